From an optimization exercise on the open Yosys and OpenROAD flow, aimed at small area, a short achievable clock period and few clock cycles per item; shortcuts taken in it are not production practice. The RTL was checked by simulation tests, not by an equivalence proof against the original design. The runs stand in the order in which they began. Some may have run side by side, so a run need not build on the results above it, and the first need not be the original design. Not every run is shown, and edits may drop behaviour that the tests do not exercise. Power is estimated from default activity; no workload was simulated.

<file path="flow/config.mk">
export PLATFORM = sky130hd
export DESIGN_NAME = controller
export DESIGN_NICKNAME = controller
export VERILOG_FILES = /design/flow/design.v
export SDC_FILE = /design/flow/constraint.sdc
export NUM_CORES = 4
export LEC_CHECK = 0
export CAP_MARGIN = 20
export CORE_MARGIN = 2
export CORE_UTILIZATION = 40
export SLEW_MARGIN = 20
</file>
<file path="flow/constraint.sdc">
create_clock -name core_clock -period 10.0 [get_ports {clk}]
set_input_delay 2.0000 -clock core_clock [delete_from_list [all_inputs] [get_ports {clk}]]
set_output_delay 2.0000 -clock core_clock [all_outputs]
set_load 0.01 [all_outputs]
</file>
<file path="flow/design.v">
module MAC_Element #(
    parameter DW = 16
)
(
    input clk,
    input rst,   
    input start,
    input signed [DW-1:0] x_i,
    input signed [DW-1:0] w_i,
    input signed [2*DW-1:0] acc_in,
    output reg signed [2*DW-1:0] acc_out,
    output reg done
);
    wire signed [2*DW-1:0] product;
    assign product = x_i * w_i;
    always @(posedge clk) begin
        if (rst) begin
            acc_out <= 0;
            done <= 0;
        end
        else if (start) begin
            acc_out <= acc_in + product;
            done <= 1;
        end
        else begin
            done <= 0;
        end
    end
endmodule
module ROW_Element #(
    parameter DW = 16
)(
    input clk,
    input rst,
    input start,
    input signed [DW-1:0] x0,
    input signed [DW-1:0] x1,
    input signed [DW-1:0] x2,
    input signed [DW-1:0] w0,
    input signed [DW-1:0] w1,
    input signed [DW-1:0] w2,
    input signed [2*DW-1:0] acc_in,
    output signed [2*DW-1:0] acc0_out,
    output signed [2*DW-1:0] acc1_out,
    output signed [2*DW-1:0] acc2_out,
    output done
);
    wire done0, done1, done2;
    MAC_Element #(.DW(DW)) mac0 (
        .clk(clk),
        .rst(rst),
        .start(start),
        .x_i(x0),
        .w_i(w0),
        .acc_in(acc_in),
        .acc_out(acc0_out),
        .done(done0)
    );
    MAC_Element #(.DW(DW)) mac1 (
        .clk(clk),
        .rst(rst),
        .start(start),
        .x_i(x1),
        .w_i(w1),
        .acc_in(acc_in),
        .acc_out(acc1_out),
        .done(done1)
    );
    MAC_Element #(.DW(DW)) mac2 (
        .clk(clk),
        .rst(rst),
        .start(start),
        .x_i(x2),
        .w_i(w2),
        .acc_in(acc_in),
        .acc_out(acc2_out),
        .done(done2)
    );
    assign done = done0 & done1 & done2;
endmodule
module controller #(
    parameter DW = 16
)(
    input clk,
    input rst,
    input start,
    input signed [DW-1:0] x0,
    input signed [DW-1:0] x1,
    input signed [DW-1:0] x2,
    input signed [DW-1:0] w00, input signed [DW-1:0] w01, input signed [DW-1:0] w02,
    input signed [DW-1:0] w10, input signed [DW-1:0] w11, input signed [DW-1:0] w12,
    input signed [DW-1:0] w20, input signed [DW-1:0] w21, input signed [DW-1:0] w22,
    input signed [2*DW-1:0] b0,
    input signed [2*DW-1:0] b1,
    input signed [2*DW-1:0] b2,
    output signed [2*DW-1:0] y0,
    output signed [2*DW-1:0] y1,
    output signed [2*DW-1:0] y2,
    output done
);
    wire signed [2*DW-1:0] r0_0, r0_1, r0_2;
    wire signed [2*DW-1:0] r1_0, r1_1, r1_2;
    wire signed [2*DW-1:0] r2_0, r2_1, r2_2;
    wire done0, done1, done2;
    reg signed [2*DW-1:0] b0_r, b1_r, b2_r;
    always @(posedge clk) begin
        if (start && !rst) begin
            b0_r <= b0;
            b1_r <= b1;
            b2_r <= b2;
        end
    end
    ROW_Element #(.DW(DW)) row0 (
        .clk(clk),
        .rst(rst),
        .start(start),
        .x0(x0), .x1(x1), .x2(x2),
        .w0(w00), .w1(w01), .w2(w02),
        .acc_in(0),
        .acc0_out(r0_0), .acc1_out(r0_1), .acc2_out(r0_2),
        .done(done0)
    );
    ROW_Element #(.DW(DW)) row1 (
        .clk(clk),
        .rst(rst),
        .start(start),
        .x0(x0), .x1(x1), .x2(x2),
        .w0(w10), .w1(w11), .w2(w12),
        .acc_in(0),
        .acc0_out(r1_0), .acc1_out(r1_1), .acc2_out(r1_2),
        .done(done1)
    );
    ROW_Element #(.DW(DW)) row2 (
        .clk(clk),
        .rst(rst),
        .start(start),
        .x0(x0), .x1(x1), .x2(x2),
        .w0(w20), .w1(w21), .w2(w22),
        .acc_in(0),
        .acc0_out(r2_0), .acc1_out(r2_1), .acc2_out(r2_2),
        .done(done2)
    );
    wire signed [2*DW-1:0] dot0 = r0_0 + r0_1 + r0_2 + b0_r;
    wire signed [2*DW-1:0] dot1 = r1_0 + r1_1 + r1_2 + b1_r;
    wire signed [2*DW-1:0] dot2 = r2_0 + r2_1 + r2_2 + b2_r;
    assign y0 = (dot0 > 0) ? dot0 : 0;
    assign y1 = (dot1 > 0) ? dot1 : 0;
    assign y2 = (dot2 > 0) ? dot2 : 0;
    assign done = done0 & done1 & done2;
endmodule
</file>
<file path="flow/run.sh">
#!/bin/bash
# synth_recipe.tcl (not shown) runs the flow's synth.tcl, then flattens the netlist and writes it again
# the make line also repeats each setting of config.mk as NAME=value (left out here)
make -C /OpenROAD-flow-scripts/flow DESIGN_CONFIG=/design/flow/config.mk WORK_HOME=/design/flow/orfs CLKGATE_MAP_FILE= SYNTH_SCRIPT=/design/flow/synth_recipe.tcl finish
</file>
==> results of run 1 <==
[cell usage after synthesis, types with 10 or more instances]
library cell               count
sky130_fd_sc_hd__xnor2_1     286
sky130_fd_sc_hd__a31oi_1      33
sky130_fd_sc_hd__dfxtp_1     289
sky130_fd_sc_hd__a21oi_1     286
sky130_fd_sc_hd__and2_1     1116
sky130_fd_sc_hd__mux2i_1     128
sky130_fd_sc_hd__nand2_1    1255
sky130_fd_sc_hd__o22ai_1      10
sky130_fd_sc_hd__and3_1       27
sky130_fd_sc_hd__o31ai_1      19
sky130_fd_sc_hd__o211ai_1     15
sky130_fd_sc_hd__or3_1        18
sky130_fd_sc_hd__o21bai_1     55
sky130_fd_sc_hd__nor3_1       52
sky130_fd_sc_hd__a211oi_1     64
sky130_fd_sc_hd__inv_1      2665
sky130_fd_sc_hd__o21a_1       49
sky130_fd_sc_hd__edfxtp_1     96
sky130_fd_sc_hd__ha_1        831
sky130_fd_sc_hd__a21o_1      145
sky130_fd_sc_hd__o21ai_0     201
sky130_fd_sc_hd__a211o_1      12
sky130_fd_sc_hd__nor2b_1      39
sky130_fd_sc_hd__fa_1       2544
sky130_fd_sc_hd__buf_1        19
sky130_fd_sc_hd__nand4_1      28
sky130_fd_sc_hd__clkbuf_1    449
sky130_fd_sc_hd__nand2b_1     81
sky130_fd_sc_hd__nand3_1      77
sky130_fd_sc_hd__nor2_1      517
sky130_fd_sc_hd__xor2_1      108
[registers in the layout, summed over array words and instances (netlist names)]
register	count
b0_r	32
b1_r	32
b2_r	32
row0.mac0.acc_out	32
row0.mac1.acc_out	32
row0.mac2.acc_out	32
row1.mac0.acc_out	32
row1.mac1.acc_out	32
row1.mac2.acc_out	32
row2.mac0.acc_out	32
row2.mac1.acc_out	32
row2.mac2.acc_out	32
row1.mac0.done	1
[metal layers]
layer	vias up	GRT usage [%]	wire length, microns
met4	14	9.77	15600
li1	35258	-	-
met3	391	2.51	14800
met1	40432	32.0	137000
met5	-	0	89
met2	1838	38.1	147000
[layout by cell type, fill, tap and decap left out, types with 48 or more instances in the layout]
master,Yosys,routed
sky130_fd_sc_hd__nor2_1,517,516
sky130_fd_sc_hd__nand2_1,1255,1254
sky130_fd_sc_hd__edfxtp_1,96,96
sky130_fd_sc_hd__dfxtp_1,289,289
sky130_fd_sc_hd__a21oi_1,286,286
sky130_fd_sc_hd__clkdlybuf4s50_1,0,334
sky130_fd_sc_hd__o21a_1,49,49
sky130_fd_sc_hd__o21bai_1,55,55
sky130_fd_sc_hd__buf_4,4,171
sky130_fd_sc_hd__xor2_1,108,107
sky130_fd_sc_hd__mux2i_1,128,128
sky130_fd_sc_hd__xnor2_1,286,285
sky130_fd_sc_hd__nand3_1,77,77
sky130_fd_sc_hd__a211oi_1,64,64
sky130_fd_sc_hd__o21ai_0,201,201
sky130_fd_sc_hd__nor3_1,52,52
sky130_fd_sc_hd__clkbuf_16,0,50
sky130_fd_sc_hd__buf_2,8,48
sky130_fd_sc_hd__a21o_1,145,145
sky130_fd_sc_hd__fa_1,2544,2544
sky130_fd_sc_hd__inv_1,2665,2664
sky130_fd_sc_hd__ha_1,831,831
sky130_fd_sc_hd__and2_1,1116,1116
sky130_fd_sc_hd__nand2b_1,81,81
[kinds of logic (layout without fill, tap and decap cells)]
logic type	Yosys count	count (layout)
AO/OA/AOI/OAI	1024	1024
XOR/XNOR	394	394
other	1	27
multiplexers	128	128
buffers and inverters	3148	3327
adder cells (fa/ha/maj)	3375	3375
flip-flops	385	385
AND/OR/NAND/NOR	3258	3258
[worst min-delay path by stage]
stage | endpoint | cells after the start
2_1_floorplan | row2.mac2.acc_out[31] | 2
3_3_place_gp | row2.mac0.acc_out[0] | 2
3_5_place_dp | row2.mac0.acc_out[0] | 2
4_1_cts | row2.mac0.acc_out[0] | 2
5_1_grt | row2.mac0.acc_out[0] | 2
6_report | row2.mac0.acc_out[0] | 2
[tightest hold or removal path, delay by kind of cell, from the launching register on]
kind,cells,cell delay [ps]
DFF,1,320
and+or+nand+nor,1,60
AOI/OAI and AO/OA,1,50
[layout make-up]
type                       count  area, sq um  area share [%]
sequential                   385         8670            7.30
inverter                    2667        10000            8.44
timing repair buffer         566         5120            4.31
tap                         3570         4470            3.76
clock inverter                31          422           0.355
clock buffer                  63         1350            1.14
antenna                       24         60.1          0.0506
multi-input combinational   8182        88600            74.6
[stage by stage]
stage | setup slack, ps | area (sq um) | utilization (%) | cells
5_1_grt | 727 | 119000 | 43.8 | 15484
3_3_place_gp | 841 | 117000 | 43.1 | 15370
4_1_cts | 1030 | 119000 | 43.8 | 15464
3_5_place_dp | 831 | 117000 | 43.1 | 15370
6_report | 893 | 119000 | 43.8 | 15488
2_1_floorplan | 1810 | 109000 | - | 11715
==> summary.txt, run 1 <==
Synthesis
The area share of fa/ha/maj cells after synthesis is 56.2%. After Yosys synthesis, and, or, nand and nor cells account for 14.5% of the synthesized area. The number of distinct standard cells referenced by the synthesized netlist is 91.

The share of async-settable or async-resettable flops after synthesis is 0%. The synthesized design spends more area on one cell type than any other, namely sky130_fd_sc_hd__fa_1. In the synthesized netlist, mux cells make up 1.17% of the area. The average instance area after synthesis is 9.31 sq um.

The synthesized design devotes to its leading area cell type 46.7% of total area. Summing the areas of all compound-gate instances in the mapped netlist gives 6.10% of the synthesized area. The number of warnings reported in the yosys synthesis log is 2. The cell area after synthesis is 109000 sq um. Ranked by total cell area, the synthesized netlist is headed by sky130_fd_sc_hd__fa_1 (47%), sky130_fd_sc_hd__ha_1 (9.5%), sky130_fd_sc_hd__inv_1 (9.2%), sky130_fd_sc_hd__and2_1 (6.4%), sky130_fd_sc_hd__dfxtp_1 (5.3%).

The synthesized design contains 96 enable-type register cells. The main combinational cell family by area after synthesis is adder cells. The fraction of the yosys area taken by sequential cells is 7.95%. Among all flip-flop cells after synthesis, the most frequent one is sky130_fd_sc_hd__dfxtp_1. The post-synthesis sequential element count is 385. The parity-gate share of the synthesized area counting xor and xnor cells is 3.16%.

Synthesis produced a netlist whose cell count is 11713.

Clock tree
Post-CTS timing repair inserted 0 buffers for setup. The number of gates resized after cts is 0. The clock reaches the later pin of the worst-skew pair after 690 ps. In this run the deepest clock path goes through 3 buffers.

The CTS tree is done. The register clock-pin slew on the reported worst setup and hold paths is 60 ps. The H-tree was split into 2 levels. Buffers inserted to repair hold after CTS numbered 0.

The TritonCTS sink count is 385. The clock tree root driver cell is sky130_fd_sc_hd__clkbuf_16. In this run, CTS created clock tree buffers numbering 50.

Critical path
The largest stage delay on the critical path is 680 ps. The start of the worst register-to-register path is row1.mac0.acc_out[24]. Data on the critical path is required at its endpoint by 8000 ps. The endpoint identified for the worst register-to-register timing path is row1.mac0.acc_out[24]. The signal on the critical path passes through fa_1, fa_1, ha_1, o21ai_1, a211oi_2, a31oi_1, o311a_1, o21a_1, o21ai_2, a41oi_2, o21ai_0, a311oi_4, buf_4, nor3_1, clkdlybuf4s50_1. The cell with the largest stage delay on the worst path is sky130_fd_sc_hd__a211oi_2. The critical path starts at row2.mac1.acc_out[5]. The type of the worst setup path is register to output port. The endpoint kind of the worst setup timing path is an output port. The cell class contributing the biggest share of worst-path delay is compound AO/OA/AOI/OAI gates. The register-to-register setup slack is 8820 ps. Following the worst setup path forward leads to its endpoint at y2[5]. The cell that appears most often on the critical path is sky130_fd_sc_hd__fa_1. The cell depth of the worst flop-to-flop path is 2. The nature of the critical path startpoint is a register. The data arrival at the endpoint of the critical path is 7110 ps. The number of buffers and inverters on the critical path is 2.

In this run the worst path has a maximum fanout of 29. The critical path depth in cells is 15.

GRT
The global-route wire length before repair is 499 mm. The largest net degree at the start of global routing is 81. The number of antenna violations at the first check in global routing is 33. After global routing the overflow that remains totals 0. Global routing consumed, over all layers together, 23.5% of the routing resources. The number of global-route vias before repair was 84002.

Timing
The worst hold slack after final layout is 479 ps. The worst clock skew is 0 ps. The pin slew with the least headroom to its limit is 1060 ps. For the final routed database, the setup TNS stands at 0 ps. The number of hold violations in the final report is 0. The post-route clock period utilization is 91.1%. The clock period could shrink to 9110 ps. For this run, the top clock speed supported by timing is 0.110 GHz. The number of pins exceeding their max-slew limit in the final report is 0. Setup repair after global routing left no endpoint under its margin.

The headroom to the max-slew limit is 28.9%. Setup violations remaining at the end of the flow were counted as 0.

Floorplanning
The initial cell density of the core is 40.3%. For this design the top-level I/O count stands at 388. The floorplan step set the die width to 526 microns. The region available for standard cell placement spans 271000 sq um. The full die area is 277000 sq um. After floorplanning, the core was divided into 191 placement rows. The die outline height is 526 microns.

Detailed routing
The first-pass iteration count of the detailed router is 8. The count of unresolved DRC violations after routing is 0. The count of vias placed by the detailed router is 77933. The via-per-instance ratio is 5.03. Summed over all layers, the routed wires come to 315 mm. The starting DRC count in detailed routing is 4218. The detailed-route wire length per cell is 20.3 microns. Once detail routing completed, the nets flagged for antenna violations numbered 0.

Min path
The critical hold path startpoint is row2.mac0.acc_out[0]. The min-delay analysis places its worst path in the category register to register.

Status
The run finished with no timing, DRC or antenna violations.

Finish
Fill cells in the final layout number 26640. The number of nets at the end of the flow is 15518. Relative to the synthesized area, the layout overhead comes to 8.84%. The fraction of final layout cells with drive strength greater than 1 is 2.97%.

Placement
Routability-driven placement finished with a final weighted congestion of 0.919. The half-perimeter wire length after placement is 262 mm. The count of port buffers added during placement is 384.

Job
The max-capacitance violation count is 0.
Testbench counts, summed over its fixed seeds: cycles 2,056, items 2,048.
Power of run 1 is not shown: default switching activity piles up to over one toggle a cycle in this logic, so the estimate is an artifact.
## Run 2: large edit since run 1, in outline
flow/design.v: 150 -> 5188 lines; modules unchanged: 0
  MAC_Element: edited, 29 -> 24 lines
  FA: new, 4 lines
  HA: new, 4 lines
  controller: edited, 70 -> 5156 lines, shown in part
  removed: ROW_Element
==> module MAC_Element as of run 2 <==
module MAC_Element #(
    parameter DW = 16
)(
    input clk,
    input rst,
    input start,
    input signed [DW-1:0] x_i,
    input signed [DW-1:0] w_i,
    input signed [2*DW-1:0] acc_in,
    output reg signed [2*DW-1:0] acc_out,
    output reg done
);
    always @(posedge clk) begin
        if (rst) begin
            acc_out <= 0;
            done <= 0;
        end else if (start) begin
            acc_out <= acc_in + x_i * w_i;
            done <= 1;
        end else begin
            done <= 0;
        end
    end
endmodule
==> module FA as of run 2 <==
module FA (input a, input b, input c, output s, output co);
  assign s = a ^ b ^ c;
  assign co = (a & b) | (a & c) | (b & c);
endmodule
==> module HA as of run 2 <==
module HA (input a, input b, output s, output co);
  assign s = a ^ b;
  assign co = a & b;
endmodule
==> module controller, changes in run 2, first 61 of 5187 lines <==
@@ -20,51 +20,5137 @@
 );
-    wire signed [2*DW-1:0] r0_0, r0_1, r0_2;
-    wire signed [2*DW-1:0] r1_0, r1_1, r1_2;
-    wire signed [2*DW-1:0] r2_0, r2_1, r2_2;
-    wire done0, done1, done2;
-    reg signed [2*DW-1:0] b0_r, b1_r, b2_r;
-    always @(posedge clk) begin
-        if (start && !rst) begin
-            b0_r <= b0;
-            b1_r <= b1;
-            b2_r <= b2;
-        end
-    end
-    ROW_Element #(.DW(DW)) row0 (
-        .clk(clk),
-        .rst(rst),
-        .start(start),
-        .x0(x0), .x1(x1), .x2(x2),
-        .w0(w00), .w1(w01), .w2(w02),
-        .acc_in(0),
-        .acc0_out(r0_0), .acc1_out(r0_1), .acc2_out(r0_2),
-        .done(done0)
-    );
-    ROW_Element #(.DW(DW)) row1 (
-        .clk(clk),
-        .rst(rst),
-        .start(start),
-        .x0(x0), .x1(x1), .x2(x2),
-        .w0(w10), .w1(w11), .w2(w12),
-        .acc_in(0),
-        .acc0_out(r1_0), .acc1_out(r1_1), .acc2_out(r1_2),
-        .done(done1)
-    );
-    ROW_Element #(.DW(DW)) row2 (
-        .clk(clk),
-        .rst(rst),
-        .start(start),
-        .x0(x0), .x1(x1), .x2(x2),
-        .w0(w20), .w1(w21), .w2(w22),
-        .acc_in(0),
-        .acc0_out(r2_0), .acc1_out(r2_1), .acc2_out(r2_2),
-        .done(done2)
-    );
-    wire signed [2*DW-1:0] dot0 = r0_0 + r0_1 + r0_2 + b0_r;
-    wire signed [2*DW-1:0] dot1 = r1_0 + r1_1 + r1_2 + b1_r;
-    wire signed [2*DW-1:0] dot2 = r2_0 + r2_1 + r2_2 + b2_r;
-    assign y0 = (dot0 > 0) ? dot0 : 0;
-    assign y1 = (dot1 > 0) ? dot1 : 0;
-    assign y2 = (dot2 > 0) ? dot2 : 0;
-    assign done = done0 & done1 & done2;
+  reg [2:0] vld;
+  always @(posedge clk) begin
+    if (rst) vld <= 3'd0;
+    else vld <= {vld[1:0], start};
+  end
+  assign done = vld[2];
+  reg r1;
+  reg r2;
+  reg r3;
+  reg r4;
--- a/flow/config.mk
+++ b/flow/config.mk
@@ -7,5 +7,8 @@
 export LEC_CHECK = 0
+export ABC_AREA = 1
 export CAP_MARGIN = 20
 export CORE_MARGIN = 2
-export CORE_UTILIZATION = 40
+export CORE_UTILIZATION = 55
 export SLEW_MARGIN = 20
+export SYNTH_HIERARCHICAL = 1
+export SYNTH_MINIMUM_KEEP_SIZE = 0
==> run 2 against run 1 <==
Global-route usage up 20 points. Largest cell class unchanged. Sequential share of layout area up 13 points. Die area down 54%. Worst setup slack better by 3300 ps. Highest routed layer unchanged. Worst hold slack worse by 150 ps. Area after synthesis down 37%. Critical endpoint is now r2819. Critical path depth down 5. First-iteration DRC count up 74%.
==> summary.txt, run 2 <==
Status
Outcome: no timing/DRC/antenna violations (unchanged).

Timing
The worst clock skew is 36.7 ps (was 0 ps). The number of pins exceeding their max-slew limit in the final report is 0 (unchanged). The headroom to the max-slew limit is 19.0% (was 28.9%). The total negative slack came to 0 ps (unchanged). The post-route worst setup slack is 4190 ps (was 893 ps). The number of hold violations in the final report is 0 (unchanged). The time the final worst path needs with I/O delays and setup is 5810 ps (was 9110 ps). The post-route clock period utilization is 58.1% (was 91.1%). The maximum operating frequency is 0.172 GHz (was 0.110 GHz). The pin slew with the least headroom to its limit came to 1210 ps (was 1060 ps). The final number of setup-violating endpoints is 0 (unchanged).

Unrepaired setup endpoints after global routing: no (unchanged).

Min path
The critical hold path startpoint is r226 (was row2.mac0.acc_out[0]). The capture endpoint of the worst hold path is r2760 (was row2.mac0.acc_out[0]). The path type of the worst min-delay path is register to register (unchanged). The count of cells along the worst hold path is 0 (was 2).

Clock tree
The H-tree level count is 3 (was 2). The register clock-pin slew on the reported worst setup and hold paths is 70 ps (was 60 ps). The count of buffers added by post-CTS timing repair for setup is 0 (unchanged).

The TritonCTS sink count is 760 (was 385). The CTS tree is done (unchanged). The clock tree root driver cell is sky130_fd_sc_hd__clkbuf_16 (unchanged).

The latest clock arrival within the worst-skew pair is 740 ps (was 690 ps). The cts-stage hold buffer count came to 0 (unchanged). The total CTS buffers was 89 (was 50). The number of gates resized after cts was 0 (unchanged). The maximum root-to-sink buffer count is 3 (unchanged).

Job
The max-capacitance violation count came to 0 (unchanged).

Detailed routing
The number of antenna-violating nets in the routed design was 0 (unchanged). The detailed-route wire length per cell came to 31.9 microns (was 20.3 microns). The first-pass iteration count of the detailed router came to 7 (was 8). The via-per-instance ratio is 6.46 (was 5.03). The starting DRC count in detailed routing is 7349 (was 4218). The count of vias placed by the detailed router is 56213 (was 77933). The count of unresolved DRC violations after routing came to 0 (unchanged). The total wirelength of the detailed-routed design came to 277 mm (was 315 mm).

Synthesis
The number of warnings reported in the yosys synthesis log came to 7 (was 2). Most area-consuming cells after synthesis: sky130_fd_sc_hd__fa_1 (35%), sky130_fd_sc_hd__dfxtp_1 (22%), sky130_fd_sc_hd__xor2_1 (15%), sky130_fd_sc_hd__o22ai_1 (9.7%), sky130_fd_sc_hd__nand2_1 (4.4%) (was sky130_fd_sc_hd__fa_1 (47%), sky130_fd_sc_hd__ha_1 (9.5%), sky130_fd_sc_hd__inv_1 (9.2%), sky130_fd_sc_hd__and2_1 (6.4%), sky130_fd_sc_hd__dfxtp_1 (5.3%)). The parity-gate share of the synthesized area counting xor and xnor cells was 15.2% (was 3.16%).

The complex-gate fraction of the synthesized area is 11.3% (was 6.10%). The main combinational cell family by area after synthesis is adder cells (unchanged). The fraction of the mapped netlist area in simple logic gates is 7.55% (was 14.5%).

The share of async-settable or async-resettable flops after synthesis is 0% (unchanged). The number of distinct standard cells referenced by the synthesized netlist came to 33 (was 91). The cell area after synthesis is 69000 sq um (was 109000 sq um). The most used flip-flop cell after synthesis was sky130_fd_sc_hd__dfxtp_1 (unchanged). The cell with the most instances after synthesis is sky130_fd_sc_hd__fa_1 (was sky130_fd_sc_hd__inv_1).

Cell types with the highest counts after synthesis: sky130_fd_sc_hd__fa_1 (1197), sky130_fd_sc_hd__xor2_1 (1149), sky130_fd_sc_hd__o22ai_1 (1071) (was sky130_fd_sc_hd__inv_1 (2665), sky130_fd_sc_hd__fa_1 (2544), sky130_fd_sc_hd__nand2_1 (1255)). The number of flops mapped to enable cells by yosys is 0 (was 96). The area share of fa/ha/maj cells after synthesis was 37.4% (was 56.2%). The average instance area after synthesis is 9.97 sq um (was 9.31 sq um). The share of the synthesized area in the top cell type is 34.7% (was 46.7%). The multiplexer area fraction after synthesis is 0% (was 1.17%).

The count of mapped cells out of synthesis is 6922 (was 11713). The fraction of the yosys area taken by sequential cells is 22.1% (was 7.95%). The cell taking the most area after synthesis is sky130_fd_sc_hd__fa_1 (unchanged). The post-synthesis sequential element count is 760 (was 385).

GRT
The overflow left after global routing is 0 (unchanged). The largest net degree at the start of global routing is 56 (was 81). The number of antenna violations at the first check in global routing is 11 (was 33). The number of global-route vias before repair is 58377 (was 84002). The global-route wire length before repair is 397 mm (was 499 mm). The overall routing resource usage is 43.4% (was 23.5%).

Floorplanning
The initial cell density of the core is 55.6% (was 40.3%). The number of rows in the core area came to 129 (was 191). The die outline height is 358 microns (was 526 microns). The width of the die is 358 microns (was 526 microns). The count of boundary I/O pins was 388 (unchanged). The area of the placeable core is 124000 sq um (was 271000 sq um). The full die area came to 128000 sq um (was 277000 sq um).

Critical path
The endpoint kind of the worst setup timing path is a register (was output port). The largest fanout on the critical path was 55 (was 29). The largest stage delay on the critical path is 1100 ps (was 680 ps). CP Cell Sequence: inv_1, o21ai_4, buf_4, o22ai_1, xor2_1, fa_1, fa_1, fa_1, fa_1, fa_1 (was fa_1, fa_1, ha_1, o21ai_1, a211oi_2, a31oi_1, o311a_1, o21a_1, o21ai_2, a41oi_2, o21ai_0, a311oi_4, buf_4, nor3_1, clkdlybuf4s50_1). The data arrival at the endpoint of the critical path was 6410 ps (was 7110 ps).

The start of the worst register-to-register path is r24 (was row1.mac0.acc_out[24]). The most prevalent standard cell on the critical path is sky130_fd_sc_hd__fa_1 (unchanged). The register-to-register setup slack was 4190 ps (was 8820 ps). The data required time at the worst endpoint is 10610 ps (was 8000 ps). The type of the worst setup path is register to register (was register to output port). The cell depth of the worst flop-to-flop path was 10 (was 2).

The nature of the critical path startpoint is a register (unchanged). The start point of the critical path is r24 (was row2.mac1.acc_out[5]). The cell with the largest stage delay on the worst path was sky130_fd_sc_hd__dfxtp_4 (was sky130_fd_sc_hd__a211oi_2). The reg-to-reg critical path endpoint is r2819 (was row1.mac0.acc_out[24]).

Finish
In the final layout, the registers with the most flip-flops are yr0: 31 flops, yr1: 31 flops, yr2: 31 flops. The most common cell after layout, fill and taps aside is sky130_fd_sc_hd__fa_1 (was sky130_fd_sc_hd__inv_1). The area growth from synthesis to layout is 11.3% (was 8.84%). The fraction of final layout cells with drive strength greater than 1 is 4.85% (was 2.97%).

Highest-count cells in the layout ignoring fill and taps: sky130_fd_sc_hd__fa_1 (1197), sky130_fd_sc_hd__xor2_1 (1149), sky130_fd_sc_hd__o22ai_1 (1071) (was sky130_fd_sc_hd__inv_1 (2664), sky130_fd_sc_hd__fa_1 (2544), sky130_fd_sc_hd__nand2_1 (1254)). The number of nets at the end of the flow is 8632 (was 15518).

Placement
The half-perimeter wire length after placement is 204 mm (was 262 mm). The routability congestion estimate from global placement is 1.00 (was 0.919). The post-placement setup slack was 4390 ps (was 831 ps). The count of port buffers added during placement is 384 (unchanged).
## run 2: cell count changes after synthesis, sizes merged, moves of 681 or more
cell and delta:
and2 -1107, ha -681, fa -1347, xor2 +1041, o22ai +1061, inv -2132
## run 2: worst max-delay path by stage
stage                  to  slack, ps  cells past startpoint
floorplan           r2836       5930                     13
global placement    r2824       4480                     10
detailed placement  r2819       4390                     10
CTS                 r2819       4380                     10
global route        r2686       4150                     11
finish              r2819       4190                     10
## run 2: per-stage QoR
stage | hold slack [ps] | instance area (sq um) | utilization [%] | instances
after floorplan | 310 | 69000 | - | 6924
after global placement | 311 | 73600 | 59.3 | 8540
after detailed placement | 313 | 73600 | 59.3 | 8540
after CTS | 325 | 76800 | 61.8 | 8704
after global routing | 328 | 76800 | 61.9 | 8704
final | 325 | 76800 | 61.9 | 8707
## run 2: layout make-up
| class | instances | area (sq um) |
|---|---|---|
| inverter | 540 | 2030 |
| tap | 1637 | 2050 |
| sequential | 760 | 15300 |
| fill | 10495 | 47300 |
| clock inverter | 53 | 707 |
| clock buffer | 111 | 2460 |
| antenna | 3 | 7.51 |
| multi-input combinational | 5103 | 49500 |
| timing repair buffer | 500 | 4710 |
## run 2: kinds of logic after synthesis
group	Yosys count
compound gates	1251
xor+xnor	1194
fa+ha+maj	1347
buf+inv	1061
flops	760
other cells	1
simple gates	1308
## run 2: worst max-delay path, delay by kind of cell (launching register included)
kind | cells | cell delay [ps]
flops | 1 | 1100
xor+xnor | 1 | 210
compound gates | 2 | 950
buf+inv | 2 | 780
fa+ha+maj | 5 | 2540
## run 2: Yosys stat by module (local to each module, per instance)
module	times used	flops+latches	cell area, sq um
FA	1194	0	20.0
controller	1	760	44400
HA	54	0	12.5
## run 2: layer usage
metal / share of wire (%) / track usage (%)
met2: 42 / 62.8
met4: 9.2 / 32.2
met3: 14 / 17.4
met5: 0.076 / 0.333
met1: 35 / 52.0
Testbench counts for the RTL of run 2, summed over its fixed seeds: cycles 2,072, items 2,048.
Power of run 2 is left out for the same reason.
==> run 3: too many edits to list; what changed since run 2 <==
flow/design.v: 5188 -> 5536 lines; modules unchanged: 3
  controller: edited, 5156 -> 5504 lines, shown in part
==> module controller, changes in run 3, first 128 of 2407 lines <==
@@ -314,2 +314,179 @@
   reg r288;
+  reg r2452;
+  reg r2453;
+  reg r2454;
+  reg r2455;
+  reg r2456;
+  reg r2457;
+  reg r2458;
+  reg r2459;
+  reg r2460;
+  reg r2461;
+  reg r2462;
+  reg r2463;
+  reg r2464;
+  reg r2465;
+  reg r2466;
+  reg r2467;
+  reg r2468;
+  reg r2469;
+  reg r2470;
+  reg r2471;
+  reg r2472;
+  reg r2473;
+  reg r2474;
+  reg r2475;
+  reg r2476;
+  reg r2477;
+  reg r2478;
+  reg r2479;
+  reg r2480;
+  reg r2481;
+  reg r2482;
+  reg r2483;
+  reg r2484;
+  reg r2485;
+  reg r2486;
+  reg r2487;
+  reg r2488;
+  reg r2489;
+  reg r2490;
+  reg r2491;
+  reg r2492;
+  reg r2493;
+  reg r2494;
+  reg r2495;
+  reg r2496;
+  reg r2497;
+  reg r2498;
+  reg r2499;
+  reg r2500;
+  reg r2501;
+  reg r2502;
+  reg r2503;
+  reg r2504;
+  reg r2505;
+  reg r2506;
+  reg r2507;
+  reg r2508;
+  reg r2509;
+  reg r2510;
+  reg r2511;
+  reg r2512;
+  reg r2513;
+  reg r2514;
+  reg r2515;
+  reg r2516;
+  reg r2517;
+  reg r2518;
+  reg r2519;
+  reg r2520;
+  reg r2521;
+  reg r2522;
+  reg r2523;
+  reg r2524;
+  reg r2525;
+  reg r2526;
+  reg r2527;
+  reg r2528;
+  reg r2529;
+  reg r2530;
+  reg r2531;
+  reg r2532;
+  reg r2533;
+  reg r2534;
+  reg r2535;
+  reg r2536;
+  reg r2537;
+  reg r2538;
+  reg r2539;
+  reg r2540;
+  reg r2541;
+  reg r2542;
+  reg r2543;
+  reg r2544;
+  reg r2545;
+  reg r2546;
+  reg r2547;
+  reg r2548;
+  reg r2549;
+  reg r2550;
+  reg r2551;
+  reg r2552;
+  reg r2553;
+  reg r2554;
+  reg r2555;
+  reg r2556;
+  reg r2557;
+  reg r2558;
+  reg r2559;
+  reg r2560;
+  reg r2561;
+  reg r2562;
+  reg r2563;
+  reg r2564;
+  reg r2565;
+  reg r2566;
+  reg r2567;
+  reg r2568;
+  reg r2569;
+  reg r2570;
+  reg r2571;
+  reg r2572;
+  reg r2573;
+  reg r2574;
+  reg r2575;
+  reg r2576;
+  reg r2577;
==> run 3 against run 2 <==
Critical path depth rose by 2. Highest routed layer unchanged. Via count fell by 0.26%. Critical path type unchanged. Global-route usage fell by 1.6 points. Critical endpoint is now r2732.
==> summary.txt, run 3 <==
Status
Outcome: no timing/DRC/antenna violations (unchanged).

Detailed routing
The detailed-route wire length per cell came to 31.2 microns (was 31.9 microns). The via-per-instance ratio came to 6.23 (was 6.46). The first-pass iteration count of the detailed router is 8 (was 7).

The number of antenna-violating nets in the routed design is 0 (unchanged). The count of unresolved DRC violations after routing was 0 (unchanged). The total wirelength of the detailed-routed design is 281 mm (was 277 mm).

The starting DRC count in detailed routing came to 7149 (was 7349). The count of vias placed by the detailed router is 56069 (was 56213).

Floorplanning
The full die area was 135000 sq um (was 128000 sq um). The count of boundary I/O pins is 388 (unchanged). The initial cell density of the core is 55.2% (was 55.6%). The die outline height is 367 microns (was 358 microns). The number of rows in the core area is 133 (was 129). The area of the placeable core was 131000 sq um (was 124000 sq um). The width of the die is 367 microns (was 358 microns).

Timing
The headroom to the max-slew limit is 20.6% (was 19.0%). The total negative slack was 0 ps (unchanged). The post-route worst setup slack came to 4350 ps (was 4190 ps).

The pin slew with the least headroom to its limit is 1190 ps (was 1210 ps). The number of hold violations in the final report is 0 (unchanged). The final number of setup-violating endpoints came to 0 (unchanged). The maximum operating frequency is 0.177 GHz (was 0.172 GHz). Unrepaired setup endpoints after global routing: no (unchanged).

The post-route clock period utilization came to 56.5% (was 58.1%). The worst clock skew is 51.1 ps (was 36.7 ps). The time the final worst path needs with I/O delays and setup is 5650 ps (was 5810 ps). The number of pins exceeding their max-slew limit in the final report is 0 (unchanged).

Finish
The most common cell after layout, fill and taps aside is sky130_fd_sc_hd__fa_1 (unchanged). The number of antenna repair diodes is 0 (was 3). The number of nets at the end of the flow is 8791 (was 8632). The fraction of final layout cells with drive strength greater than 1 is 5.07% (was 4.85%).

Highest-count cells in the layout ignoring fill and taps: sky130_fd_sc_hd__fa_1 (1197), sky130_fd_sc_hd__xor2_1 (1149), sky130_fd_sc_hd__o22ai_1 (1071) (unchanged). Largest registers in the final layout: yr0: 31 flops, yr1: 31 flops, yr2: 31 flops (unchanged). The area growth from synthesis to layout came to 11.5% (was 11.3%).

GRT
The number of antenna violations at the first check in global routing came to 8 (was 11). The number of global-route vias before repair is 57451 (was 58377). The largest net degree at the start of global routing is 49 (was 56).

The overflow left after global routing is 0 (unchanged). The overall routing resource usage was 41.8% (was 43.4%). The routing usage on met3 was 18.3% (was 17.4%). The global-route wire length before repair came to 406 mm (was 397 mm). The global routing's busiest layer is met2 (unchanged). The met1 global-route usage is 53.4% (was 52.0%). The global routing met2 resource utilization is 59.9% (was 62.8%).

Critical path
The data arrival at the endpoint of the critical path is 6280 ps (was 6410 ps). CP Cell Sequence: buf_4, nor2_1, inv_1, nand2_2, buf_4, o22ai_1, xor2_1, ha_1, inv_1, fa_1, fa_1, fa_1 (was inv_1, o21ai_4, buf_4, o22ai_1, xor2_1, fa_1, fa_1, fa_1, fa_1, fa_1). The type of the worst setup path is register to register (unchanged). The largest fanout on the critical path is 34 (was 55). The data required time at the worst endpoint was 10630 ps (was 10610 ps). The nature of the critical path startpoint is a register (unchanged). The largest stage delay on the critical path is 750 ps (was 1100 ps). The most prevalent standard cell on the critical path was sky130_fd_sc_hd__fa_1 (unchanged). The endpoint kind of the worst setup timing path is a register (unchanged). The cell with the largest stage delay on the worst path is sky130_fd_sc_hd__dfxtp_2 (was sky130_fd_sc_hd__dfxtp_4).

Synthesis
The number of flops mapped to enable cells by yosys is 0 (unchanged). The fraction of the yosys area taken by sequential cells came to 25.7% (was 22.1%). The number of distinct standard cells referenced by the synthesized netlist is 33 (unchanged). The cell with the most instances after synthesis is sky130_fd_sc_hd__fa_1 (unchanged). The cell area after synthesis is 72400 sq um (was 69000 sq um). The share of async-settable or async-resettable flops after synthesis is 0% (unchanged). The cell taking the most area after synthesis is sky130_fd_sc_hd__fa_1 (unchanged). The count of mapped cells out of synthesis was 7092 (was 6922). Most area-consuming cells after synthesis: sky130_fd_sc_hd__fa_1 (33%), sky130_fd_sc_hd__dfxtp_1 (26%), sky130_fd_sc_hd__xor2_1 (14%), sky130_fd_sc_hd__o22ai_1 (9.3%), sky130_fd_sc_hd__nand2_1 (4.2%) (was sky130_fd_sc_hd__fa_1 (35%), sky130_fd_sc_hd__dfxtp_1 (22%), sky130_fd_sc_hd__xor2_1 (15%), sky130_fd_sc_hd__o22ai_1 (9.7%), sky130_fd_sc_hd__nand2_1 (4.4%)). The most used flip-flop cell after synthesis is sky130_fd_sc_hd__dfxtp_1 (unchanged). The share of the synthesized area in the top cell type was 33.1% (was 34.7%). Cell types with the highest counts after synthesis: sky130_fd_sc_hd__fa_1 (1197), sky130_fd_sc_hd__xor2_1 (1149), sky130_fd_sc_hd__o22ai_1 (1071) (unchanged). The number of warnings reported in the yosys synthesis log is 7 (unchanged). The average instance area after synthesis was 10.2 sq um (was 9.97 sq um). The post-synthesis sequential element count was 930 (was 760).

Clock tree
The count of buffers added by post-CTS timing repair for setup was 0 (unchanged). The H-tree level count is 3 (unchanged). The total CTS buffers is 102 (was 89). The number of gates resized after cts is 0 (unchanged). The clock tree root driver cell is sky130_fd_sc_hd__clkbuf_16 (unchanged). The cts-stage hold buffer count is 0 (unchanged). The CTS tree is done (unchanged).

The maximum root-to-sink buffer count was 3 (unchanged). The latest clock arrival within the worst-skew pair is 780 ps (was 740 ps). The TritonCTS sink count came to 930 (was 760). The register clock-pin slew on the reported worst setup and hold paths came to 60 ps (was 70 ps).

Min path
The path type of the worst min-delay path is register to register (unchanged).

Placement
The routability congestion estimate from global placement is 1.00 (about the same). The half-perimeter wire length after placement is 210 mm (was 204 mm). The post-placement setup slack is 4770 ps (was 4390 ps). The count of port buffers added during placement is 384 (unchanged).

Job
The max-capacitance violation count is 0 (unchanged).
## run 3: cell types whose count changed after synthesis
cell	previous run	this run
sky130_fd_sc_hd__buf_1	5	10
sky130_fd_sc_hd__clkbuf_1	254	249
sky130_fd_sc_hd__dfxtp_1	760	930
sky130_fd_sc_hd__buf_2	212	218
sky130_fd_sc_hd__buf_4	41	35
## run 3: modules after synthesis, one instance, submodules excluded
| module | cell area, sq um | flops+latches | cells |
|---|---|---|---|
| FA | 20.0 | 0 | 1 |
| controller | 47800 | 930 | 5844 |
| HA | 12.5 | 0 | 1 |
## run 3: per-layer routing
metal  vias to the layer above  part of all wire [%]
met2                      4136                    41
met4                         8                   6.5
li1                      23246                     -
met3                       907                    15
met1                     27772                    37
met5                         -                 0.016
## run 3: area by class of cell
| type | count | area (sq um) |
|---|---|---|
| sequential | 930 | 18700 |
| clock buffer | 137 | 2960 |
| timing repair buffer | 476 | 4530 |
| clock inverter | 55 | 693 |
| multi-input combinational | 5103 | 49600 |
| inverter | 540 | 2030 |
| fill | 11091 | 50400 |
| tap | 1755 | 2200 |
## run 3: stage by stage
stage / hold slack [ps] / util, % / std cells / cell area, sq um
after global placement: 311 / 58.8 / 8804 / 77000
after global routing: 331 / 61.5 / 8996 / 80700
after floorplan: 310 / - / 7094 / 72400
after detailed placement: 312 / 58.8 / 8804 / 77000
after CTS: 326 / 61.5 / 8996 / 80700
final: 326 / 61.5 / 8996 / 80700
## run 3: worst paths after layout
check                              to  cells after the start  slack (ps)  start
worst max-delay path            r2732                     12        4350     r2
worst min-delay path            r3003                      0         330   r288
worst max register to register  r2732                     12        4350     r2
worst min register to register  r3003                      0         330   r288
## run 3: kinds of logic after synthesis
family | share of synthesized area [%]
AND/OR/NAND/NOR | 7.19
other | 0.00518
flip-flops | 25.7
AO/OA/AOI/OAI | 10.8
adder cells (fa/ha/maj) | 35.7
buffers and inverters | 6.15
XOR/XNOR | 14.4
## run 3: worst max-delay path, delay by kind of cell, from the launching register on
family	cells	cell delay, ps
AND/OR/NAND/NOR	2	430
flip-flops	1	750
buffers and inverters	4	1200
AO/OA/AOI/OAI	1	510
adder cells (fa/ha/maj)	4	1860
XOR/XNOR	1	740
Testbench counts for the RTL of run 3, summed over its fixed seeds: cycles 2,072, items 2,048.
Power of run 3 is left out for the same reason.
## Run 4: large edit since run 3, in outline
flow/design.v: 5536 -> 5122 lines; modules unchanged: 3
  controller: edited, 5504 -> 5090 lines, shown in part
==> module controller as of run 4, first 118 of 5090 lines <==
module controller #(
    parameter DW = 16
)(
    input clk,
    input rst,
    input start,
    input signed [DW-1:0] x0,
    input signed [DW-1:0] x1,
    input signed [DW-1:0] x2,
    input signed [DW-1:0] w00, input signed [DW-1:0] w01, input signed [DW-1:0] w02,
    input signed [DW-1:0] w10, input signed [DW-1:0] w11, input signed [DW-1:0] w12,
    input signed [DW-1:0] w20, input signed [DW-1:0] w21, input signed [DW-1:0] w22,
    input signed [2*DW-1:0] b0,
    input signed [2*DW-1:0] b1,
    input signed [2*DW-1:0] b2,
    output signed [2*DW-1:0] y0,
    output signed [2*DW-1:0] y1,
    output signed [2*DW-1:0] y2,
    output done
);
  reg [2:0] vld;
  always @(posedge clk) begin
    if (rst) vld <= 3'd0;
    else vld <= {vld[1:0], start};
  end
  assign done = vld[2];
  reg r1;
  reg r2;
  reg r3;
  reg r4;
  reg r5;
  reg r6;
  reg r7;
  reg r8;
  reg r9;
  reg r10;
  reg r11;
  reg r12;
  reg r13;
  reg r14;
  reg r15;
  reg r16;
  reg r17;
  reg r18;
  reg r19;
  reg r20;
  reg r21;
  reg r22;
  reg r23;
  reg r24;
  reg r25;
  reg r26;
  reg r27;
  reg r28;
  reg r29;
  reg r30;
  reg r31;
  reg r32;
  reg r33;
  reg r34;
  reg r35;
  reg r36;
  reg r37;
  reg r38;
  reg r39;
  reg r40;
  reg r41;
  reg r42;
  reg r43;
  reg r44;
  reg r45;
  reg r46;
  reg r47;
  reg r48;
  reg r49;
  reg r50;
  reg r51;
  reg r52;
  reg r53;
  reg r54;
  reg r55;
  reg r56;
  reg r57;
  reg r58;
  reg r59;
  reg r60;
  reg r61;
  reg r62;
  reg r63;
  reg r64;
  reg r65;
  reg r66;
  reg r67;
  reg r68;
  reg r69;
  reg r70;
  reg r71;
  reg r72;
  reg r73;
  reg r74;
  reg r75;
  reg r76;
  reg r77;
  reg r78;
  reg r79;
  reg r80;
  reg r81;
  reg r82;
  reg r83;
  reg r84;
  reg r85;
  reg r86;
  reg r87;
  reg r88;
  reg r89;
  reg r90;
  reg r91;
  reg r92;
removed: flow/run.sh
==> flow/flow/run.sh (new file) <==
#!/bin/bash
# Standard layout (standard.sh, unchanged synthesis and steps), with the
# timing repair asked to leave a larger setup margin than the 10 ns clock needs,
# so that the resizer works on the paths that set the achieved period.
set -euo pipefail
M=$(cat flow/margin.txt)
bash standard.sh SETUP_SLACK_MARGIN=$M finish > flow_make.log 2>&1
==> flow/flow/margin.txt (new file) <==
6.5
==> flow/standard.sh (new file) <==
#!/bin/bash
# synth_recipe.tcl (not shown) runs the flow's synth.tcl, then flattens the netlist and writes it again
# the make line also repeats each setting of config.mk as NAME=value (left out here)
make -C /OpenROAD-flow-scripts/flow DESIGN_CONFIG=/design/flow/config.mk WORK_HOME=/design/flow/orfs CLKGATE_MAP_FILE= SYNTH_SCRIPT=/design/flow/synth_recipe.tcl "${@:-finish}"
==> run 4 against run 3 <==
The flow now stops in global routing. Area after synthesis decreased by 6.0%. Synthesized cell count decreased by 2.3%.
==> summary.txt, run 4 <==
Placement
The half-perimeter wire length after placement is 209 mm (was 210 mm). The routability congestion estimate from global placement is 1.04 (was 1.00). The number of placed cells counting well taps was 8478 (was 8804). The count of port buffers added during placement was 384 (unchanged).

Clock tree
The maximum root-to-sink buffer count is 3 (unchanged). The H-tree level count is 3 (unchanged). The clock tree root driver cell is sky130_fd_sc_hd__clkbuf_16 (unchanged).

The cts-stage hold buffer count is 0 (unchanged). The total CTS buffers is 83 (was 102). The TritonCTS sink count is 735 (was 930).

Synthesis
The most used flip-flop cell after synthesis is sky130_fd_sc_hd__dfxtp_1 (unchanged). The number of flops mapped to enable cells by yosys is 0 (unchanged). The cell area after synthesis was 68100 sq um (was 72400 sq um).

The fraction of the yosys area taken by sequential cells is 21.6% (was 25.7%). The number of distinct standard cells referenced by the synthesized netlist is 32 (was 33). Most area-consuming cells after synthesis: sky130_fd_sc_hd__fa_1 (35%), sky130_fd_sc_hd__dfxtp_1 (22%), sky130_fd_sc_hd__xor2_1 (13%), sky130_fd_sc_hd__o22ai_1 (8.7%), sky130_fd_sc_hd__nand2_1 (4.2%) (was sky130_fd_sc_hd__fa_1 (33%), sky130_fd_sc_hd__dfxtp_1 (26%), sky130_fd_sc_hd__xor2_1 (14%), sky130_fd_sc_hd__o22ai_1 (9.3%), sky130_fd_sc_hd__nand2_1 (4.2%)). The cell taking the most area after synthesis is sky130_fd_sc_hd__fa_1 (unchanged). Cell types with the highest counts after synthesis: sky130_fd_sc_hd__fa_1 (1206), sky130_fd_sc_hd__xor2_1 (1017), sky130_fd_sc_hd__o22ai_1 (945) (was sky130_fd_sc_hd__fa_1 (1197), sky130_fd_sc_hd__xor2_1 (1149), sky130_fd_sc_hd__o22ai_1 (1071)).

The number of warnings reported in the yosys synthesis log is 7 (unchanged). The share of async-settable or async-resettable flops after synthesis came to 0% (unchanged). The average instance area after synthesis was 9.83 sq um (was 10.2 sq um). The share of the synthesized area in the top cell type was 35.5% (was 33.1%). The post-synthesis sequential element count is 735 (was 930). The count of mapped cells out of synthesis came to 6928 (was 7092). The cell with the most instances after synthesis is sky130_fd_sc_hd__fa_1 (unchanged).

Floorplanning
The count of boundary I/O pins came to 388 (unchanged). The number of rows in the core area is 129 (was 133). The initial cell density of the core is 55.2% (about the same).

The die outline height is 356 microns (was 367 microns). The width of the die is 356 microns (was 367 microns).

GRT
The largest net degree at the start of global routing is 56.

Status
The last stage reached is global routing. The tool reported: "[ERROR GRT-0232] Routing congestion too high. Check the congestion heatmap in the GUI". Outcome: did not finish (was no timing/DRC/antenna violations).
-- run 4: cell count changes after synthesis, moves of 79 or more --
cell                      previous run  this run
sky130_fd_sc_hd__a21oi_1            59       174
sky130_fd_sc_hd__buf_1              10        96
sky130_fd_sc_hd__dfxtp_1           930       735
sky130_fd_sc_hd__inv_1             533       444
sky130_fd_sc_hd__nor2_1            352       431
sky130_fd_sc_hd__o21ai_0            18       147
sky130_fd_sc_hd__o22ai_1          1071       945
sky130_fd_sc_hd__xor2_1           1149      1017
-- run 4: how the worst min path moves through the flow --
stage | endpoint | from | depth (start not counted)
after detailed placement | yr1[2] | r2724 | 2
after floorplan | vld[1] | vld[0] | 2
after global placement | vld[1] | vld[0] | 2
after CTS | yr1[2] | r2724 | 2
-- run 4: logic make-up after synthesis --
kind of cell               share of synthesized area, %
buffers and inverters                              6.21
other                                           0.00551
xor gates and xnor gates                           13.7
and+or+nand+nor                                    8.35
AOI/OAI and AO/OA                                  12.3
adders and majority gates                          37.8
DFF                                                21.6
-- run 4: modules after synthesis (local to each module, per instance) --
module,cell area [sq um],cells inside,copies in the design,flops+latches
HA,12.5,1,39,0
controller,43500,5686,1,735
FA,20.0,1,1203,0
-- run 4: per-stage QoR --
stage               utilization [%]  instance area, sq um  setup WS (ps)
floorplan                         -                 68100           6500
detailed placement             58.7                 72400           4730
CTS                            67.7                 83500           6300
global placement               58.7                 72400           4740
-- run 4: timing repair --
| item | 4_1_cts |
|---|---|
| gates resized for setup | 1014 |
| cloned | 92 |
| setup buffers | 251 |
| pin swaps | 287 |
| endpoints found under the hold margin | 0 |
| endpoints found under the setup margin | 536 |
Testbench counts for the RTL of run 4, summed over its fixed seeds: cycles 2,072, items 2,048.
## Run 5: large edit since run 4, in outline
flow/design.v: 5122 -> 4948 lines; modules unchanged: 3
  controller: edited, 5090 -> 4916 lines, shown in part
==> module controller as of run 5, first 118 of 4916 lines <==
module controller #(
    parameter DW = 16
)(
    input clk,
    input rst,
    input start,
    input signed [DW-1:0] x0,
    input signed [DW-1:0] x1,
    input signed [DW-1:0] x2,
    input signed [DW-1:0] w00, input signed [DW-1:0] w01, input signed [DW-1:0] w02,
    input signed [DW-1:0] w10, input signed [DW-1:0] w11, input signed [DW-1:0] w12,
    input signed [DW-1:0] w20, input signed [DW-1:0] w21, input signed [DW-1:0] w22,
    input signed [2*DW-1:0] b0,
    input signed [2*DW-1:0] b1,
    input signed [2*DW-1:0] b2,
    output signed [2*DW-1:0] y0,
    output signed [2*DW-1:0] y1,
    output signed [2*DW-1:0] y2,
    output done
);
  reg [2:0] vld;
  always @(posedge clk) begin
    if (rst) vld <= 3'd0;
    else vld <= {vld[1:0], start};
  end
  assign done = vld[2];
  reg r1;
  reg r2;
  reg r3;
  reg r4;
  reg r5;
  reg r6;
  reg r7;
  reg r8;
  reg r9;
  reg r10;
  reg r11;
  reg r12;
  reg r13;
  reg r14;
  reg r15;
  reg r16;
  reg r17;
  reg r18;
  reg r19;
  reg r20;
  reg r21;
  reg r22;
  reg r23;
  reg r24;
  reg r25;
  reg r26;
  reg r27;
  reg r28;
  reg r29;
  reg r30;
  reg r31;
  reg r32;
  reg r33;
  reg r34;
  reg r35;
  reg r36;
  reg r37;
  reg r38;
  reg r39;
  reg r40;
  reg r41;
  reg r42;
  reg r43;
  reg r44;
  reg r45;
  reg r46;
  reg r47;
  reg r48;
  reg r49;
  reg r50;
  reg r51;
  reg r52;
  reg r53;
  reg r54;
  reg r55;
  reg r56;
  reg r57;
  reg r58;
  reg r59;
  reg r60;
  reg r61;
  reg r62;
  reg r63;
  reg r64;
  reg r65;
  reg r66;
  reg r67;
  reg r68;
  reg r69;
  reg r70;
  reg r71;
  reg r72;
  reg r73;
  reg r74;
  reg r75;
  reg r76;
  reg r77;
  reg r78;
  reg r79;
  reg r80;
  reg r81;
  reg r82;
  reg r83;
  reg r84;
  reg r85;
  reg r86;
  reg r87;
  reg r88;
  reg r89;
  reg r90;
  reg r91;
  reg r92;
==> flow/flow/margin.txt (replaced) <==
6
==> run 5 against run 4 <==
The flow again stops in global routing. Area after synthesis decreased by 3.1%. Synthesized cell count decreased by 6.3%.
==> summary.txt, run 5 <==
Floorplanning
The width of the die was 350 microns (was 356 microns). The count of boundary I/O pins is 388 (unchanged). The number of rows in the core area came to 127 (was 129).

The initial cell density of the core is 55.2% (about the same). The die outline height is 350 microns (was 356 microns).

Status
Outcome: did not finish (unchanged). Error that ended the run: [ERROR GRT-0232] Routing congestion too high. Check the congestion heatmap in the GUI (unchanged). The last stage reached is global routing (unchanged).

Clock tree
The cts-stage hold buffer count is 0 (unchanged). The clock tree root driver cell was sky130_fd_sc_hd__clkbuf_16 (unchanged). The total CTS buffers was 76 (was 83). The maximum root-to-sink buffer count is 3 (unchanged). The H-tree level count came to 3 (unchanged).

The TritonCTS sink count came to 648 (was 735).

Placement
The routability congestion estimate from global placement is 1.03 (was 1.04). The half-perimeter wire length after placement is 200 mm (was 209 mm). The number of placed cells counting well taps is 8036 (was 8478). The cell area reported after detailed placement is 70200 sq um (was 72400 sq um). The count of port buffers added during placement came to 384 (unchanged).

Synthesis
The most used flip-flop cell after synthesis is sky130_fd_sc_hd__dfxtp_1 (unchanged). The cell area after synthesis is 65900 sq um (was 68100 sq um). Cell types with the highest counts after synthesis: sky130_fd_sc_hd__fa_1 (1209), sky130_fd_sc_hd__xor2_1 (1149), sky130_fd_sc_hd__o22ai_1 (1071) (was sky130_fd_sc_hd__fa_1 (1206), sky130_fd_sc_hd__xor2_1 (1017), sky130_fd_sc_hd__o22ai_1 (945)). The count of mapped cells out of synthesis is 6490 (was 6928). The fraction of the yosys area taken by sequential cells was 19.7% (was 21.6%). The number of distinct standard cells referenced by the synthesized netlist is 37 (was 32).

The cell with the most instances after synthesis is sky130_fd_sc_hd__fa_1 (unchanged). The number of warnings reported in the yosys synthesis log is 7 (unchanged). The share of async-settable or async-resettable flops after synthesis is 0% (unchanged). The cell taking the most area after synthesis is sky130_fd_sc_hd__fa_1 (unchanged). The post-synthesis sequential element count is 648 (was 735). Most area-consuming cells after synthesis: sky130_fd_sc_hd__fa_1 (37%), sky130_fd_sc_hd__dfxtp_1 (20%), sky130_fd_sc_hd__xor2_1 (15%), sky130_fd_sc_hd__o22ai_1 (10%), sky130_fd_sc_hd__nand2_1 (3.3%) (was sky130_fd_sc_hd__fa_1 (35%), sky130_fd_sc_hd__dfxtp_1 (22%), sky130_fd_sc_hd__xor2_1 (13%), sky130_fd_sc_hd__o22ai_1 (8.7%), sky130_fd_sc_hd__nand2_1 (4.2%)). The number of flops mapped to enable cells by yosys is 0 (unchanged).

The share of the synthesized area in the top cell type is 36.7% (was 35.5%). The average instance area after synthesis is 10.2 sq um (was 9.83 sq um).

GRT
The largest net degree at the start of global routing is 49.
==> run 5: cell types whose count changed after synthesis, sizes merged, moves of 25 or more <==
cell   previous run  this run
a21oi           183        49
buf             336       311
dfxtp           735       648
inv             465       433
nand2           780       604
nor2            489       349
o21ai           168        44
o22ai           945      1071
xor2           1017      1149
==> run 5: timing repair <==
item	4_1_cts
pin swaps	220
setup endpoints to repair	256
buffers inserted	241
gates cloned	75
resized for setup	641
==> run 5: Yosys stat by module (local to each module, per instance) <==
module,cells,cell area (sq um),copies in the design,flops+latches
controller,5248,41400,1,648
HA,1,12.5,36,0
FA,1,20.0,1206,0
==> run 5: cell families after synthesis <==
group | after synthesis | share of synthesized area [%]
adder cells (fa/ha/maj) | 1329 | 39.0
AO/OA/AOI/OAI | 1261 | 12.1
flip-flops | 648 | 19.7
XOR/XNOR | 1197 | 15.9
other | 1 | 0.00569
buffers and inverters | 961 | 6.28
AND/OR/NAND/NOR | 1093 | 7.11
==> run 5: worst max-delay path by stage <==
stage | startpoint | endpoint | slack, ps
4_1_cts | r44 | r2760 | 5930
3_5_place_dp | r30 | r2742 | 4220
3_3_place_gp | r30 | r2760 | 4230
2_1_floorplan | r10 | r2914 | 6010
==> run 5: metrics by stage <==
step	setup WS [ps]	utilization (%)
after detailed placement	4220	58.8
after CTS	5930	66.8
after floorplan	6010	-
after global placement	4230	58.7
Testbench counts for the RTL of run 5, summed over its fixed seeds: cycles 2,072, items 2,048.
## Run 6: large edit since run 5, in outline
flow/design.v: 4948 -> 5986 lines; modules unchanged: 3
  controller: edited, 4916 -> 5954 lines, shown in part
==> module controller, changes in run 6, first 126 of 8863 lines <==
@@ -20,8 +20,8 @@
 );
-  reg [2:0] vld;
+  reg [3:0] vld;
   always @(posedge clk) begin
-    if (rst) vld <= 3'd0;
-    else vld <= {vld[1:0], start};
+    if (rst) vld <= 4'd0;
+    else vld <= {vld[2:0], start};
   end
-  assign done = vld[2];
+  assign done = vld[3];
   reg r1;
@@ -266,4 +266,2 @@
   reg r240;
-  reg r241;
-  reg r242;
   reg r243;
@@ -272,9 +270,4 @@
   reg r246;
-  reg r247;
   reg r248;
-  reg r249;
   reg r250;
-  reg r251;
-  reg r252;
-  reg r253;
   reg r254;
@@ -283,9 +276,4 @@
   reg r257;
-  reg r258;
   reg r259;
-  reg r260;
   reg r261;
-  reg r262;
-  reg r263;
-  reg r264;
   reg r265;
@@ -294,9 +282,4 @@
   reg r268;
-  reg r269;
   reg r270;
-  reg r271;
   reg r272;
-  reg r273;
-  reg r274;
-  reg r275;
   reg r276;
@@ -305,11 +288,166 @@
   reg r279;
-  reg r280;
   reg r281;
-  reg r282;
   reg r283;
-  reg r284;
-  reg r285;
-  reg r286;
   reg r287;
   reg r288;
+  reg r289;
+  reg r290;
+  reg r292;
+  reg r294;
+  reg r298;
+  reg r299;
+  reg r300;
+  reg r301;
+  reg r303;
+  reg r305;
+  reg r309;
+  reg r310;
+  reg r311;
+  reg r312;
+  reg r314;
+  reg r316;
+  reg r320;
+  reg r321;
+  reg r322;
+  reg r323;
+  reg r325;
+  reg r327;
+  reg r331;
+  reg r332;
+  reg r333;
+  reg r334;
+  reg r336;
+  reg r338;
+  reg r342;
+  reg r343;
+  reg r344;
+  reg r345;
+  reg r347;
+  reg r349;
+  reg r353;
+  reg r354;
+  reg r355;
+  reg r356;
+  reg r358;
+  reg r360;
+  reg r364;
+  reg r365;
+  reg r366;
+  reg r367;
+  reg r369;
+  reg r371;
+  reg r375;
+  reg r376;
+  reg r377;
+  reg r378;
+  reg r380;
+  reg r382;
+  reg r386;
+  reg r387;
+  reg r388;
+  reg r389;
+  reg r391;
+  reg r393;
+  reg r397;
+  reg r398;
+  reg r399;
+  reg r400;
+  reg r402;
+  reg r404;
+  reg r408;
+  reg r409;
+  reg r410;
==> flow/flow/margin.txt (replaced) <==
6.9
==> run 6 against run 5 <==
Now clean on timing, DRC and antenna. Area after synthesis up 15%. Synthesized cell count up 8.8%.
==> summary.txt, run 6 <==
Floorplanning
The die covers 140000 sq um. The die outline height was 375 microns (was 350 microns). The number of rows in the core area is 135 (was 127). The count of boundary I/O pins is 388 (unchanged). The width of the die is 375 microns (was 350 microns). The initial cell density of the core was 55.6% (was 55.2%). The area of the placeable core is 136000 sq um.

Placement
The count of port buffers added during placement is 384 (unchanged). The half-perimeter wire length after placement is 213 mm (was 200 mm). The routability congestion estimate from global placement is 1.01 (was 1.03). The post-placement setup slack is 5800 ps (was 4220 ps).

Synthesis
The cell taking the most area after synthesis is sky130_fd_sc_hd__fa_1 (unchanged). The number of flops mapped to enable cells by yosys is 0 (unchanged). The cell area after synthesis is 75500 sq um (was 65900 sq um). The number of distinct standard cells referenced by the synthesized netlist is 31 (was 37).

The cell with the most instances after synthesis is sky130_fd_sc_hd__xor2_1 (was sky130_fd_sc_hd__fa_1). The share of async-settable or async-resettable flops after synthesis was 0% (unchanged). Most area-consuming cells after synthesis: sky130_fd_sc_hd__fa_1 (32%), sky130_fd_sc_hd__dfxtp_1 (30%), sky130_fd_sc_hd__xor2_1 (14%), sky130_fd_sc_hd__o22ai_1 (8.9%), sky130_fd_sc_hd__nand2_1 (2.9%) (was sky130_fd_sc_hd__fa_1 (37%), sky130_fd_sc_hd__dfxtp_1 (20%), sky130_fd_sc_hd__xor2_1 (15%), sky130_fd_sc_hd__o22ai_1 (10%), sky130_fd_sc_hd__nand2_1 (3.3%)). Cell types with the highest counts after synthesis: sky130_fd_sc_hd__xor2_1 (1217), sky130_fd_sc_hd__fa_1 (1215), sky130_fd_sc_hd__dfxtp_1 (1132) (was sky130_fd_sc_hd__fa_1 (1209), sky130_fd_sc_hd__xor2_1 (1149), sky130_fd_sc_hd__o22ai_1 (1071)).

The fraction of the yosys area taken by sequential cells is 30.0% (was 19.7%). The number of warnings reported in the yosys synthesis log was 7 (unchanged). The average instance area after synthesis was 10.7 sq um (was 10.2 sq um). The most used flip-flop cell after synthesis is sky130_fd_sc_hd__dfxtp_1 (unchanged). The count of mapped cells out of synthesis is 7058 (was 6490). The share of the synthesized area in the top cell type is 32.2% (was 36.7%). The post-synthesis sequential element count is 1132 (was 648).

Timing
The number of hold violations in the final report is 0. The post-route worst setup slack is 6790 ps. The number of pins exceeding their max-slew limit in the final report is 0. Setup violations remaining at the end of the flow were counted as 0. For the pin with the worst max-slew slack, the measured transition is 1110 ps. Setup repair after global routing could not meet its margin everywhere.

The maximum operating frequency is 0.311 GHz. The post-route clock period utilization is 32.1%. In the final timing run, aggregate negative setup slack is 0 ps.

After layout, the minimum clock period comes to 3210 ps. The worst hold slack after final layout is 324 ps. Clock skew on the completed layout was measured at 37.3 ps. The headroom to the max-slew limit is 26.0%.

Finish
Fill cells in the final layout number 10987. The fraction of final layout cells with drive strength greater than 1 is 10.2%. The final layout contains 8865 nets. The area growth from synthesis to layout is 14.6%. The library cells used most frequently in the layout, excluding fill and tap cells, are sky130_fd_sc_hd__fa_1 (1215), sky130_fd_sc_hd__xor2_1 (1194), sky130_fd_sc_hd__o22ai_1 (1078). The largest registers in the layout are yr0: 31 flops, yr1: 31 flops, yr2: 31 flops. The most common cell after layout, fill and taps aside is sky130_fd_sc_hd__fa_1.

Clock tree
The cts-stage hold buffer count is 0 (unchanged). The total CTS buffers is 130 (was 76). The H-tree level count is 4 (was 3). Clock latency on the worst-skew pair, taken at its later pin, is 800 ps. The CTS tree is done.

After clock tree synthesis, the clock-pin slew on the worst setup and hold paths is 60 ps. The clock tree root driver cell is sky130_fd_sc_hd__clkbuf_16 (unchanged). The TritonCTS sink count is 1132 (was 648). The maximum root-to-sink buffer count is 3 (unchanged).

Min path
The count of cells along the worst hold path is 0. For hold timing, the worst endpoint is r3537. The path type of the worst min-delay path is register to register. In this run the most critical hold path is launched from r2965.

Detailed routing
Dividing the detail-routed via count by the number of cells gives 6.36. The number of antenna-violating nets in the routed design is 0. The count of unresolved DRC violations after routing is 0. The detailed-route wire length per cell is 32.9 microns. The detailed router finished its first iteration with 8658 violations.

The first-pass iteration count of the detailed router is 7. Detailed routing inserted a total of 58172 vias. The total wirelength of the detailed-routed design is 301 mm.

GRT
Entering global routing, the biggest net connects 35 pins. The overflow left after global routing is 0. The overall routing resource usage is 42.5%.

The number of global-route vias before repair is 58966. The first global-routing pass estimated 424 mm of wire. The number of antenna violations at the first check in global routing came to 20.

Critical path
The reg-to-reg critical path endpoint is r2841. Measured in cells, the most critical reg-to-reg path has a length of 6. The worst setup path is captured at an output port. Across all register-to-register paths, the minimum setup slack is 6830 ps.

For this design, the slowest cell found on the critical path is sky130_fd_sc_hd__dfxtp_1. Of all nets on the critical path, the largest fanout is 1. The nature of the critical path startpoint is a register. At the worst endpoint, the required time is 8000 ps. The signal on the critical path passes through buf_2. The worst register-to-register path begins at r378. The data arrival at the endpoint of the critical path is 1210 ps. The largest single stage delay on the critical path is 320 ps. The worst setup path is of the register to output port kind. The cell class contributing the biggest share of worst-path delay is flip-flops.

The number of buffers and inverters on the critical path is 1.

Pwr
The power density over cell area is 377 nW/um^2. The leakage power figure is 36.5 nW. Overall power consumption after layout is estimated at 32.6 mW.

The worst vdd rail ir drop is 0.604 mV.

Status
Outcome: no timing/DRC/antenna violations (was did not finish).

Job
The max-capacitance violation count is 0.
[run 6: report_power, final]
group	internal (mW)	switching [mW]	total [mW]
logic	7.76	12.0	19.8
registers	6.69	1.05	7.74
clock network	3.04	2.06	5.10
[run 6: per-stage QoR]
stage	cell area (sq um)	std cells	util, %
final	86500	9143	63.7
after global routing	86500	9134	63.6
after CTS	84800	9056	62.4
after detailed placement	80200	8802	59.0
after global placement	80200	8802	59.0
after floorplan	75600	7060	-
[run 6: routing by layer]
layer / vias up / track usage [%] / wire length (microns) / share of wire [%]
li1: 23281 / - / - / -
met1: 28533 / 53.9 / 109000 / 36
met2: 5005 / 59.3 / 122000 / 41
met3: 1333 / 18.8 / 45600 / 15
met4: 20 / 26.6 / 23600 / 7.9
met5: - / 0.309 / 172 / 0.057
[run 6: layout make-up]
| type | instances | area, sq um | area share (%) |
|---|---|---|---|
| Antenna cell | 10 | 25.0 | 0.0289 |
| Clock buffer | 168 | 3680 | 4.25 |
| Clock inverter | 65 | 898 | 1.04 |
| Inverter | 606 | 2530 | 2.92 |
| Multi-Input combinational cell | 4810 | 48700 | 56.3 |
| Sequential cell | 1132 | 22800 | 26.4 |
| Tap cell | 1781 | 2230 | 2.57 |
| Timing Repair Buffer | 571 | 5670 | 6.55 |
[run 6: timing repair]
| item | CTS | global route |
|---|---|---|
| resized for setup | 489 | 158 |
| endpoints found under the setup margin | 401 | 272 |
| pin swaps | 0 | 1 |
| buffers inserted | 21 | 77 |
[run 6: worst max path at each step]
stage | startpoint | to | cells past startpoint
6_report | yr2[0] | y2[0] | 1
3_5_place_dp | r349 | r2874 | 6
2_1_floorplan | r272 | r2859 | 7
5_1_grt | yr1[22] | y1[22] | 1
3_3_place_gp | r349 | r2874 | 6
4_1_cts | yr2[17] | y2[17] | 1
[run 6: cell families after synthesis]
| logic type | share of synthesized area [%] |
|---|---|
| fa+ha+maj | 34.0 |
| xor+xnor | 14.7 |
| compound gates | 10.1 |
| flops | 30.0 |
| buf+inv | 5.86 |
| simple gates | 5.38 |
| other cells | 0.00496 |
[run 6: modules after synthesis (local to each module, per instance)]
module / times used / cells / flip-flops and latches / area [sq um]
FA: 1212 / 1 / 0 / 20.0
HA: 30 / 1 / 0 / 12.5
controller: 1 / 5816 / 1132 / 50900
Testbench counts for the RTL of run 6, summed over its fixed seeds: cycles 2,080, items 2,048.
==> run 7, diff against run 6 <==
==> flow/flow/run.sh (replaced) <==
#!/bin/bash
# Standard layout (standard.sh: unchanged synthesis and steps), with
#  - the timing repair asked to leave a larger setup margin than the 10 ns clock
#    needs, so that the resizer works on the paths that set the achieved period;
#  - the port buffers made with the smallest buffer cell (every port still gets one).
set -euo pipefail
M=$(cat flow/margin.txt)
bash standard.sh SETUP_SLACK_MARGIN=$M "BUFFER_PORTS_ARGS=-buffer_cell sky130_fd_sc_hd__buf_1" finish > flow_make.log 2>&1
==> run 7 against run 6 <==
Clock power decreased by 6.7%. First-iteration DRC count fell by 10%. Combinational power barely moved. Largest power group unchanged. Still clean on timing, DRC and antenna. Critical endpoint is now y2[8]. Count of clock-buffer cells in the layout shrank 11. Global-route usage is 0.30 points lower. Total power down 1.3%. Die area unchanged. Maximum frequency fell by 0.39%.
==> summary.txt, run 7 <==
Timing
The headroom to the max-slew limit is 31.1% (was 26.0%). The final number of setup-violating endpoints was 0 (unchanged). The total negative slack was 0 ps (unchanged). The time the final worst path needs with I/O delays and setup is 3230 ps (was 3210 ps). The pin slew with the least headroom to its limit is 1030 ps (was 1110 ps). The number of hold violations in the final report is 0 (unchanged).

The maximum operating frequency came to 0.310 GHz (was 0.311 GHz). Unrepaired setup endpoints after global routing: yes (unchanged). The post-route clock period utilization is 32.3% (was 32.1%).

The number of pins exceeding their max-slew limit in the final report is 0 (unchanged). The worst clock skew is 69.4 ps (was 37.3 ps).

Detailed routing
The number of antenna-violating nets in the routed design came to 0 (unchanged). The detailed-route wire length per cell came to 32.6 microns (was 32.9 microns). The starting DRC count in detailed routing came to 7772 (was 8658). The via-per-instance ratio came to 6.31 (was 6.36). The count of vias placed by the detailed router was 57820 (was 58172). The first-pass iteration count of the detailed router came to 8 (was 7).

The total wirelength of the detailed-routed design is 298 mm (was 301 mm). The count of unresolved DRC violations after routing is 0 (unchanged).

Clock tree
The register clock-pin slew on the reported worst setup and hold paths is 60 ps (about the same). The latest clock arrival within the worst-skew pair is 810 ps (was 800 ps). The cts-stage hold buffer count came to 0 (unchanged).

The CTS tree is done (unchanged). The TritonCTS sink count is 1132 (unchanged). The clock tree root driver cell was sky130_fd_sc_hd__clkbuf_16 (unchanged).

The maximum root-to-sink buffer count is 3 (unchanged). The H-tree level count is 3 (was 4). The total CTS buffers is 119 (was 130).

Finish
The most common cell after layout, fill and taps aside is sky130_fd_sc_hd__fa_1 (unchanged). The number of nets at the end of the flow was 8878 (was 8865). The area growth from synthesis to layout is 12.2% (was 14.6%). Highest-count cells in the layout ignoring fill and taps: sky130_fd_sc_hd__fa_1 (1212), sky130_fd_sc_hd__xor2_1 (1199), sky130_fd_sc_hd__o22ai_1 (1079) (was sky130_fd_sc_hd__fa_1 (1215), sky130_fd_sc_hd__xor2_1 (1194), sky130_fd_sc_hd__o22ai_1 (1078)). The fraction of final layout cells with drive strength greater than 1 came to 10.4% (was 10.2%). The final core area utilization is 62.3% (was 63.7%). The area of all placed cells without fillers is 84700 sq um (was 86500 sq um). Largest registers in the final layout: yr0: 31 flops, yr1: 31 flops, yr2: 31 flops (unchanged).

Synthesis
The number of distinct standard cells referenced by the synthesized netlist is 31 (unchanged). The cell taking the most area after synthesis is sky130_fd_sc_hd__fa_1 (unchanged). The number of warnings reported in the yosys synthesis log is 7 (unchanged). The number of flops mapped to enable cells by yosys is 0 (unchanged).

The count of mapped cells out of synthesis is 7058 (unchanged). The average instance area after synthesis was 10.7 sq um (unchanged). The share of the synthesized area in the top cell type is 32.2% (unchanged). The share of async-settable or async-resettable flops after synthesis is 0% (unchanged). The cell with the most instances after synthesis is sky130_fd_sc_hd__xor2_1 (unchanged). Most area-consuming cells after synthesis: sky130_fd_sc_hd__fa_1 (32%), sky130_fd_sc_hd__dfxtp_1 (30%), sky130_fd_sc_hd__xor2_1 (14%), sky130_fd_sc_hd__o22ai_1 (8.9%), sky130_fd_sc_hd__nand2_1 (2.9%) (unchanged). Cell types with the highest counts after synthesis: sky130_fd_sc_hd__xor2_1 (1217), sky130_fd_sc_hd__fa_1 (1215), sky130_fd_sc_hd__dfxtp_1 (1132) (unchanged).

The fraction of the yosys area taken by sequential cells is 30.0% (unchanged). The cell area after synthesis is 75500 sq um (unchanged). The post-synthesis sequential element count is 1132 (unchanged). The most used flip-flop cell after synthesis is sky130_fd_sc_hd__dfxtp_1 (unchanged).

Placement
The count of port buffers added during placement is 384 (unchanged). The routability congestion estimate from global placement is 1.01 (about the same). The half-perimeter wire length after placement is 214 mm (was 213 mm). The cell area reported after detailed placement was 77800 sq um (was 80200 sq um).

GRT
The global-route wire length before repair is 422 mm (was 424 mm). The number of antenna violations at the first check in global routing is 22 (was 20). The largest net degree at the start of global routing came to 35 (unchanged).

The overflow left after global routing is 0 (unchanged). The number of global-route vias before repair came to 58402 (was 58966). The overall routing resource usage was 42.2% (was 42.5%).

Pwr
The worst vdd rail ir drop is 0.451 mV (was 0.604 mV). The power density over cell area was 380 nW/um^2 (was 377 nW/um^2). The total power is 32.2 mW (was 32.6 mW). The leakage power figure is 35.6 nW (was 36.5 nW).

Critical path
The register-to-register setup slack is 6820 ps (was 6830 ps). CP Cell Sequence: buf_6 (was buf_2). The type of the worst setup path is register to output port (unchanged). The largest stage delay on the critical path came to 320 ps (about the same). The cell with the largest stage delay on the worst path was sky130_fd_sc_hd__dfxtp_2 (was sky130_fd_sc_hd__dfxtp_1). The start point of the critical path is yr2[8] (was yr2[0]).

The data arrival at the endpoint of the critical path was 1230 ps (was 1210 ps). The start of the worst register-to-register path is r477 (was r378). The data required time at the worst endpoint came to 8000 ps (about the same). The number of buffers and inverters on the critical path came to 1 (unchanged). The nature of the critical path startpoint is a register (unchanged). The largest fanout on the critical path came to 1 (unchanged). The endpoint kind of the worst setup timing path is an output port (unchanged). The cell class contributing the biggest share of worst-path delay is flip-flops (unchanged).

Floorplanning
The width of the die is 375 microns (unchanged). The count of boundary I/O pins is 388 (unchanged). The full die area was 140000 sq um (unchanged). The number of rows in the core area is 135 (unchanged). The initial cell density of the core is 55.6% (unchanged).

The area of the placeable core is 136000 sq um (unchanged). The die outline height is 375 microns (unchanged).

Min path
The path type of the worst min-delay path is register to register (unchanged). The critical hold path startpoint is r2965 (unchanged).

Status
Outcome: no timing/DRC/antenna violations (unchanged).

Job
The max-capacitance violation count is 0 (unchanged).
==> run 7: area by class of cell <==
cell class	instances	area, sq um
Multi-Input combinational cell	4810	48700
Tap cell	1781	2230
Clock inverter	65	923
Inverter	606	2570
Sequential cell	1132	22800
Antenna cell	11	27.5
Timing Repair Buffer	594	4190
Fill cell	11221	51200
Clock buffer	157	3330
Timing Repair inverter	1	5.00
==> run 7: kinds of logic after synthesis <==
family,synth area share (%)
and+or+nand+nor,5.38
AOI/OAI and AO/OA,10.1
xor gates and xnor gates,14.7
adders and majority gates,34.0
other,0.00496
buffers and inverters,5.86
DFF,30.0
==> run 7: what timing repair did <==
item / in CTS / in global routing
setup endpoints to repair: 410 / 279
resized for setup: 214 / 159
buffers inserted: 12 / 105
pin swaps: 0 / 0
gates cloned: 0 / 1
==> run 7: worst paths after layout <==
kind                              end  depth (start not counted)
worst max-delay path            y2[8]                          1
worst min-delay path            r3537                          0
worst max register to register  r2845                          6
worst min register to register  r3537                          0
==> run 7: metal layers <==
layer / track usage (%) / vias up / part of all wire [%]
li1: - / 23300 / -
met1: 53.9 / 28580 / 37
met2: 59.6 / 4679 / 41
met3: 17.9 / 1239 / 14
met4: 25.0 / 22 / 7.5
met5: 0.137 / - / 0.092
==> run 7: modules after synthesis, one instance, submodules excluded <==
module | copies in the design | flip-flops and latches
FA | 1212 | 0
HA | 30 | 0
controller | 1 | 1132
==> run 7: stage by stage <==
stage | cells | hold WS (ps) | setup slack, ps
2_1_floorplan | 7060 | 310 | 7280
3_3_place_gp | 8806 | 312 | 6270
3_5_place_dp | 8806 | 314 | 6250
4_1_cts | 9040 | 329 | 6730
5_1_grt | 9148 | 330 | 6730
6_report | 9157 | 329 | 6770
==> run 7: where the power goes <==
group / internal, mW / switching, mW
Sequential: 6.69 / 1.03
Combinational: 7.69 / 12.0
Clock: 2.74 / 2.03
==> run 8, diff against run 7 <==
--- a/flow/config.mk
+++ b/flow/config.mk
@@ -11,2 +11,4 @@
 export CORE_UTILIZATION = 55
+export CTS_CLUSTER_DIAMETER = 80
+export CTS_CLUSTER_SIZE = 24
 export SLEW_MARGIN = 20
==> run 8 against run 7 <==
Still clean on timing, DRC and antenna. Core utilization decreased by 1.5 points. Sequential share of layout area grew 0.64 points. Final cell count fell by 1.3%. Sequential power about the same. Register-to-register slack worse by 40 ps. Sequential cell count unchanged. Largest cell class unchanged.
==> summary.txt, run 8 <==
Synthesis
The cell taking the most area after synthesis is sky130_fd_sc_hd__fa_1 (unchanged). The number of flops mapped to enable cells by yosys is 0 (unchanged). The post-synthesis sequential element count is 1132 (unchanged).

Cell types with the highest counts after synthesis: sky130_fd_sc_hd__xor2_1 (1217), sky130_fd_sc_hd__fa_1 (1215), sky130_fd_sc_hd__dfxtp_1 (1132) (unchanged). The share of async-settable or async-resettable flops after synthesis came to 0% (unchanged). The count of mapped cells out of synthesis is 7058 (unchanged).

The average instance area after synthesis is 10.7 sq um (unchanged). The fraction of the yosys area taken by sequential cells is 30.0% (unchanged). The number of warnings reported in the yosys synthesis log came to 7 (unchanged). The cell area after synthesis is 75500 sq um (unchanged). The number of distinct standard cells referenced by the synthesized netlist is 31 (unchanged). The cell with the most instances after synthesis is sky130_fd_sc_hd__xor2_1 (unchanged). Most area-consuming cells after synthesis: sky130_fd_sc_hd__fa_1 (32%), sky130_fd_sc_hd__dfxtp_1 (30%), sky130_fd_sc_hd__xor2_1 (14%), sky130_fd_sc_hd__o22ai_1 (8.9%), sky130_fd_sc_hd__nand2_1 (2.9%) (unchanged).

The share of the synthesized area in the top cell type is 32.2% (unchanged). The most used flip-flop cell after synthesis is sky130_fd_sc_hd__dfxtp_1 (unchanged).

Pwr
The worst vdd rail ir drop is 0.450 mV (was 0.451 mV). The power density over cell area came to 373 nW/um^2 (was 380 nW/um^2). The leakage power figure is 34.7 nW (was 35.6 nW).

Floorplanning
The width of the die is 375 microns (unchanged). The count of boundary I/O pins is 388 (unchanged). The area of the placeable core is 136000 sq um (unchanged). The full die area is 140000 sq um (unchanged).

The number of rows in the core area is 135 (unchanged). The die outline height is 375 microns (unchanged). The initial cell density of the core was 55.6% (unchanged).

Timing
The number of hold violations in the final report is 0 (unchanged). The maximum operating frequency is 0.311 GHz (was 0.310 GHz). The post-route worst setup slack is 6780 ps (was 6770 ps). The post-route clock period utilization is 32.2% (was 32.3%). The total negative slack is 0 ps (unchanged). The number of pins exceeding their max-slew limit in the final report is 0 (unchanged). Unrepaired setup endpoints after global routing: yes (unchanged). The pin slew with the least headroom to its limit is 1050 ps (was 1030 ps).

The final number of setup-violating endpoints is 0 (unchanged). The worst clock skew is 41.0 ps (was 69.4 ps). The headroom to the max-slew limit is 30.2% (was 31.1%).

The time the final worst path needs with I/O delays and setup is 3220 ps (was 3230 ps).

Detailed routing
The via-per-instance ratio is 6.35 (was 6.31). The total wirelength of the detailed-routed design is 296 mm (was 298 mm). The count of vias placed by the detailed router is 57364 (was 57820). The detailed-route wire length per cell is 32.8 microns (was 32.6 microns). The number of antenna-violating nets in the routed design came to 0 (unchanged). The count of unresolved DRC violations after routing is 0 (unchanged). The starting DRC count in detailed routing is 7466 (was 7772).

The first-pass iteration count of the detailed router is 7 (was 8).

Clock tree
The latest clock arrival within the worst-skew pair was 730 ps (was 810 ps). The maximum root-to-sink buffer count came to 3 (unchanged). The clock tree root driver cell is sky130_fd_sc_hd__clkbuf_16 (unchanged).

The register clock-pin slew on the reported worst setup and hold paths is 90 ps (was 60 ps). The TritonCTS sink count is 1132 (unchanged). The H-tree level count is 3 (unchanged).

The total CTS buffers came to 75 (was 119). The CTS tree is done (unchanged).

GRT
The overflow left after global routing is 0 (unchanged). The overall routing resource usage is 42.0% (was 42.2%). The global-route wire length before repair is 420 mm (was 422 mm). The largest net degree at the start of global routing came to 35 (unchanged). The number of antenna violations at the first check in global routing is 23 (was 22). The number of global-route vias before repair came to 57770 (was 58402).

Finish
The area growth from synthesis to layout is 9.49% (was 12.2%). The area of all sequential standard cells was 22800 sq um (about the same). The fraction of final layout cells with drive strength greater than 1 was 8.97% (was 10.4%).

The number of inserted filler cells in the final layout is 11409 (was 11221). Highest-count cells in the layout ignoring fill and taps: sky130_fd_sc_hd__fa_1 (1212), sky130_fd_sc_hd__xor2_1 (1199), sky130_fd_sc_hd__o22ai_1 (1079) (unchanged). The most common cell after layout, fill and taps aside was sky130_fd_sc_hd__fa_1 (unchanged).

Largest registers in the final layout: yr0: 31 flops, yr1: 31 flops, yr2: 31 flops (unchanged). The area of the multi-input gates is 48600 sq um (was 48700 sq um). The number of nets at the end of the flow is 8815 (was 8878).

Critical path
The nature of the critical path startpoint is a register (unchanged). The cell with the largest stage delay on the worst path is sky130_fd_sc_hd__dfxtp_1 (was sky130_fd_sc_hd__dfxtp_2). The endpoint kind of the worst setup timing path is a register (was output port). The cell class contributing the biggest share of worst-path delay is adder cells (was flip-flops). The cell that appears most often on the critical path is sky130_fd_sc_hd__fa_1. The largest stage delay on the critical path is 900 ps (was 320 ps). The type of the worst setup path is register to register (was register to output port). The largest fanout on the critical path was 9 (was 1). The number of buffers and inverters on the critical path is 1 (unchanged).

CP Cell Sequence: inv_1, o22ai_1, xor2_1, fa_1, fa_1 (was buf_6). The data required time at the worst endpoint is 10590 ps (was 8000 ps). The data arrival at the endpoint of the critical path is 3810 ps (was 1230 ps).

Placement
The routability congestion estimate from global placement came to 1.01 (unchanged). The post-placement setup slack is 6250 ps (unchanged). The count of port buffers added during placement is 384 (unchanged). The half-perimeter wire length after placement is 214 mm (unchanged).

Job
The max-capacitance violation count is 0 (unchanged).

Min path
The path type of the worst min-delay path is register to register (unchanged).

Status
Outcome: no timing/DRC/antenna violations (unchanged).
## run 8: cell counts after synthesis
Identical to the previous run, type by type.
## run 8: through the flow
| step | cell area, sq um | utilization, % | total power [mW] | std cells | hold slack [ps] |
|---|---|---|---|---|---|
| floorplan | 75600 | - | 18.6 | 7060 | 310 |
| global placement | 77800 | 57.2 | 26.4 | 8806 | 312 |
| detailed placement | 77800 | 57.2 | 26.7 | 8806 | 314 |
| CTS | 81000 | 59.5 | 30.2 | 8941 | 321 |
| global route | 82700 | 60.8 | 32.9 | 9029 | 321 |
| finish | 82700 | 60.8 | 30.9 | 9035 | 323 |
## run 8: path summary, 6_finish.rpt
check / startpoint / end / slack [ps] / cells after the start
setup / recovery: r81 / r2853 / 6780 / 5
hold / removal: r2967 / r3540 / 320 / 0
setup reg to reg: r81 / r2853 / 6780 / 5
hold reg to reg: r2967 / r3540 / 320 / 0
## run 8: cell families (layout without fill, tap and decap cells)
logic type	after synthesis	after routing	share of synthesized area (%)
buffers and inverters	1118	1303	5.86
DFF	1132	1132	30.0
adders and majority gates	1323	1323	34.0
xor gates and xnor gates	1270	1270	14.7
AOI/OAI and AO/OA	1246	1246	10.1
other	1	12	0.00496
and+or+nand+nor	968	968	5.38
## run 8: power breakdown
group	switching, mW	leakage [nW]	total (mW)	internal (mW)
logic	12.1	23.9	19.7	7.67
registers	1.02	9.55	7.69	6.68
clock network	1.86	1.25	3.44	1.58
total	14.9	34.7	30.9	15.9
## run 8: what timing repair did
action                     CTS  global route
resized for setup          210           140
hold buffers                 0             0
gates cloned                 0             1
pin swaps                    0             1
setup endpoints to repair  399           283
setup buffers               14            84
## run 8: final cells by class
cell class,count,area share [%]
multi-input combinational,4810,58.8
sequential,1132,27.6
timing repair buffer,575,4.72
inverter,606,3.07
tap,1781,2.69
clock buffer,78,2.32
clock inverter,43,0.791
antenna,9,0.0272
timing repair inverter,1,0.00605
## run 8: Yosys stat by module (local to each module, per instance)
module      cells  cell area, sq um
HA              1              12.5
FA              1              20.0
controller   5816             50900
## run 8: per-layer routing
metal  share of wire [%]  track usage [%]  vias to the layer above
met3                  15             17.7                     1223
met2                  41             59.2                     4621
met4                 7.7             25.2                       28
met5               0.071            0.446                        -
li1                    -                -                    23146
met1                  37             53.7                    28346
## run 8: worst register-to-register path, delay by kind of cell (launching register included)
family | cells | cell delay [ps]
buffers and inverters | 1 | 480
adder cells (fa/ha/maj) | 2 | 990
XOR/XNOR | 1 | 430
flip-flops | 1 | 900
AO/OA/AOI/OAI | 1 | 290
==> run 9, diff against run 8 <==
--- a/flow/config.mk
+++ b/flow/config.mk
@@ -10,5 +10,5 @@
 export CORE_MARGIN = 2
-export CORE_UTILIZATION = 55
+export CORE_UTILIZATION = 62
 export CTS_CLUSTER_DIAMETER = 80
-export CTS_CLUSTER_SIZE = 24
+export CTS_CLUSTER_SIZE = 22
 export SLEW_MARGIN = 20
==> run 9 against run 8 <==
Combinational power is essentially flat. First-iteration DRC count grew 12%. Routed wire length shrank 2.3%. Clock power shrank 4%. Sequential power is essentially flat. Synthesized cell count is the same. Clock skew grew 1.7 ps. Largest power group unchanged. Highest routed layer unchanged.
==> summary.txt, run 9 <==
Status
Outcome: no timing/DRC/antenna violations (unchanged).

Detailed routing
The count of vias placed by the detailed router is 58402 (was 57364). The number of antenna-violating nets in the routed design is 0 (unchanged). The total wirelength of the detailed-routed design came to 290 mm (was 296 mm).

The via-per-instance ratio came to 6.57 (was 6.35). The starting DRC count in detailed routing is 8393 (was 7466). The detailed-route wire length per cell is 32.6 microns (was 32.8 microns). The count of unresolved DRC violations after routing is 0 (unchanged). The first-pass iteration count of the detailed router is 7 (unchanged).

Timing
Unrepaired setup endpoints after global routing: yes (unchanged). The pin slew with the least headroom to its limit is 1190 ps (was 1050 ps). The post-route worst setup slack is 6800 ps (was 6780 ps). The number of pins exceeding their max-slew limit in the final report is 0 (unchanged). The post-route clock period utilization is 32.0% (was 32.2%). The headroom to the max-slew limit is 20.6% (was 30.2%). The number of hold violations in the final report is 0 (unchanged). The final number of setup-violating endpoints is 0 (unchanged).

The time the final worst path needs with I/O delays and setup is 3200 ps (was 3220 ps). The maximum operating frequency is 0.313 GHz (was 0.311 GHz). The worst clock skew is 42.7 ps (was 41.0 ps).

The total negative slack is 0 ps (unchanged).

Clock tree
The TritonCTS sink count is 1132 (unchanged). The clock tree root driver cell was sky130_fd_sc_hd__clkbuf_16 (unchanged). The maximum root-to-sink buffer count is 3 (unchanged).

The H-tree level count is 3 (unchanged). The CTS tree is done (unchanged). The total CTS buffers is 73 (was 75). The latest clock arrival within the worst-skew pair came to 730 ps (about the same). The register clock-pin slew on the reported worst setup and hold paths is 90 ps (about the same).

Synthesis
The number of warnings reported in the yosys synthesis log is 7 (unchanged). The count of mapped cells out of synthesis is 7058 (unchanged). The share of the synthesized area in the top cell type is 32.2% (unchanged). The most used flip-flop cell after synthesis was sky130_fd_sc_hd__dfxtp_1 (unchanged). The post-synthesis sequential element count is 1132 (unchanged). The fraction of the yosys area taken by sequential cells is 30.0% (unchanged). The number of distinct standard cells referenced by the synthesized netlist is 31 (unchanged). Cell types with the highest counts after synthesis: sky130_fd_sc_hd__xor2_1 (1217), sky130_fd_sc_hd__fa_1 (1215), sky130_fd_sc_hd__dfxtp_1 (1132) (unchanged).

The cell taking the most area after synthesis is sky130_fd_sc_hd__fa_1 (unchanged). The cell with the most instances after synthesis is sky130_fd_sc_hd__xor2_1 (unchanged). The average instance area after synthesis is 10.7 sq um (unchanged).

The cell area after synthesis was 75500 sq um (unchanged). Most area-consuming cells after synthesis: sky130_fd_sc_hd__fa_1 (32%), sky130_fd_sc_hd__dfxtp_1 (30%), sky130_fd_sc_hd__xor2_1 (14%), sky130_fd_sc_hd__o22ai_1 (8.9%), sky130_fd_sc_hd__nand2_1 (2.9%) (unchanged). The number of flops mapped to enable cells by yosys is 0 (unchanged). The share of async-settable or async-resettable flops after synthesis came to 0% (unchanged).

Finish
The area of the multi-input gates was 48600 sq um (about the same). The final core area utilization is 67.8% (was 60.8%). The fraction of final layout cells with drive strength greater than 1 is 8.99% (was 8.97%).

The number of inserted filler cells in the final layout is 9526 (was 11409). The area growth from synthesis to layout is 9.00% (was 9.49%). The number of nets at the end of the flow was 8825 (was 8815). Largest registers in the final layout: yr0: 31 flops, yr1: 31 flops, yr2: 31 flops (unchanged). The area of all placed cells without fillers is 82300 sq um (was 82700 sq um). The area of all sequential standard cells was 22800 sq um (about the same). The most common cell after layout, fill and taps aside was sky130_fd_sc_hd__fa_1 (unchanged). Highest-count cells in the layout ignoring fill and taps: sky130_fd_sc_hd__fa_1 (1213), sky130_fd_sc_hd__xor2_1 (1200), sky130_fd_sc_hd__o22ai_1 (1079) (was sky130_fd_sc_hd__fa_1 (1212), sky130_fd_sc_hd__xor2_1 (1199), sky130_fd_sc_hd__o22ai_1 (1079)).

GRT
The global-route wire length before repair came to 412 mm (was 420 mm). The overall routing resource usage is 46.2% (was 42.0%). The overflow left after global routing is 0 (unchanged).

The largest net degree at the start of global routing is 34 (was 35). The number of antenna violations at the first check in global routing came to 23 (unchanged). The number of global-route vias before repair was 59900 (was 57770).

Floorplanning
The width of the die is 353 microns (was 375 microns). The die outline height is 353 microns (was 375 microns). The area of the placeable core is 121000 sq um (was 136000 sq um). The number of rows in the core area is 128 (was 135). The initial cell density of the core is 62.2% (was 55.6%). The full die area is 125000 sq um (was 140000 sq um). The count of boundary I/O pins is 388 (unchanged).

Pwr
The power density over cell area is 375 nW/um^2 (was 373 nW/um^2). The total power is 30.9 mW (about the same). The leakage power figure is 34.7 nW (about the same).

The worst vdd rail ir drop is 0.637 mV (was 0.450 mV).

Placement
The count of port buffers added during placement was 384 (unchanged). The cell area reported after detailed placement came to 77500 sq um (was 77800 sq um). The routability congestion estimate from global placement is 1.04 (was 1.01).

The post-placement setup slack came to 6070 ps (was 6250 ps). The half-perimeter wire length after placement was 206 mm (was 214 mm).

Job
The max-capacitance violation count is 0 (unchanged).

Critical path
The nature of the critical path startpoint was a register (unchanged). The endpoint kind of the worst setup timing path is a register (unchanged). The data required time at the worst endpoint is 10610 ps (was 10590 ps). The data arrival at the endpoint of the critical path is 3810 ps (about the same). The largest fanout on the critical path is 32 (was 9). The type of the worst setup path is register to register (unchanged).

Min path
The path type of the worst min-delay path is register to register (unchanged).
## run 9: cell counts after synthesis
Identical to the previous run, type by type.
## run 9: timing repair
action / in CTS / in global routing
hold buffers: 0 / 0
buffers inserted: 39 / 83
cloned: 0 / 0
gates resized for setup: 196 / 140
endpoints found under the setup margin: 423 / 276
## run 9: path summary, 6_finish.rpt
| kind | start | end | slack [ps] | cells past startpoint |
|---|---|---|---|---|
| worst max-delay path | r336 | r3048 | 6800 | 5 |
| worst min-delay path | r3123 | r3596 | 330 | 0 |
| worst max register to register | r336 | r3048 | 6800 | 5 |
| worst min register to register | r3123 | r3596 | 330 | 0 |
## run 9: stage by stage
step / std cells / hold WS, ps
final: 8887 / 335
after global routing: 8881 / 343
after CTS: 8792 / 333
after detailed placement: 8639 / 315
after global placement: 8638 / 311
after floorplan: 7060 / 310
## run 9: modules after synthesis, one instance, submodules excluded
module	cells	cell area, sq um	copies in the design	flip-flops and latches
FA	1	20.0	1212	0
HA	1	12.5	30	0
controller	5816	50900	1	1132
## run 9: metal layers
layer	vias to the layer above	wire length, microns	global-route usage [%]
met2	5227	118000	65.1
met3	1501	46400	21.1
met5	-	420	1.25
li1	23141	-	-
met4	20	24700	30.6
met1	28513	100000	57.1
## run 9: power by group
part / leakage (nW) / internal [mW] / total, mW / switching, mW
clock: 1.14 / 1.51 / 3.29 / 1.77
combinational: 24.0 / 7.75 / 19.9 / 12.2
sequential: 9.55 / 6.67 / 7.70 / 1.02
total: 34.7 / 15.9 / 30.9 / 15.0
## run 9: worst max-delay path, cell delays in order, from the launching register on
cell                      delay, ps
sky130_fd_sc_hd__dfxtp_4        690
sky130_fd_sc_hd__a21oi_1        160
sky130_fd_sc_hd__xor2_1         670
sky130_fd_sc_hd__fa_1           570
sky130_fd_sc_hd__fa_1           540
sky130_fd_sc_hd__fa_1           430
## run 9: kinds of logic (layout without fill, tap and decap cells)
logic type | count (synthesis) | in the layout | share of synthesized area, %
adder cells (fa/ha/maj) | 1323 | 1323 | 34.0
flip-flops | 1132 | 1132 | 30.0
AO/OA/AOI/OAI | 1246 | 1246 | 10.1
AND/OR/NAND/NOR | 968 | 968 | 5.38
buffers and inverters | 1118 | 1308 | 5.86
XOR/XNOR | 1270 | 1270 | 14.7
other | 1 | 15 | 0.00496
## run 9: area by class of cell
class                   instances  area share [%]
repair buffers                588            4.74
clock inverters                35           0.573
multi-input cells            4810            59.1
clock buffers                  79            2.31
well taps                    1625            2.47
inverters                     606            3.11
diodes                         12          0.0365
flip-flops and latches       1132            27.7
==> run 10, diff against run 9 <==
==> flow/flow/margin.txt (replaced) <==
6.7
--- a/flow/config.mk
+++ b/flow/config.mk
@@ -10,5 +10,5 @@
 export CORE_MARGIN = 2
-export CORE_UTILIZATION = 62
+export CORE_UTILIZATION = 55
 export CTS_CLUSTER_DIAMETER = 80
-export CTS_CLUSTER_SIZE = 22
+export CTS_CLUSTER_SIZE = 24
 export SLEW_MARGIN = 20
==> run 10 against run 9 <==
Still clean on timing, DRC and antenna. Synthesized cell count unchanged. Sequential cell count unchanged. First-iteration DRC count down 5.8%. Critical endpoint is now r2965. Largest power group unchanged.
==> summary.txt, run 10 <==
Timing
The headroom to the max-slew limit was 18.7% (was 20.6%). The total negative slack is 0 ps (unchanged). The worst clock skew is 41.0 ps (was 42.7 ps). The number of hold violations in the final report was 0 (unchanged). The post-route clock period utilization is 34.1% (was 32.0%). Unrepaired setup endpoints after global routing: yes (unchanged). The pin slew with the least headroom to its limit was 1220 ps (was 1190 ps). The number of pins exceeding their max-slew limit in the final report is 0 (unchanged). The maximum operating frequency is 0.293 GHz (was 0.313 GHz).

The final number of setup-violating endpoints is 0 (unchanged). The time the final worst path needs with I/O delays and setup is 3410 ps (was 3200 ps).

Clock tree
The total CTS buffers came to 75 (was 73). The latest clock arrival within the worst-skew pair is 730 ps (about the same). The register clock-pin slew on the reported worst setup and hold paths is 90 ps (about the same). The TritonCTS sink count was 1132 (unchanged).

The H-tree level count came to 3 (unchanged). The cts-stage hold buffer count is 0 (unchanged). The CTS tree is done (unchanged). The clock tree root driver cell is sky130_fd_sc_hd__clkbuf_16 (unchanged). The maximum root-to-sink buffer count is 3 (unchanged).

Floorplanning
The area of the placeable core is 136000 sq um (was 121000 sq um). The width of the die is 375 microns (was 353 microns). The full die area was 140000 sq um (was 125000 sq um). The initial cell density of the core is 55.6% (was 62.2%).

The number of rows in the core area is 135 (was 128). The count of boundary I/O pins came to 388 (unchanged). The die outline height is 375 microns (was 353 microns).

Detailed routing
The first-pass iteration count of the detailed router is 8 (was 7). The via-per-instance ratio came to 6.35 (was 6.57). The detailed-route wire length per cell was 33.1 microns (was 32.6 microns). The count of vias placed by the detailed router is 56750 (was 58402). The count of unresolved DRC violations after routing is 0 (unchanged). The starting DRC count in detailed routing is 7908 (was 8393). The total wirelength of the detailed-routed design is 296 mm (was 290 mm). The number of antenna-violating nets in the routed design was 0 (unchanged).

Placement
The routability congestion estimate from global placement is 1.01 (was 1.04). The count of port buffers added during placement was 384 (unchanged). The half-perimeter wire length after placement came to 214 mm (was 206 mm).

Critical path
The cell with the largest stage delay on the worst path is sky130_fd_sc_hd__xor2_1 (was sky130_fd_sc_hd__dfxtp_4). The destination of the critical timing path is r2965 (was r3048). The data arrival at the endpoint of the critical path came to 4020 ps (was 3810 ps).

The largest stage delay on the critical path is 760 ps (was 690 ps). The nature of the critical path startpoint is a register (unchanged). The type of the worst setup path is register to register (unchanged). The endpoint kind of the worst setup timing path was a register (unchanged). The reg-to-reg critical path endpoint is r2965 (was r3048). The start of the worst register-to-register path is r413 (was r336). The start point of the critical path is r413 (was r336). The number of buffers and inverters on the critical path came to 1 (was 0). The largest fanout on the critical path came to 27 (was 32). The most prevalent standard cell on the critical path was sky130_fd_sc_hd__fa_1 (unchanged). The register-to-register setup slack is 6590 ps (was 6800 ps). The critical path depth in cells came to 6 (was 5).

The cell depth of the worst flop-to-flop path is 6 (was 5). The cell class contributing the biggest share of worst-path delay is adder cells (unchanged). The data required time at the worst endpoint is 10610 ps (about the same). CP Cell Sequence: buf_4, a21oi_1, xor2_1, fa_1, fa_1, xnor2_1 (was a21oi_1, xor2_1, fa_1, fa_1, fa_1).

Synthesis
The number of warnings reported in the yosys synthesis log is 7 (unchanged). The number of flops mapped to enable cells by yosys is 0 (unchanged). Cell types with the highest counts after synthesis: sky130_fd_sc_hd__xor2_1 (1217), sky130_fd_sc_hd__fa_1 (1215), sky130_fd_sc_hd__dfxtp_1 (1132) (unchanged).

The most used flip-flop cell after synthesis is sky130_fd_sc_hd__dfxtp_1 (unchanged). The post-synthesis sequential element count is 1132 (unchanged). The number of distinct standard cells referenced by the synthesized netlist is 31 (unchanged). The cell area after synthesis was 75500 sq um (unchanged). The count of mapped cells out of synthesis is 7058 (unchanged).

The share of the synthesized area in the top cell type is 32.2% (unchanged). Most area-consuming cells after synthesis: sky130_fd_sc_hd__fa_1 (32%), sky130_fd_sc_hd__dfxtp_1 (30%), sky130_fd_sc_hd__xor2_1 (14%), sky130_fd_sc_hd__o22ai_1 (8.9%), sky130_fd_sc_hd__nand2_1 (2.9%) (unchanged). The fraction of the yosys area taken by sequential cells is 30.0% (unchanged). The cell taking the most area after synthesis was sky130_fd_sc_hd__fa_1 (unchanged).

The share of async-settable or async-resettable flops after synthesis is 0% (unchanged). The average instance area after synthesis came to 10.7 sq um (unchanged). The cell with the most instances after synthesis is sky130_fd_sc_hd__xor2_1 (unchanged).

Finish
Highest-count cells in the layout ignoring fill and taps: sky130_fd_sc_hd__fa_1 (1215), sky130_fd_sc_hd__xor2_1 (1210), sky130_fd_sc_hd__dfxtp_1 (1099) (was sky130_fd_sc_hd__fa_1 (1213), sky130_fd_sc_hd__xor2_1 (1200), sky130_fd_sc_hd__o22ai_1 (1079)). The area of all sequential standard cells was 22700 sq um (was 22800 sq um). The number of inserted filler cells in the final layout was 11653 (was 9526). The most common cell after layout, fill and taps aside is sky130_fd_sc_hd__fa_1 (unchanged). The area of the multi-input gates was 48500 sq um (was 48600 sq um). The number of nets at the end of the flow is 8721 (was 8825).

The fraction of final layout cells with drive strength greater than 1 is 4.66% (was 8.99%). The area growth from synthesis to layout is 6.64% (was 9.00%). Largest registers in the final layout: yr0: 31 flops, yr1: 31 flops, yr2: 31 flops (unchanged).

GRT
The number of antenna violations at the first check in global routing is 22 (was 23). The overall routing resource usage is 42.0% (was 46.2%). The largest net degree at the start of global routing came to 35 (was 34). The global-route wire length before repair is 419 mm (was 412 mm). The overflow left after global routing is 0 (unchanged). The number of global-route vias before repair is 57693 (was 59900).

Pwr
The worst vdd rail ir drop is 0.459 mV (was 0.637 mV). The total power is 30.6 mW (was 30.9 mW). The leakage power figure is 33.9 nW (was 34.7 nW). The power density over cell area is 380 nW/um^2 (was 375 nW/um^2).

Min path
The path type of the worst min-delay path is register to register (unchanged). The count of cells along the worst hold path was 0 (unchanged).

Status
Outcome: no timing/DRC/antenna violations (unchanged).

Job
The max-capacitance violation count came to 0 (unchanged).
-- run 10: cell counts after synthesis --
Identical to the previous run, type by type.
-- run 10: per-module statistics from Yosys, one instance, submodules excluded --
module	cells	flip-flops and latches
controller	5816	1132
FA	1	0
HA	1	0
-- run 10: worst min-delay path by stage --
stage | start | slack, ps | end
after floorplan | r2650 | 310 | r3421
after CTS | r2967 | 320 | r3540
after detailed placement | r2965 | 310 | r3537
after global placement | r2650 | 310 | r3421
final | r2967 | 320 | r3540
after global routing | r2967 | 320 | r3540
-- run 10: metal layers --
| layer | share of wire, % | track usage [%] | wire length, microns |
|---|---|---|---|
| met3 | 14 | 17.5 | 42700 |
| met5 | 0.089 | 0.206 | 264 |
| met1 | 37 | 53.8 | 109000 |
| met2 | 41 | 59.0 | 121000 |
| met4 | 7.7 | 25.4 | 22800 |
-- run 10: repair_timing --
item | 4_1_cts | 5_1_grt
hold endpoints to repair | 0 | 0
setup buffers | 0 | 4
resized for setup | 25 | 27
setup endpoints to repair | 212 | 120
-- run 10: final cells by class --
cell class,count,area share [%]
clock buffer,78,2.38
antenna,5,0.0155
timing repair buffer,482,2.74
inverter,606,2.86
tap,1781,2.77
multi-input combinational,4810,60.2
sequential,1132,28.2
clock inverter,43,0.812
-- run 10: logic make-up after synthesis --
logic type / Yosys count / synth area share, %
and+or+nand+nor: 968 / 5.38
xor gates and xnor gates: 1270 / 14.7
DFF: 1132 / 30.0
AOI/OAI and AO/OA: 1246 / 10.1
adders and majority gates: 1323 / 34.0
buffers and inverters: 1118 / 5.86
other: 1 / 0.00496
-- run 10: stage by stage --
step                hold slack, ps  util, %  setup WS [ps]  cells  instance area, sq um
detailed placement             314     57.2           6250   8806                 77800
finish                         325     59.2           6590   8937                 80600
floorplan                      310        -           7280   7060                 75600
global placement               312     57.2           6270   8806                 77800
CTS                            321     59.1           6700   8927                 80400
global route                   321     59.2           6630   8934                 80600
-- run 10: where the power goes --
part | total [mW] | leakage [nW] | switching [mW] | internal (mW)
Clock | 3.43 | 1.25 | 1.85 | 1.58
Sequential | 7.66 | 9.54 | 0.998 | 6.66
Combinational | 19.5 | 23.1 | 12.0 | 7.52
Total | 30.6 | 33.9 | 14.9 | 15.8
==> run 11: too many edits to list; what changed since run 10 <==
flow/design.v: 5986 -> 6478 lines; modules unchanged: 3
  controller: edited, 5954 -> 6446 lines, shown in part
==> module controller, changes in run 11, first 88 of 1955 lines <==
@@ -884,35 +884,2 @@
   reg r3123;
-  reg r3421;
-  reg r3422;
-  reg r3423;
-  reg r3424;
-  reg r3425;
-  reg r3426;
-  reg r3427;
-  reg r3428;
-  reg r3429;
-  reg r3430;
-  reg r3431;
-  reg r3432;
-  reg r3433;
-  reg r3434;
-  reg r3435;
-  reg r3436;
-  reg r3437;
-  reg r3438;
-  reg r3439;
-  reg r3440;
-  reg r3441;
-  reg r3442;
-  reg r3443;
-  reg r3444;
-  reg r3445;
-  reg r3446;
-  reg r3447;
-  reg r3448;
-  reg r3449;
-  reg r3450;
-  reg r3451;
-  reg r3452;
-  reg r3453;
   reg r3454;
@@ -1061,2 +1028,38 @@
   reg r3597;
+  reg r3598;
+  reg r3599;
+  reg r3600;
+  reg r3601;
+  reg r3602;
+  reg r3603;
+  reg r3604;
+  reg r3605;
+  reg r3606;
+  reg r3607;
+  reg r3608;
+  reg r3609;
+  reg r3610;
+  reg r3611;
+  reg r3612;
+  reg r3613;
+  reg r3614;
+  reg r3615;
+  reg r3616;
+  reg r3617;
+  reg r3618;
+  reg r3619;
+  reg r3620;
+  reg r3621;
+  reg r3622;
+  reg r3623;
+  reg r3624;
+  reg r3625;
+  reg r3626;
+  reg r3627;
+  reg r3628;
+  reg r3629;
+  reg r3630;
+  reg r3631;
+  reg r3632;
+  reg r3633;
   wire n241 = x0[0] ^ 1'b0;
@@ -4245,664 +4248,1150 @@
   wire n3127, n3127_c;
-  FA u3127 (.a(r2660), .b(n3126), .c(n3125_c), .s(n3127), .co(n3127_c));
+  FA u3127 (.a(r2661), .b(r2662), .c(r2663), .s(n3127), .co(n3127_c));
   wire n3128, n3128_c;
-  FA u3128 (.a(r2661), .b(r2662), .c(r2663), .s(n3128), .co(n3128_c));
+  FA u3128 (.a(r2664), .b(r2665), .c(r2666), .s(n3128), .co(n3128_c));
   wire n3129, n3129_c;
-  FA u3129 (.a(n3126_c), .b(n3128), .c(n3127_c), .s(n3129), .co(n3129_c));
+  FA u3129 (.a(r2667), .b(r2668), .c(n3127_c), .s(n3129), .co(n3129_c));
   wire n3130, n3130_c;
-  FA u3130 (.a(r2664), .b(r2665), .c(r2666), .s(n3130), .co(n3130_c));
+  FA u3130 (.a(r2669), .b(r2670), .c(r2671), .s(n3130), .co(n3130_c));
==> flow/flow/margin.txt (replaced) <==
6.9
==> run 11 against run 10 <==
Still clean. Total power shrank 10%. Final cell count shrank 2.6%. Core utilization increased by 2.5 points. First-iteration DRC count decreased by 7.7%. Critical path depth is the same. Via count decreased by 2.4%. Count of clock-buffer cells in the layout increased by 4. Critical path type unchanged. Critical endpoint is now r3113. Largest cell class unchanged.
==> summary.txt, run 11 <==
GRT
The number of antenna violations at the first check in global routing is 31 (was 22). The global-route wire length before repair was 402 mm (was 419 mm). The number of global-route vias before repair is 56669 (was 57693). The overall routing resource usage came to 41.2% (was 42.0%).

The largest net degree at the start of global routing is 34 (was 35). The overflow left after global routing is 0 (unchanged).

Synthesis
The count of mapped cells out of synthesis is 6685 (was 7058). The cell with the most instances after synthesis was sky130_fd_sc_hd__fa_1 (was sky130_fd_sc_hd__xor2_1). The post-synthesis sequential element count was 1135 (was 1132).

The number of flops mapped to enable cells by yosys came to 0 (unchanged). The fraction of the yosys area taken by sequential cells is 30.6% (was 30.0%). Cell types with the highest counts after synthesis: sky130_fd_sc_hd__fa_1 (1218), sky130_fd_sc_hd__xor2_1 (1212), sky130_fd_sc_hd__dfxtp_1 (1135) (was sky130_fd_sc_hd__xor2_1 (1217), sky130_fd_sc_hd__fa_1 (1215), sky130_fd_sc_hd__dfxtp_1 (1132)). The most used flip-flop cell after synthesis was sky130_fd_sc_hd__dfxtp_1 (unchanged).

The share of the synthesized area in the top cell type is 32.9% (was 32.2%). The cell area after synthesis is 74200 sq um (was 75500 sq um). Most area-consuming cells after synthesis: sky130_fd_sc_hd__fa_1 (33%), sky130_fd_sc_hd__dfxtp_1 (31%), sky130_fd_sc_hd__xor2_1 (14%), sky130_fd_sc_hd__o22ai_1 (9.1%), sky130_fd_sc_hd__inv_1 (2.3%) (was sky130_fd_sc_hd__fa_1 (32%), sky130_fd_sc_hd__dfxtp_1 (30%), sky130_fd_sc_hd__xor2_1 (14%), sky130_fd_sc_hd__o22ai_1 (8.9%), sky130_fd_sc_hd__nand2_1 (2.9%)).

The number of warnings reported in the yosys synthesis log was 7 (unchanged). The number of distinct standard cells referenced by the synthesized netlist came to 33 (was 31). The share of async-settable or async-resettable flops after synthesis is 0% (unchanged). The cell taking the most area after synthesis is sky130_fd_sc_hd__fa_1 (unchanged). The average instance area after synthesis is 11.1 sq um (was 10.7 sq um).

Floorplanning
The full die area was 138000 sq um (was 140000 sq um). The count of boundary I/O pins was 388 (unchanged). The area of the placeable core was 134000 sq um (was 136000 sq um). The width of the die was 371 microns (was 375 microns). The die outline height is 371 microns (was 375 microns). The number of rows in the core area came to 134 (was 135). The initial cell density of the core is 55.5% (was 55.6%).

Timing
The time the final worst path needs with I/O delays and setup is 3260 ps (was 3410 ps). The headroom to the max-slew limit was 8.36% (was 18.7%). The number of pins exceeding their max-slew limit in the final report was 0 (unchanged). The worst clock skew is 42.2 ps (was 41.0 ps). The total negative slack came to 0 ps (unchanged). The number of hold violations in the final report is 0 (unchanged). The pin slew with the least headroom to its limit is 1370 ps (was 1220 ps). The final number of setup-violating endpoints is 0 (unchanged). The maximum operating frequency came to 0.307 GHz (was 0.293 GHz).

Unrepaired setup endpoints after global routing: yes (unchanged). The post-route clock period utilization came to 32.6% (was 34.1%).

Critical path
CP Cell Sequence: buf_4, a21oi_1, xor2_2, fa_1, fa_1, fa_1 (was buf_4, a21oi_1, xor2_1, fa_1, fa_1, xnor2_1). The cell with the largest stage delay on the worst path is sky130_fd_sc_hd__xor2_2 (was sky130_fd_sc_hd__xor2_1). The data required time at the worst endpoint is 10630 ps (was 10610 ps).

The largest stage delay on the critical path came to 610 ps (was 760 ps). The endpoint kind of the worst setup timing path is a register (unchanged). The data arrival at the endpoint of the critical path is 3890 ps (was 4020 ps). The most prevalent standard cell on the critical path is sky130_fd_sc_hd__fa_1 (unchanged). The register-to-register setup slack was 6740 ps (was 6590 ps). The largest fanout on the critical path is 32 (was 27). The nature of the critical path startpoint is a register (unchanged). The type of the worst setup path is register to register (unchanged).

Detailed routing
The detailed-route wire length per cell was 32.6 microns (was 33.1 microns). The number of antenna-violating nets in the routed design is 0 (unchanged). The first-pass iteration count of the detailed router came to 9 (was 8). The total wirelength of the detailed-routed design is 283 mm (was 296 mm). The count of unresolved DRC violations after routing is 0 (unchanged).

The count of vias placed by the detailed router came to 55363 (was 56750). The via-per-instance ratio is 6.36 (was 6.35). The starting DRC count in detailed routing is 7297 (was 7908).

Status
Outcome: no timing/DRC/antenna violations (unchanged).

Finish
Highest-count cells in the layout ignoring fill and taps: sky130_fd_sc_hd__fa_1 (1217), sky130_fd_sc_hd__xor2_1 (1187), sky130_fd_sc_hd__o22ai_1 (1079) (was sky130_fd_sc_hd__fa_1 (1215), sky130_fd_sc_hd__xor2_1 (1210), sky130_fd_sc_hd__dfxtp_1 (1099)). The most common cell after layout, fill and taps aside is sky130_fd_sc_hd__fa_1 (unchanged). The final cell count without fillers is 8707 (was 8937). Largest registers in the final layout: yr0: 31 flops, yr1: 31 flops, yr2: 31 flops (unchanged).

The number of nets at the end of the flow is 8505 (was 8721). The fraction of final layout cells with drive strength greater than 1 is 11.1% (was 4.66%). The area growth from synthesis to layout is 11.3% (was 6.64%).

Job
The max-capacitance violation count is 0 (unchanged).

Clock tree
The total CTS buffers is 76 (was 75). The latest clock arrival within the worst-skew pair is 760 ps (was 730 ps). The TritonCTS sink count is 1135 (was 1132). The clock tree root driver cell is sky130_fd_sc_hd__clkbuf_16 (unchanged).

The maximum root-to-sink buffer count is 3 (unchanged). The register clock-pin slew on the reported worst setup and hold paths is 90 ps (about the same). The H-tree level count is 3 (unchanged). The CTS tree is done (unchanged). The cts-stage hold buffer count came to 0 (unchanged).

Pwr
The leakage power figure came to 34.0 nW (was 33.9 nW). The power density over cell area is 333 nW/um^2 (was 380 nW/um^2). The total power is 27.5 mW (was 30.6 mW). The worst vdd rail ir drop is 0.644 mV (was 0.459 mV).

Placement
The routability congestion estimate from global placement came to 1.02 (was 1.01). The half-perimeter wire length after placement is 199 mm (was 214 mm). The count of port buffers added during placement is 384 (unchanged).

The number of placed cells counting well taps is 8396 (was 8806).

Min path
The path type of the worst min-delay path is register to register (unchanged).
==> run 11: cell count changes after synthesis, moves of 12 or more <==
cell	before	now
sky130_fd_sc_hd__buf_2	119	97
sky130_fd_sc_hd__inv_1	581	458
sky130_fd_sc_hd__nand2_1	592	385
sky130_fd_sc_hd__nand3_1	60	48
sky130_fd_sc_hd__nand4_1	26	3
sky130_fd_sc_hd__nor2_2	50	30
sky130_fd_sc_hd__nand2_2	7	21
sky130_fd_sc_hd__buf_1	14	38
==> run 11: per-layer routing <==
layer  up-vias  track usage, %  share of wire (%)
li1      22179               -                  -
met1     27526            52.0                 36
met2      4324            58.7                 42
met3      1288            17.6                 15
met4        46            24.3                7.8
met5         -               0               0.15
==> run 11: per-module statistics from Yosys, one instance, submodules excluded <==
module      cell area (sq um)  cells
FA                       20.0      1
controller              49600   5443
HA                       12.5      1
==> run 11: through the flow <==
| stage | hold slack (ps) | utilization, % | setup WS (ps) | instance area (sq um) |
|---|---|---|---|---|
| finish | 331 | 61.8 | 6740 | 82600 |
| global route | 343 | 61.8 | 6750 | 82600 |
| CTS | 334 | 59.9 | 6780 | 80000 |
| detailed placement | 312 | 57.1 | 5880 | 76300 |
| global placement | 312 | 57.1 | 5870 | 76300 |
| floorplan | 310 | - | 7230 | 74200 |
==> run 11: what timing repair did <==
action	in CTS	in global routing
gates cloned	0	0
gates resized for setup	249	172
buffers inserted	37	136
setup endpoints to repair	442	321
pin swaps	0	0
hold endpoints to repair	0	0
==> run 11: cells by family (layout without fill, tap and decap cells) <==
group,count (synthesis),after routing,synth area share (%)
fa+ha+maj,1335,1335,34.8
xor+xnor,1258,1258,14.8
compound gates,1257,1257,10.4
flops,1135,1135,30.6
buf+inv,1002,1243,5.35
simple gates,697,697,3.98
other cells,1,14,0.00505
==> run 11: cell type report <==
type                       count  area (sq um)
fill                       10993         51100
multi-input combinational   4550         47800
sequential                  1135         22900
timing repair buffer         629          4640
inverter                     487          2290
tap                         1768          2210
clock buffer                  82          1970
clock inverter                45           679
antenna                       11          27.5
==> run 11: report_power, final <==
group          total, mW  switching [mW]  internal (mW)
clock               3.48            1.93           1.55
combinational       16.2            9.24           6.91
sequential          7.84            1.13           6.71
==> run 11: worst paths after layout <==
path,from,end,depth (start not counted)
max,r303,r3113,6
min,r2809,r3515,0
min reg2reg,r2809,r3515,0
max reg2reg,r303,r3113,6
==> run 11: critical path: cells and delay by family, from the launching register on <==
family                   cells  cell delay, ps
adder cells (fa/ha/maj)      3            1490
XOR/XNOR                     1             610
buffers and inverters        1             480
flip-flops                   1             320
AO/OA/AOI/OAI                1             210
Testbench counts for the RTL of run 11, summed over its fixed seeds: cycles 2,080, items 2,048.
==> run 12, diff against run 11 <==
==> flow/design.v: back to that of run 6 <==
==> flow/flow/margin.txt (replaced) <==
7.1
==> run 12 against run 11 <==
Total power grew 14%. Die area is 1.8% higher. Global-route usage is 1.5 points higher. Worst setup slack better by 94 ps. Largest power group unchanged. Sequential cell count down 3. Still clean on timing, DRC and antenna. Register-to-register slack better by 270 ps.
==> summary.txt, run 12 <==
Status
Outcome: no timing/DRC/antenna violations (unchanged).

Synthesis
Cell types with the highest counts after synthesis: sky130_fd_sc_hd__xor2_1 (1217), sky130_fd_sc_hd__fa_1 (1215), sky130_fd_sc_hd__dfxtp_1 (1132) (was sky130_fd_sc_hd__fa_1 (1218), sky130_fd_sc_hd__xor2_1 (1212), sky130_fd_sc_hd__dfxtp_1 (1135)). The cell with the most instances after synthesis is sky130_fd_sc_hd__xor2_1 (was sky130_fd_sc_hd__fa_1). The complex-gate fraction of the synthesized area is 10.1% (was 10.4%). The count of mapped cells out of synthesis is 7058 (was 6685). The post-synthesis sequential element count is 1132 (was 1135).

The fraction of the yosys area taken by sequential cells came to 30.0% (was 30.6%). The area share of fa/ha/maj cells after synthesis is 34.0% (was 34.8%). The cell area after synthesis was 75500 sq um (was 74200 sq um). The multiplexer area fraction after synthesis is 0% (unchanged). The parity-gate share of the synthesized area counting xor and xnor cells was 14.7% (was 14.8%). The number of distinct standard cells referenced by the synthesized netlist came to 31 (was 33). The number of flops mapped to enable cells by yosys is 0 (unchanged). The fraction of the mapped netlist area in simple logic gates was 5.38% (was 3.98%). The most used flip-flop cell after synthesis is sky130_fd_sc_hd__dfxtp_1 (unchanged). The share of the synthesized area in the top cell type is 32.2% (was 32.9%).

The average instance area after synthesis is 10.7 sq um (was 11.1 sq um). Most area-consuming cells after synthesis: sky130_fd_sc_hd__fa_1 (32%), sky130_fd_sc_hd__dfxtp_1 (30%), sky130_fd_sc_hd__xor2_1 (14%), sky130_fd_sc_hd__o22ai_1 (8.9%), sky130_fd_sc_hd__nand2_1 (2.9%) (was sky130_fd_sc_hd__fa_1 (33%), sky130_fd_sc_hd__dfxtp_1 (31%), sky130_fd_sc_hd__xor2_1 (14%), sky130_fd_sc_hd__o22ai_1 (9.1%), sky130_fd_sc_hd__inv_1 (2.3%)). The share of async-settable or async-resettable flops after synthesis is 0% (unchanged). The number of warnings reported in the yosys synthesis log is 7 (unchanged).

The cell taking the most area after synthesis is sky130_fd_sc_hd__fa_1 (unchanged). The main combinational cell family by area after synthesis is adder cells (unchanged).

Critical path
The largest fanout on the critical path is 1 (was 32). The cell class contributing the biggest share of worst-path delay was flip-flops (was adder cells). The cell depth of the worst flop-to-flop path was 8 (was 6). The number of buffers and inverters on the critical path was 1 (unchanged). The reg-to-reg critical path endpoint is r2683 (was r3113). The largest stage delay on the critical path is 330 ps (was 610 ps). The start of the worst register-to-register path is r255 (was r303). The critical path depth in cells came to 1 (was 6). The type of the worst setup path was register to output port (was register to register). The cell with the largest stage delay on the worst path is sky130_fd_sc_hd__dfxtp_2 (was sky130_fd_sc_hd__xor2_2). The register-to-register setup slack came to 7010 ps (was 6740 ps). CP Cell Sequence: buf_6 (was buf_4, a21oi_1, xor2_2, fa_1, fa_1, fa_1).

The nature of the critical path startpoint is a register (unchanged). The endpoint kind of the worst setup timing path is an output port (was register). The data required time at the worst endpoint was 8000 ps (was 10630 ps). The data arrival at the endpoint of the critical path came to 1170 ps (was 3890 ps).

Detailed routing
The count of vias placed by the detailed router was 58828 (was 55363). The total wirelength of the detailed-routed design is 304 mm (was 283 mm). The detailed-route wire length per cell was 32.8 microns (was 32.6 microns). The via-per-instance ratio is 6.34 (was 6.36).

The number of antenna-violating nets in the routed design was 0 (unchanged). The first-pass iteration count of the detailed router was 8 (was 9). The starting DRC count in detailed routing came to 8337 (was 7297).

The count of unresolved DRC violations after routing was 0 (unchanged).

Finish
Highest-count cells in the layout ignoring fill and taps: sky130_fd_sc_hd__fa_1 (1189), sky130_fd_sc_hd__xor2_1 (1164), sky130_fd_sc_hd__o22ai_1 (1060) (was sky130_fd_sc_hd__fa_1 (1217), sky130_fd_sc_hd__xor2_1 (1187), sky130_fd_sc_hd__o22ai_1 (1079)). The number of inserted filler cells in the final layout is 10874 (was 10993). The area growth from synthesis to layout was 15.7% (was 11.3%). Largest registers in the final layout: yr0: 31 flops, yr1: 31 flops, yr2: 31 flops (unchanged).

The number of nets at the end of the flow is 9056 (was 8505). The final core area utilization is 64.3% (was 61.8%). The area of the multi-input gates is 49200 sq um (was 47800 sq um).

The most common cell after layout, fill and taps aside is sky130_fd_sc_hd__fa_1 (unchanged). The area of all sequential standard cells is 22900 sq um (about the same). The fraction of final layout cells with drive strength greater than 1 is 14.8% (was 11.1%).

Floorplanning
The width of the die is 375 microns (was 371 microns). The initial cell density of the core is 55.6% (was 55.5%). The area of the placeable core is 136000 sq um (was 134000 sq um). The full die area is 140000 sq um (was 138000 sq um).

The die outline height is 375 microns (was 371 microns). The count of boundary I/O pins is 388 (unchanged). The number of rows in the core area is 135 (was 134).

Timing
The time the final worst path needs with I/O delays and setup is 3170 ps (was 3260 ps). The final number of setup-violating endpoints came to 0 (unchanged). The headroom to the max-slew limit is 38.7% (was 8.36%).

The post-route clock period utilization is 31.7% (was 32.6%). The number of hold violations in the final report is 0 (unchanged). The maximum operating frequency came to 0.316 GHz (was 0.307 GHz). The total negative slack was 0 ps (unchanged). The pin slew with the least headroom to its limit is 916 ps (was 1370 ps). The worst clock skew is 41.9 ps (was 42.2 ps).

The number of pins exceeding their max-slew limit in the final report is 0 (unchanged). Unrepaired setup endpoints after global routing: yes (unchanged).

GRT
The global-route wire length before repair is 426 mm (was 402 mm). The number of global-route vias before repair is 59224 (was 56669). The largest net degree at the start of global routing is 35 (was 34). The overflow left after global routing is 0 (unchanged). The overall routing resource usage is 42.6% (was 41.2%).

The number of antenna violations at the first check in global routing came to 20 (was 31).

Min path
The path type of the worst min-delay path is register to register (unchanged). The critical hold path startpoint is r2967 (was r2809). The count of cells along the worst hold path is 0 (unchanged). The capture endpoint of the worst hold path is r3540 (was r3515).

Clock tree
The latest clock arrival within the worst-skew pair was 730 ps (was 760 ps). The TritonCTS sink count is 1132 (was 1135). The clock tree root driver cell is sky130_fd_sc_hd__clkbuf_16 (unchanged). The total CTS buffers was 75 (was 76). The CTS tree is done (unchanged). The register clock-pin slew on the reported worst setup and hold paths is 90 ps (about the same). The maximum root-to-sink buffer count was 3 (unchanged).

The H-tree level count is 3 (unchanged).

Pwr
The leakage power figure was 36.1 nW (was 34.0 nW). The power density over cell area is 357 nW/um^2 (was 333 nW/um^2). The worst vdd rail ir drop is 0.452 mV (was 0.644 mV).

The total power was 31.2 mW (was 27.5 mW).

Placement
The count of port buffers added during placement came to 384 (unchanged). The routability congestion estimate from global placement is 1.01 (was 1.02). The half-perimeter wire length after placement is 214 mm (was 199 mm).

Job
The max-capacitance violation count is 0 (unchanged).
run 12: cell count changes after synthesis, moves of 20 or more:
cell                      before  now
sky130_fd_sc_hd__buf_2        97  119
sky130_fd_sc_hd__inv_1       458  581
sky130_fd_sc_hd__buf_1        38   14
sky130_fd_sc_hd__nand2_1     385  592
sky130_fd_sc_hd__nand4_1       3   26
sky130_fd_sc_hd__nor2_2       30   50
run 12: cell type report:
cell class,count,share of cell area (%)
multi-input combinational,4810,56.3
clock inverter,43,0.748
tap,1781,2.55
timing repair inverter,2,0.0172
inverter,606,3.39
antenna,12,0.0343
clock buffer,78,2.20
sequential,1132,26.2
timing repair buffer,815,8.55
run 12: worst max path at each step:
stage / slack (ps) / endpoint / startpoint
2_1_floorplan: 7280 / r2859 / r272
3_3_place_gp: 6270 / r2890 / r492
3_5_place_dp: 6250 / r2846 / r349
4_1_cts: 6800 / y2[1] / yr2[1]
5_1_grt: 6790 / y0[7] / yr0[7]
6_report: 6830 / y2[1] / yr2[1]
run 12: repair_timing:
item | CTS | global route
gates resized for setup | 427 | 284
buffers inserted | 220 | 116
pin swaps | 2 | 36
setup endpoints to repair | 553 | 381
hold buffers | 0 | 0
cloned | 1 | 3
run 12: cell families (layout without fill, tap and decap cells):
logic type,count (synthesis),after routing
adder cells (fa/ha/maj),1323,1323
other,1,15
buffers and inverters,1118,1544
XOR/XNOR,1270,1270
flip-flops,1132,1132
AND/OR/NAND/NOR,968,968
AO/OA/AOI/OAI,1246,1246
run 12: metal layers:
metal	wire length, microns	up-vias	part of all wire (%)	GRT usage, %
li1	-	23598	-	-
met5	155	-	0.051	0.137
met3	46100	1359	15	18.5
met1	109000	28910	36	53.9
met4	24800	22	8.2	26.5
met2	124000	4939	41	59.9
run 12: modules after synthesis, one instance, submodules excluded:
| module | cells inside | cell area, sq um |
|---|---|---|
| FA | 1 | 20.0 |
| HA | 1 | 12.5 |
| controller | 5816 | 50900 |
run 12: report_power, final:
| part | leakage, nW | internal [mW] | switching (mW) | total (mW) |
|---|---|---|---|---|
| clock | 1.25 | 1.58 | 1.87 | 3.44 |
| sequential | 9.56 | 6.67 | 1.03 | 7.70 |
| combinational | 25.3 | 7.92 | 12.2 | 20.1 |
| total | 36.1 | 16.2 | 15.1 | 31.2 |
run 12: stage by stage:
stage | std cells | hold WS, ps | setup WS [ps] | cell area (sq um)
4_1_cts | 9148 | 321 | 6800 | 84600
3_5_place_dp | 8806 | 314 | 6250 | 77800
3_3_place_gp | 8806 | 312 | 6270 | 77800
5_1_grt | 9270 | 321 | 6790 | 87400
6_report | 9279 | 323 | 6830 | 87400
2_1_floorplan | 7060 | 310 | 7280 | 75600
Testbench counts for the RTL of run 12, summed over its fixed seeds: cycles 2,080, items 2,048.
==> run 13, diff against run 12 <==
==> flow/flow/margin.txt (replaced) <==
6.9
--- a/flow/config.mk
+++ b/flow/config.mk
@@ -11,4 +11,4 @@
 export CORE_UTILIZATION = 55
-export CTS_CLUSTER_DIAMETER = 80
-export CTS_CLUSTER_SIZE = 24
+export CTS_CLUSTER_DIAMETER = 60
+export CTS_CLUSTER_SIZE = 18
 export SLEW_MARGIN = 20
==> run 13 against run 12 <==
Sequential share of layout area is 0.97 points higher. Non-clock buffer count down 240. Final cell count fell by 1.9%. Sequential power hardly changed. Via count decreased by 2.5%. Sequential cell count is the same. Worst setup slack got worse by 42 ps. Core utilization is 2.6 points lower. Clock power up 27%. Critical path depth unchanged. Routed wire length fell by 2.2%. Critical path type unchanged. Critical endpoint unchanged. Largest cell class unchanged.
==> summary.txt, run 13 <==
Pwr
The sequential fraction of design power is 24.2% (was 24.6%). The share of total power in the clock network came to 13.7% (was 11.0%). The leakage power figure is 35.3 nW (was 36.1 nW). The net load switching power is 15.2 mW (was 15.1 mW). The power density over cell area came to 379 nW/um^2 (was 357 nW/um^2). The design internal power is 16.6 mW (was 16.2 mW). The total power is 31.8 mW (was 31.2 mW). The switching power share of the total was 47.8% (was 48.2%). The share of total power in combinational logic came to 62.0% (was 64.3%). The worst vdd rail ir drop is 0.459 mV (was 0.452 mV).

Critical path
The cell depth of the worst flop-to-flop path is 5 (was 8). The cell class contributing the biggest share of worst-path delay was flip-flops (unchanged). The cell with the largest stage delay on the worst path was sky130_fd_sc_hd__dfxtp_2 (unchanged). The number of buffers and inverters on the critical path is 1 (unchanged). The largest stage delay on the critical path is 330 ps (about the same). The data required time at the worst endpoint is 8000 ps (about the same).

The largest fanout on the critical path is 1 (unchanged). The endpoint kind of the worst setup timing path was an output port (unchanged). The start of the worst register-to-register path is r81 (was r255). The register-to-register setup slack came to 6820 ps (was 7010 ps). The data arrival at the endpoint of the critical path came to 1210 ps (was 1170 ps). CP Cell Sequence: buf_6 (unchanged). The nature of the critical path startpoint is a register (unchanged). The type of the worst setup path is register to output port (unchanged). The reg-to-reg critical path endpoint was r2853 (was r2683).

Timing
The pin slew with the least headroom to its limit is 1040 ps (was 916 ps). The maximum operating frequency came to 0.312 GHz (was 0.316 GHz). The final number of setup-violating endpoints is 0 (unchanged). The total negative slack is 0 ps (unchanged). The number of hold violations in the final report is 0 (unchanged). The post-route clock period utilization is 32.1% (was 31.7%). The number of pins exceeding their max-slew limit in the final report is 0 (unchanged). The time the final worst path needs with I/O delays and setup is 3210 ps (was 3170 ps). Unrepaired setup endpoints after global routing: yes (unchanged).

The headroom to the max-slew limit is 30.7% (was 38.7%). The worst clock skew is 38.6 ps (was 41.9 ps).

Placement
The count of port buffers added during placement is 384 (unchanged). The routability congestion estimate from global placement came to 1.01 (unchanged). The half-perimeter wire length after placement is 214 mm (unchanged).

Synthesis
The cell with the most instances after synthesis is sky130_fd_sc_hd__xor2_1 (unchanged). The cell taking the most area after synthesis is sky130_fd_sc_hd__fa_1 (unchanged). The number of flops mapped to enable cells by yosys is 0 (unchanged). The average instance area after synthesis is 10.7 sq um (unchanged). The number of warnings reported in the yosys synthesis log is 7 (unchanged). The fraction of the yosys area taken by sequential cells is 30.0% (unchanged). The post-synthesis sequential element count is 1132 (unchanged). The number of distinct standard cells referenced by the synthesized netlist is 31 (unchanged). The share of the synthesized area in the top cell type is 32.2% (unchanged).

The share of async-settable or async-resettable flops after synthesis is 0% (unchanged). The count of mapped cells out of synthesis is 7058 (unchanged). The most used flip-flop cell after synthesis is sky130_fd_sc_hd__dfxtp_1 (unchanged). Most area-consuming cells after synthesis: sky130_fd_sc_hd__fa_1 (32%), sky130_fd_sc_hd__dfxtp_1 (30%), sky130_fd_sc_hd__xor2_1 (14%), sky130_fd_sc_hd__o22ai_1 (8.9%), sky130_fd_sc_hd__nand2_1 (2.9%) (unchanged). Cell types with the highest counts after synthesis: sky130_fd_sc_hd__xor2_1 (1217), sky130_fd_sc_hd__fa_1 (1215), sky130_fd_sc_hd__dfxtp_1 (1132) (unchanged).

The cell area after synthesis came to 75500 sq um (unchanged).

Detailed routing
The total wirelength of the detailed-routed design was 297 mm (was 304 mm). The count of vias placed by the detailed router is 57363 (was 58828). The via-per-instance ratio is 6.30 (was 6.34).

The starting DRC count in detailed routing is 7897 (was 8337). The first-pass iteration count of the detailed router is 6 (was 8). The count of unresolved DRC violations after routing is 0 (unchanged). The detailed-route wire length per cell is 32.7 microns (was 32.8 microns). The number of antenna-violating nets in the routed design was 0 (unchanged).

Min path
The capture endpoint of the worst hold path is r3537 (was r3540). The path type of the worst min-delay path is register to register (unchanged). The critical hold path startpoint is r2965 (was r2967). The count of cells along the worst hold path is 0 (unchanged).

GRT
The number of global-route vias before repair is 58136 (was 59224). The overall routing resource usage is 42.2% (was 42.6%). The number of antenna violations at the first check in global routing is 19 (was 20). The overflow left after global routing is 0 (unchanged). The global-route wire length before repair is 421 mm (was 426 mm). The largest net degree at the start of global routing is 35 (unchanged).

Clock tree
The CTS tree is done (unchanged). The clock tree root driver cell is sky130_fd_sc_hd__clkbuf_16 (unchanged). The total CTS buffers came to 108 (was 75).

The cts-stage hold buffer count came to 0 (unchanged). The register clock-pin slew on the reported worst setup and hold paths came to 70 ps (was 90 ps). The maximum root-to-sink buffer count came to 3 (unchanged).

The TritonCTS sink count is 1132 (unchanged). The latest clock arrival within the worst-skew pair was 770 ps (was 730 ps). The H-tree level count is 3 (unchanged).

Finish
The fraction of final layout cells with drive strength greater than 1 came to 9.80% (was 14.8%). The most common cell after layout, fill and taps aside was sky130_fd_sc_hd__fa_1 (unchanged). The number of inserted filler cells in the final layout was 11297 (was 10874). The number of nets at the end of the flow came to 8847 (was 9056). Highest-count cells in the layout ignoring fill and taps: sky130_fd_sc_hd__fa_1 (1213), sky130_fd_sc_hd__xor2_1 (1198), sky130_fd_sc_hd__o22ai_1 (1079) (was sky130_fd_sc_hd__fa_1 (1189), sky130_fd_sc_hd__xor2_1 (1164), sky130_fd_sc_hd__o22ai_1 (1060)). The area growth from synthesis to layout is 11.1% (was 15.7%). Largest registers in the final layout: yr0: 31 flops, yr1: 31 flops, yr2: 31 flops (unchanged).

Status
Outcome: no timing/DRC/antenna violations (unchanged).

Job
The max-capacitance violation count is 0 (unchanged).

Floorplanning
The area of the placeable core is 136000 sq um (unchanged). The full die area is 140000 sq um (unchanged). The initial cell density of the core is 55.6% (unchanged). The count of boundary I/O pins is 388 (unchanged).

The die outline height was 375 microns (unchanged). The number of rows in the core area came to 135 (unchanged). The width of the die is 375 microns (unchanged).
run 13: logic make-up (layout without fill, tap and decap cells):
logic type      count (synthesis)  in the layout  share of synthesized area [%]
buf+inv                      1118           1372                           5.86
xor+xnor                     1270           1270                           14.7
flops                        1132           1132                           30.0
fa+ha+maj                    1323           1323                           34.0
other cells                     1             11                        0.00496
simple gates                  968            968                           5.38
compound gates               1246           1246                           10.1
run 13: power groups by stage:
stage | Sequential, mW | Clock, mW | Combinational, mW
after floorplan | 7.46 | 0 | 11.2
after global placement | 7.72 | 0 | 18.7
after detailed placement | 7.75 | 0 | 18.9
after CTS | 7.67 | 4.43 | 19.1
after global routing | 7.84 | 4.59 | 21.4
final | 7.70 | 4.36 | 19.7
run 13: layout make-up:
| cell class | count | area [sq um] | area share [%] |
|---|---|---|---|
| diodes | 8 | 20.0 | 0.0239 |
| clock buffers | 121 | 2880 | 3.43 |
| clock inverters | 70 | 873 | 1.04 |
| inverters | 606 | 2540 | 3.02 |
| multi-input cells | 4810 | 48700 | 58.0 |
| flip-flops and latches | 1132 | 22800 | 27.2 |
| well taps | 1781 | 2230 | 2.66 |
| repair buffers | 575 | 3900 | 4.65 |
run 13: per-module statistics from Yosys, one instance, submodules excluded:
module      area (sq um)  flip-flops and latches  cells inside  times used
FA                  20.0                       0             1        1212
HA                  12.5                       0             1          30
controller         50900                    1132          5816           1
run 13: repair_timing:
item	CTS	global route
setup buffers	15	83
setup endpoints to repair	397	272
pin swaps	0	0
resized for setup	214	139
run 13: how the worst max path moves through the flow:
| stage | start | endpoint | slack, ps | cells after the start |
|---|---|---|---|---|
| 5_1_grt | yr2[1] | y2[1] | 6760 | 1 |
| 2_1_floorplan | r272 | r2859 | 7280 | 7 |
| 3_5_place_dp | r349 | r2846 | 6250 | 6 |
| 4_1_cts | yr2[1] | y2[1] | 6760 | 1 |
| 3_3_place_gp | r492 | r2890 | 6270 | 6 |
| 6_report | yr2[1] | y2[1] | 6790 | 1 |
run 13: per-layer routing:
metal  share of wire [%]  global-route usage (%)  vias up
li1                    -                       -    23242
met1                  37                    54.1    28199
met2                  41                    59.4     4610
met3                  15                    17.6     1292
met4                 7.9                    25.2       20
met5               0.040                   0.137        -
run 13: through the flow:
step	std cells	util (%)	hold WS [ps]	setup WS [ps]	instance area (sq um)
after floorplan	7060	-	310	7280	75600
after global placement	8806	57.2	312	6270	77800
after detailed placement	8806	57.2	314	6250	77800
after CTS	9012	60.4	330	6760	82200
after global routing	9097	61.7	333	6760	83900
final	9103	61.7	331	6790	83900

==> static timing again, ports no longer ideal <==
The flow's constraints put no driver on any port. The routed layouts listed below were extracted and timed again, unchanged, in two steps.
Step 1: set_driving_cell puts a clkbuf_16 on clk and a buf_2 on each other input, an assumption about the parent block.
Step 2 adds t to the input delays and takes it off the output delays; t is the mean of the earliest and latest rising clock arrival at the registers after step 1. Input paths then give back, and output paths get back, about the clock's delay inside the block.
a / b / c = ideal / step 1 / step 2; a / b = the first two.
run	t, ns	setup slack, ns	worst slew at a driven data input, ns
run 1	0.768	0.893 / 0.799 / 0.661	0.19
run 2	0.806	4.194 / 4.194 / 4.194	0.08
run 3	0.839	4.347 / 4.347 / 4.347	0.06
run 6	0.873	6.785 / 6.693 / 6.498	0.24
run 7	0.862	6.773 / 6.688 / 6.772	0.23
run 8	0.792	6.782 / 6.751 / 6.782	0.22
run 9	0.794	6.801 / 6.732 / 6.801	0.24
run 10	0.793	6.588 / 6.588 / 6.588	0.21
run 11	0.828	6.740 / 6.703 / 6.734	0.23
run 12	0.801	6.834 / 6.745 / 6.797	0.22
run 13	0.835	6.792 / 6.706 / 6.812	0.24
After both steps setup and hold are still met in every run listed. For run 6, which loses most, drivers alone change the setup slack by -0.092 ns; drivers and shift together by -0.287 ns.
